Source: an optimization exercise on an open RTL-to-GDS flow (aim: small area, a short achievable clock period and few clock cycles per item). Production flows keep margins and buffers that such runs may drop. Only simulation tests tie the RTL to the original design; equivalence was not proved. Order is by start time. A run may have started before the one above it ended, and the first run may already hold edits. The series may have gaps, and a smaller design here may also do less where the tests do not look. No activity file was given, so power comes from the tool's default toggle rates.

==> design.v <==
module sc_ram #(
    parameter ADDR_WIDTH=8, 
    parameter DATA_WIDTH=16
)
(
    input logic clk,
    input logic rst,
    input logic wea,
    output logic wready,
    input logic [ADDR_WIDTH-1:0] addra,
    input logic [DATA_WIDTH-1:0] dia,
    input logic [ADDR_WIDTH-1:0] addrb,
    output logic [DATA_WIDTH-1:0] dob
);
localparam LW = 4;                     
localparam HW = ADDR_WIDTH - LW;       
localparam NP = 2**LW;                 
localparam NR = 2**HW;                 
logic [DATA_WIDTH-1:0] ring [NR-1:0][NP-1:0];
logic [LW-1:0] phase;
logic [LW-1:0] tag [NP-1:0];
logic                  wb_valid;
logic [ADDR_WIDTH-1:0] wb_addr;
logic [LW-1:0]         wb_place;       
logic [DATA_WIDTH-1:0] wb_data;
logic                  wb_commit;      
assign wready = !wb_valid;
assign wb_commit = wb_valid && (wb_place == NP-1);
always_ff @(posedge clk or posedge rst) begin
    if (rst) begin
        phase <= '0;
        for (int p = 0; p < NP; p++)
            tag[p] <= p[LW-1:0];
        wb_valid <= 1'b0;
    end else begin
        phase <= phase + 1'b1;
        for (int p = 1; p < NP; p++)
            tag[p] <= tag[p-1];
        tag[0] <= tag[NP-1];
        if (wea && wready)
            wb_valid <= 1'b1;
        else if (wb_commit)
            wb_valid <= 1'b0;
    end
end
always_ff @(posedge clk) begin
    if (wea && wready) begin
        wb_addr  <= addra;
        wb_place <= addra[LW-1:0] + phase + 1'b1;
        wb_data  <= dia;
    end else begin
        wb_place <= wb_place + 1'b1;
    end
end
always_ff @(posedge clk) begin
    for (int r = 0; r < NR; r++) begin
        for (int p = 1; p < NP; p++)
            ring[r][p] <= ring[r][p-1];
        ring[r][0] <= (wb_commit && wb_addr[ADDR_WIDTH-1:LW] == r[HW-1:0]) ? wb_data : ring[r][NP-1];
    end
end
logic [NP-1:0] rd_place;
logic          rd_fwd;
always_comb begin
    for (int p = 0; p < NP; p++)
        rd_place[p] = addrb[LW-1:0] == tag[p];
end
assign rd_fwd = wb_valid && (wb_addr == addrb);
logic [DATA_WIDTH-1:0] by_place [NP-1:0];
logic [DATA_WIDTH-1:0] rd_word;
logic [DATA_WIDTH-1:0] t1 [NP-1:0][7:0];
logic [DATA_WIDTH-1:0] t2 [NP-1:0][3:0];
logic [DATA_WIDTH-1:0] t3 [NP-1:0][1:0];
logic [HW-1:0] hi;
assign hi = addrb[ADDR_WIDTH-1:LW];
always_comb begin
    for (int p = 0; p < NP; p++) begin
        for (int k = 0; k < 8; k++) t1[p][k] = hi[0] ? ring[2*k+1][p] : ring[2*k][p];
        for (int k = 0; k < 4; k++) t2[p][k] = hi[1] ? t1[p][2*k+1] : t1[p][2*k];
        for (int k = 0; k < 2; k++) t3[p][k] = hi[2] ? t2[p][2*k+1] : t2[p][2*k];
        by_place[p] = hi[3] ? t3[p][1] : t3[p][0];
    end
    rd_word = '0;
    for (int p = 0; p < NP; p++)
        rd_word = rd_word | (by_place[p] & {DATA_WIDTH{rd_place[p]}});
end
assign dob = rd_fwd ? wb_data : rd_word;
endmodule  
module li_ram #(
    parameter ADDR_WIDTH=8,
    parameter DATA_WIDTH=16
)
(
    input clk,
    input rst,
    input logic [ADDR_WIDTH-1:0] rd_req_addr_in,
    input logic                      rd_req_valid_in,
    output logic                     rd_req_ready_out,
    output logic [DATA_WIDTH-1:0] rd_resp_data_out,
    output logic                      rd_resp_valid_out,
    input logic                       rd_resp_ready_in,
    input logic [ADDR_WIDTH-1:0]  wr_addr_in,
    input logic [DATA_WIDTH-1:0]  wr_data_in,
    input logic                       wr_valid_in,
    output logic                      wr_ready_out
);
logic [DATA_WIDTH-1:0] rd_data;   
logic rd_acc;
assign rd_acc = rd_req_valid_in && rd_req_ready_out;
sc_ram #(
    .ADDR_WIDTH(ADDR_WIDTH),
    .DATA_WIDTH(DATA_WIDTH)
) li_ram_storage (
    .clk(clk),
    .rst(rst),
    .wea(wr_valid_in),
    .wready(wr_ready_out),
    .addra(wr_addr_in),
    .dia(wr_data_in),
    .addrb(rd_req_addr_in),
    .dob(rd_data)
);
logic [DATA_WIDTH-1:0] skid_data;
logic                  skid_valid;
logic                  out_free;
assign rd_req_ready_out = !skid_valid;
assign out_free = !rd_resp_valid_out || rd_resp_ready_in;
always_ff @(posedge clk or posedge rst) begin
    if (rst) begin
        rd_resp_valid_out <= 1'b0;
        skid_valid <= 1'b0;
    end else begin
        if (out_free) begin
            rd_resp_valid_out <= skid_valid || rd_acc;
            skid_valid <= 1'b0;
        end else if (rd_acc) begin
            skid_valid <= 1'b1;
        end
    end
end
always_ff @(posedge clk) begin
    if (out_free)
        rd_resp_data_out <= skid_valid ? skid_data : rd_data;
    if (!out_free && !skid_valid)
        skid_data <= rd_data;
end
endmodule  
==> run.sh <==
#!/bin/bash
# synth_recipe.tcl (not shown) runs the flow's synth.tcl, then flattens the netlist and writes it again
# the make line also repeats each setting of config.mk as NAME=value (left out here)
make -C /OpenROAD-flow-scripts/flow DESIGN_CONFIG=/design/flow/config.mk WORK_HOME=/design/flow/orfs CLKGATE_MAP_FILE= SYNTH_SCRIPT=/design/flow/synth_recipe.tcl finish
==> config.mk <==
export PLATFORM = sky130hd
export DESIGN_NAME = li_ram
export DESIGN_NICKNAME = li_ram
export VERILOG_FILES = /design/flow/design.v
export SDC_FILE = /design/flow/constraint.sdc
export NUM_CORES = 4
export LEC_CHECK = 0
export CAP_MARGIN = 20
export CORE_MARGIN = 2
export CORE_UTILIZATION = 40
export CTS_CLUSTER_DIAMETER = 100
export CTS_CLUSTER_SIZE = 30
export SETUP_SLACK_MARGIN = 1.5
export SLEW_MARGIN = 20
==> constraint.sdc <==
create_clock -name core_clock -period 3.7 [get_ports {clk}]
set_input_delay 0.7400 -clock core_clock [delete_from_list [all_inputs] [get_ports {clk}]]
set_output_delay 0.7400 -clock core_clock [all_outputs]
set_load 0.01 [all_outputs]
==> reports/metrics.yaml, run 1 <==
status:
  outcome: "finished clean"
sta:
  final-hold-violation-count: 0
  tightestPinTransition_ns: 0.892
  drv_slew: 0
  fin_skew_ns: 0.0510
  layout_worst_path_cycle_share: 0.759
  hold_ws_ns: 0.0614
  fmax_ghz: 0.356
  setup_viol_count_final: 0
  fin_crit_ns: 2.81
  rsz0062_at_grt: "yes"
  setup_tns_ns: 0
  slew_headroom: 0.405
yosys:
  synth-main-ff-cell: "dfxtp_1"
  syn_area_sq_mm: 0.123
  synth_edf_count: 56
  synth_top_area_cell: "dfxtp_1"
  netlist.area_leader.share: 0.666
  ys_seq_area_frac: 0.694
  ys_ff_latch: 4227
  synth_fp_nets: 7496
  synth.top_cells.by_area: "dfxtp_1 67%, mux4_2 17%, mux2_2 2.7%"
  ys_async_sr_fraction: 0.0168
  ys_warn_count: 8
  avgSynthCellArea_sq_um: 16.5
  yosysUniqueCellTypes: 81
  synthCells: 7453
finish:
  layout.cells.most_common: "dfxtp_1"
  fin_cells: 12400
  syn_to_final_growth_pct: 17.6
  fin_util: 0.473
  mostFrequentLayoutCells: "4092 x dfxtp_1, 938 x mux4_2, 579 x buf_4, 316 x mux2i_1, 234 x mux2_2"
  layout.nets: 8268
  drive_gt1_frac: 0.328
critical_path:
  crit_chain: "mux4_2 -> mux2i_2 -> buf_4 -> o32ai_2 -> o21ai_2 -> buf_4 -> nand2_1 -> or4_4 -> nor4_4 -> o31ai_1"
  max_stage_delay_ns: 0.55
  cp.required_ns: 4.34
  worst_path_most_repeated_cell: "buf_4"
  crit_path_end_kind: "flop"
  cp_max_fo: 2
  startpoint_type: "flop"
  arrival_ns: 3.45
  cp_slowest_cell: "or4_4"
  worst-setup-path-type: "reg -> reg"
clocking:
  cts_made_buffers: 168
  clock_sink_count: 4227
  cts_tree: "built"
  htreeDepth: 4
  clk_pin_slew_ns: 0.11
  clockRootBuffer: "clkbuf_16"
  insertion_delay_ns: 0.92
  clockBufferDepth: 4
die:
  ios: 56
  die_y_um: 559
  fp.dieArea_sq_mm: 0.313
  row_count: 203
  start_util: 0.403
  die_w_um: 559
  core_sq_mm: 0.306
power:
  p_per_area_mw_per_mm2: 522
  p_sw_frac: 0.229
  peakVddDrop_mv: 0.419
  p_switching_mw: 17.4
  leakage_nw: 55.2
  seqPwrFrac: 0.637
  p_int_mw: 58.3
  power_frac_comb: 0.069
  power_frac_clock: 0.294
  power_mw: 75.7
drt:
  vias_per_cell: 5.45
  dr_total_vias: 67400
  dr.first_iter.drc_count: 6712
  ant_nets: 0
  first_pass_iters: 5
  remaining_drc_errors: 0
  drt-total-wl_um: 383000
  wl_per_cell_um: 30.9
place:
  place_hpwl_um: 257000
  portBuffers: 55
  placed_cells: 11800
  gp_congestion: 0.896
global_route:
  grt_pass1_vias: 70100
  grt_max_degree: 65
  grt-ovfl-total: 0
  grt_pass1_wl_um: 534000
  grtUsageTotal: 0.237
  antenna_found_initial: 17
hold_path:
  hold_path.class: "in -> async"
job:
  maxCapViolCount: 0
## repair_timing
item,in CTS,in global routing
setup endpoints to repair,295,203
gates resized for setup,464,250
hold buffers,0,0
setup buffers,185,82
pin swaps,77,63
cloned,33,12
## logic make-up (layout without fill, tap and decap cells)
group,count (synthesis),after routing,share of synthesized area
and+or+nand+nor,592,592,0.0231
AOI/OAI and AO/OA,538,538,0.0297
other,0,6,0
muxes,1568,1568,0.226
buffers and inverters,443,1257,0.0207
adders and majority gates,6,6,0.000670
DFF,4227,4227,0.694
xor gates and xnor gates,79,79,0.00562
## state kept, by name, summed over array words and instances, names as in the netlist
register,cells
li_ram_storage.wb_valid,1
li_ram_storage.tag,64
li_ram_storage.ring,4096
li_ram_storage.wb_addr,8
rd_resp_valid_out,1
li_ram_storage.phase,4
skid_data,16
rd_resp_data_out,16
li_ram_storage.wb_place,4
li_ram_storage.wb_data,16
skid_valid,1
## worst max-delay path: cells and delay by family, from the launching register on
kind            cells  cell delay [ns]
flops               1             0.35
simple gates        3             0.79
mux                 2             0.67
compound gates      3             0.41
buf+inv             2             0.33
## through the flow
stage	instance area, sq um	worst slack (ns)
after floorplan	124000	0.488
after global placement	134000	-0.537
after detailed placement	134000	-0.450
after CTS	143000	0.952
after global routing	145000	0.822
final	145000	0.891
## final timing paths
check                                                 start                     endpoint  slack, ns  cells past startpoint
max in group asynchronous                               rst     li_ram_storage.tag[2][3]       2.63                      3
worst max-delay path            li_ram_storage.ring[116][4]          rd_resp_data_out[4]       0.89                     10
min in group core_clock         li_ram_storage.ring[251][2]  li_ram_storage.ring[250][2]       0.32                      0
worst min register to register  li_ram_storage.ring[251][2]  li_ram_storage.ring[250][2]       0.32                      0
worst max register to register  li_ram_storage.ring[116][4]          rd_resp_data_out[4]       0.89                     10
worst min-delay path                                    rst      li_ram_storage.phase[1]       0.06                      2
## synthesized netlist by cell type, drive strengths merged (56+ instances only)
| cell type | number |
|---|---|
| nor3 | 105 |
| xnor2 | 70 |
| nand2 | 187 |
| mux2i | 330 |
| o22ai | 135 |
| dfxtp | 4100 |
| a21oi | 83 |
| nor2 | 116 |
| mux4 | 938 |
| clkbuf | 117 |
| edfxtp | 56 |
| mux2 | 300 |
| buf | 315 |
| a22oi | 107 |
## power groups by stage
stage | clock network, mW | registers [mW] | logic [mW]
6_report | 22.3 | 48.2 | 5.19
2_1_floorplan | 0 | 48.6 | 2.61
3_3_place_gp | 0 | 49.2 | 4.28
4_1_cts | 22.5 | 48.2 | 4.91
5_1_grt | 24.1 | 48.4 | 5.36
3_5_place_dp | 0 | 49.2 | 4.29
## metal layers
layer	track usage	vias up	share of wire	wire (um)
li1	-	28800	-	-
met1	0.323	35300	0.42	161000
met2	0.375	2817	0.46	175000
met3	0.0458	580	0.079	30200
met4	0.0858	10	0.042	16000
met5	0.00427	-	0.00065	250
## cell type report
type / count / area (sq um)
inverter: 11 / 86.3
clock inverter: 7 / 95.1
clock buffer: 205 / 4450
tap: 4100 / 5130
antenna: 6 / 15.0
sequential: 4227 / 85600
timing repair buffer: 1034 / 12700
multi-input combinational: 2783 / 36800
fill: 25800 / 161000
Testbench counts, summed over its fixed seeds: cycles 24,008, reads 20,000.
==> run 2: changes to the inputs <==
--- a/config.mk
+++ b/config.mk
@@ -7,7 +7,7 @@
 export LEC_CHECK = 0
 export CAP_MARGIN = 20
 export CORE_MARGIN = 2
-export CORE_UTILIZATION = 40
+export CORE_UTILIZATION = 30
 export CTS_CLUSTER_DIAMETER = 100
 export CTS_CLUSTER_SIZE = 30
 export SETUP_SLACK_MARGIN = 1.5
==> run 2 against run 1 <==
Cell count increased by 10%. Flip-flop and latch count unchanged. Global-route usage decreased by 6.1 points. Register-to-register slack improved by 0.08 ns. Largest cell class unchanged. Clock power about the same. Highest routed layer unchanged. Core utilization decreased by 12 points.
==> reports/metrics.yaml, run 2 <==
status:
  outcome: "finished clean"
finish:
  reg.largest.list: "li_ram_storage.ring x4096, li_ram_storage.tag x64"
  layout.cells.most_common: "dfxtp_1"
  largest_reg_flops: 4096  # unchanged
  drive_gt1_frac: 0.310  # -0.0183
  fin_cells: 13600  # +10%
  top_register: "li_ram_storage.ring"
  nFillCells: 38300  # +48%
  layout.nets: 8163  # -1.3%
  multiInputGateArea_sq_mm: 0.0366  # -0.57%
  syn_to_final_growth_pct: 17.5  # about the same
  final_area_sq_mm: 0.145  # about the same
  mostFrequentLayoutCells: "4098 x dfxtp_1, 938 x mux4_2, 566 x buf_4, 318 x mux2i_1, 206 x buf_12"
  seq_area_sq_mm: 0.0856  # about the same
power:
  leakage_nw: 54.4  # -1.3%
  p_switching_mw: 17.5  # +0.92%
  p_sw_frac: 0.231  # +0.00223
  peakVddDrop_mv: 0.325  # -22%
  seqPwrFrac: 0.637  # about the same
  power_frac_clock: 0.298  # +0.004
  power_frac_comb: 0.065  # -0.004
  p_int_mw: 58.2  # -0.34%
  power_mw: 75.7  # about the same
  p_per_area_mw_per_mm2: 523  # about the same
critical_path:
  arrival_ns: 3.43  # -0.02 ns
  cp_num_buf_inv: 5  # +3
  rrSetupSlack_ns: 0.97  # +0.08 ns
  startpoint_type: "input pin"
  cp_max_fo: 17  # +15
  crit_path_end_kind: "flop"
  worst_path_most_repeated_cell: "buf_12"
  cp.required_ns: 4.36  # +0.02 ns
  max_stage_delay_ns: 0.51  # -0.04 ns
  path_delay_family: "buffers and inverters"
  worst-setup-path-type: "in -> reg"
  crit_chain: "clkdlybuf4s50_1 -> buf_12 -> xor2_1 -> nor3_1 -> nand4_1 -> buf_12 -> buf_12 -> buf_12 -> o21ai_4 -> or4_4 -> nor3_4 -> a21oi_2 -> mux2_4"
  cp_slowest_cell: "clkdlybuf4s50_1"
clocking:
  cts_tree: "built"
  clockBufferDepth: 4  # unchanged
  clockRootBuffer: "clkbuf_16"
  cts_made_buffers: 166  # -1.2%
  clk_pin_slew_ns: 0.12  # about the same
  insertion_delay_ns: 0.90  # -0.02 ns
  htreeDepth: 4  # unchanged
  hold_buffers: 0  # unchanged
  clock_sink_count: 4227  # unchanged
die:
  fp.dieArea_sq_mm: 0.416  # +33%
  ios: 56  # unchanged
  row_count: 235  # +16%
  start_util: 0.301  # -0.102
  die_w_um: 645  # +15%
  die_y_um: 645  # +15%
  core_sq_mm: 0.409  # +34%
hold_path:
  hold_path.class: "in -> async"
global_route:
  grt_busiest_layer: "met2"
  met1_usage: 0.236  # -0.0879
  use_met2: 0.288  # -0.0871
  grt_pass1_wl_um: 531000  # -0.56%
  antenna_found_initial: 17  # unchanged
  grt_pass1_vias: 69900  # -0.27%
  grt-ovfl-total: 0  # unchanged
  grtUsageTotal: 0.176  # -0.0610
  grt_max_degree: 47  # -28%
  use_met3: 0.0326  # -0.0132
sta:
  rsz0062_at_grt: "yes"
  fin_skew_ns: 0.0476  # -0.00335 ns
  drv_slew: 0  # unchanged
  setup_tns_ns: 0  # unchanged
  fmax_ghz: 0.361  # +1.4%
  hold_ws_ns: 0.240  # +0.178 ns
  final-hold-violation-count: 0  # unchanged
  setup_viol_count_final: 0  # unchanged
  tightestPinTransition_ns: 0.889  # -0.00268 ns
  slew_headroom: 0.407  # +0.00179
  fin_crit_ns: 2.77  # -0.0377 ns
  layout_worst_path_cycle_share: 0.749  # -0.0102
place:
  placed_cells: 13200  # +12%
  gp_congestion: 0.885  # -1.3%
  place_area_sq_mm: 0.136  # +1.7%
  portBuffers: 55  # unchanged
  place_hpwl_um: 265000  # +2.9%
yosys:
  avgSynthCellArea_sq_um: 16.5  # unchanged
  synth_fp_nets: 7496  # unchanged
  netlist.area_leader.share: 0.666  # unchanged
  syn_area_sq_mm: 0.123  # unchanged
  ys_warn_count: 8  # unchanged
  synth-main-ff-cell: "dfxtp_1"
  yosys-top-cells-count: "4100 x dfxtp_1, 938 x mux4_2, 330 x mux2i_1"
  synth.top_cells.by_area: "dfxtp_1 67%, mux4_2 17%, mux2_2 2.7%"
  synth.most_common_cell: "dfxtp_1"
  yosysUniqueCellTypes: 81  # unchanged
  synthCells: 7453  # unchanged
  ys_ff_latch: 4227  # unchanged
  ys_async_sr_fraction: 0.0168  # unchanged
  synth_edf_count: 56  # unchanged
  synth_top_area_cell: "dfxtp_1"
  ys_seq_area_frac: 0.694  # unchanged
drt:
  dr.first_iter.drc_count: 6431  # -4.2%
  wl_per_cell_um: 27.9  # -9.7%
  ant_nets: 0  # unchanged
  first_pass_iters: 6  # +1
  dr_total_vias: 66500  # -1.3%
  vias_per_cell: 4.88  # -10%
  drt-total-wl_um: 380000  # -0.54%
  remaining_drc_errors: 0  # unchanged
job:
  maxCapViolCount: 0  # unchanged
-- run 2: cell counts after synthesis --
No cell type changed its count.
-- run 2: metal layers --
metal | share of wire | vias to the layer above | wire length (um)
li1 | - | 28500 | -
met1 | 0.42 | 34800 | 161000
met2 | 0.47 | 2592 | 177000
met3 | 0.073 | 578 | 27600
met4 | 0.038 | 6 | 14400
met5 | 0.00011 | - | 43
-- run 2: final timing paths --
path | startpoint | to | cells past startpoint
worst max-delay path | rd_req_addr_in[3] | rd_resp_data_out[2] | 13
worst min-delay path | rst | li_ram_storage.phase[0] | 2
worst max register to register | li_ram_storage.wb_addr[7] | rd_resp_data_out[2] | 11
worst min register to register | li_ram_storage.ring[237][12] | li_ram_storage.ring[236][12] | 0
max in group asynchronous | rst | li_ram_storage.tag[7][2] | 3
min in group core_clock | li_ram_storage.ring[237][12] | li_ram_storage.ring[236][12] | 0
-- run 2: power groups by stage --
stage          Sequential [mW]  Combinational [mW]  Clock, mW
6_report                  48.2                4.92       22.5
5_1_grt                   48.4                5.10       24.3
4_1_cts                   48.2                4.69       22.8
3_5_place_dp              49.2                4.36          0
3_3_place_gp              49.2                4.34          0
2_1_floorplan             48.6                2.61          0
-- run 2: final cells by class --
class                      instances  share of cell area
multi-input combinational       2783               0.253
inverter                          11            0.000536
clock inverter                    15             0.00170
tap                             5451              0.0471
sequential                      4227               0.591
antenna                            5           0.0000864
clock buffer                     208              0.0304
timing repair buffer             931              0.0761
-- run 2: logic make-up (layout without fill, tap and decap cells) --
family,after synthesis,after routing,share of synthesized area
and+or+nand+nor,592,592,0.0231
muxes,1568,1568,0.226
AOI/OAI and AO/OA,538,538,0.0297
buffers and inverters,443,1165,0.0207
xor gates and xnor gates,79,79,0.00562
DFF,4227,4227,0.694
adders and majority gates,6,6,0.000670
other,0,5,0
-- run 2: what timing repair did --
item	4_1_cts	5_1_grt
setup buffers	71	66
gates resized for setup	261	293
endpoints found under the hold margin	0	0
pin swaps	26	49
gates cloned	14	17
endpoints found under the setup margin	305	239
-- run 2: through the flow --
stage / util / worst slack (ns)
2_1_floorplan: - / 0.488
3_3_place_gp: 0.332 / -0.302
3_5_place_dp: 0.332 / -0.290
4_1_cts: 0.348 / 0.978
5_1_grt: 0.354 / 0.879
6_report: 0.354 / 0.928
-- run 2: worst register-to-register path, cell delays in order (launching register included) --
cell      delay, ns
edfxtp_1       0.50
xor2_1         0.21
nor3_1         0.08
nand4_1        0.19
buf_12         0.21
buf_12         0.18
buf_12         0.11
o21ai_4        0.05
or4_4          0.44
nor3_4         0.16
a21oi_2        0.09
mux2_4         0.26
==> run 3: changes to the inputs <==
--- a/design.v
+++ b/design.v
@@ -24,7 +24,6 @@
 logic [LW-1:0]         wb_place;       
 logic [DATA_WIDTH-1:0] wb_data;
 logic                  wb_commit;      
-assign wready = !wb_valid;
 assign wb_commit = wb_valid && (wb_place == NP-1);
 always_ff @(posedge clk or posedge rst) begin
     if (rst) begin
@@ -32,15 +31,19 @@
         for (int p = 0; p < NP; p++)
             tag[p] <= p[LW-1:0];
         wb_valid <= 1'b0;
+        wready <= 1'b1;
     end else begin
         phase <= phase + 1'b1;
         for (int p = 1; p < NP; p++)
             tag[p] <= tag[p-1];
         tag[0] <= tag[NP-1];
-        if (wea && wready)
+        if (wea && wready) begin
             wb_valid <= 1'b1;
-        else if (wb_commit)
+            wready <= 1'b0;
+        end else if (wb_commit) begin
             wb_valid <= 1'b0;
+            wready <= 1'b1;
+        end
     end
 end
 always_ff @(posedge clk) begin
@@ -123,18 +126,20 @@
 logic [DATA_WIDTH-1:0] skid_data;
 logic                  skid_valid;
 logic                  out_free;
-assign rd_req_ready_out = !skid_valid;
 assign out_free = !rd_resp_valid_out || rd_resp_ready_in;
 always_ff @(posedge clk or posedge rst) begin
     if (rst) begin
         rd_resp_valid_out <= 1'b0;
         skid_valid <= 1'b0;
+        rd_req_ready_out <= 1'b1;
     end else begin
         if (out_free) begin
             rd_resp_valid_out <= skid_valid || rd_acc;
             skid_valid <= 1'b0;
+            rd_req_ready_out <= 1'b1;
         end else if (rd_acc) begin
             skid_valid <= 1'b1;
+            rd_req_ready_out <= 1'b0;
         end
     end
 end
==> flow/run.sh (new file) <==
#!/bin/bash
# The standard layout (standard.sh: standard synthesis, then ORFS to
# finish), except that the port buffers are plain buf_4 cells instead of the
# delay cell ORFS picks by default. Every port still gets its own buffer.
set -e
export BUFFER_PORTS_ARGS="-buffer_cell sky130_fd_sc_hd__buf_4"
bash standard.sh > standard_flow.log 2>&1
==> standard.sh (new file) <==
#!/bin/bash
# synth_recipe.tcl (not shown) runs the flow's synth.tcl, then flattens the netlist and writes it again
# the make line also repeats each setting of config.mk as NAME=value (left out here)
make -C /OpenROAD-flow-scripts/flow DESIGN_CONFIG=/design/flow/config.mk WORK_HOME=/design/flow/orfs CLKGATE_MAP_FILE= SYNTH_SCRIPT=/design/flow/synth_recipe.tcl "${@:-finish}"
--- a/config.mk
+++ b/config.mk
@@ -8,7 +8,7 @@
 export CAP_MARGIN = 20
 export CORE_MARGIN = 2
 export CORE_UTILIZATION = 30
-export CTS_CLUSTER_DIAMETER = 100
+export CTS_CLUSTER_DIAMETER = 80
 export CTS_CLUSTER_SIZE = 30
 export SETUP_SLACK_MARGIN = 1.5
 export SLEW_MARGIN = 20
removed: run.sh
==> run 3 against run 2 <==
Sequential share of layout area is 1.2 points lower. Synthesized area rose by 0.68%. Clock power is 7% higher. Global-route usage up 0.42 points. Fmax down 0.17%. Combinational power down 7.9%. Via count increased by 4.3%. Synthesized cell count grew 4.3%. Cell count rose by 3.2%. Critical path type unchanged.
==> reports/metrics.yaml, run 3 <==
clocking:
  clockBufferDepth: 4  # unchanged
  clk_pin_slew_ns: 0.10  # -0.02 ns
  insertion_delay_ns: 0.93  # +0.03 ns
  clock_sink_count: 4229  # +0.047%
  cts_made_buffers: 176  # +6.0%
  clockRootBuffer: "clkbuf_16"
  htreeDepth: 4  # unchanged
  cts_tree: "built"
yosys:
  netlist.area_leader.share: 0.662  # -0.00453
  synthCells: 7773  # +4.3%
  synth_fp_nets: 7816  # +4.3%
  syn_area_sq_mm: 0.124  # +0.68%
  synth.most_common_cell: "dfxtp_1"
  synth_edf_count: 56  # unchanged
  yosys-top-cells-count: "4100 x dfxtp_1, 811 x mux4_2, 517 x mux2i_1"
  ys_warn_count: 8  # unchanged
  synth_top_area_cell: "dfxtp_1"
  synth-main-ff-cell: "dfxtp_1"
  ys_async_sr_fraction: 0.0173  # +0.000465
  ys_ff_latch: 4229  # +0.047%
  synth.top_cells.by_area: "dfxtp_1 66%, mux4_2 15%, mux2i_1 4.2%"
  yosysUniqueCellTypes: 75  # -7.4%
  avgSynthCellArea_sq_um: 16.0  # -3.5%
  ys_seq_area_frac: 0.690  # -0.00430
finish:
  drive_gt1_frac: 0.315  # +0.00535
  fin_cells: 14100  # +3.2%
  reg.largest.list: "li_ram_storage.ring x4096, li_ram_storage.tag x64"
  layout.nets: 8540  # +4.6%
  top_register: "li_ram_storage.ring"
  layout.cells.most_common: "dfxtp_1"
  fin_util: 0.358  # +0.00460
  largest_reg_flops: 4096  # unchanged
  syn_to_final_growth_pct: 19.2
  mostFrequentLayoutCells: "4097 x dfxtp_1, 815 x mux4_2, 604 x buf_4, 480 x mux2i_1, 353 x mux2_2"
sta:
  hold_ws_ns: 0.0468  # -0.193 ns
  layout_worst_path_cycle_share: 0.750  # +0.00124
  setup_tns_ns: 0  # unchanged
  slew_headroom: 0.426  # +0.0186
  setup_viol_count_final: 0  # unchanged
  rsz0062_at_grt: "yes"
  tightestPinTransition_ns: 0.861  # -0.0279 ns
  fin_skew_ns: 0.0663  # +0.0187 ns
  final-hold-violation-count: 0  # unchanged
  drv_slew: 0  # unchanged
  fin_crit_ns: 2.78  # +0.00460 ns
  fmax_ghz: 0.360  # -0.17%
die:
  die_w_um: 647  # +0.34%
  fp.dieArea_sq_mm: 0.419  # +0.68%
  ios: 56  # unchanged
  die_y_um: 647  # +0.34%
  row_count: 236  # +0.43%
  core_sq_mm: 0.413  # +0.79%
  start_util: 0.301  # -0.000304
drt:
  first_pass_iters: 5  # -1
  dr_total_vias: 69400  # +4.3%
  dr.first_iter.drc_count: 7293  # +13%
  vias_per_cell: 4.93  # +1.0%
  ant_nets: 0  # unchanged
  remaining_drc_errors: 0  # unchanged
  drt-total-wl_um: 393000  # +3.2%
  wl_per_cell_um: 27.9  # about the same
critical_path:
  startpoint_type: "input pin"
  max_stage_delay_ns: 0.47  # -0.04 ns
  worst_path_most_repeated_cell: "buf_16"
  arrival_ns: 3.39  # -0.04 ns
  crit_path_end_kind: "flop"
  cp_slowest_cell: "mux4_2"
  cp.required_ns: 4.32  # -0.04 ns
  crit_chain: "buf_16 -> buf_12 -> buf_16 -> buf_12 -> buf_16 -> buf_16 -> buf_8 -> buf_6 -> buf_6 -> mux4_2 -> mux2i_1 -> nor3_1 -> nor3_1 -> nand4_1 -> nor3_4 -> o31ai_2"
  rrSetupSlack_ns: 0.97  # about the same
  worst-setup-path-type: "in -> reg"
  cp_max_fo: 6  # -11
power:
  power_mw: 75.7  # about the same
  leakage_nw: 56.2  # +3.3%
  p_per_area_mw_per_mm2: 512  # -2.0%
  peakVddDrop_mv: 0.375  # +15%
global_route:
  grt_max_degree: 47  # unchanged
  antenna_found_initial: 38  # +21
  grt-ovfl-total: 0  # unchanged
  grtUsageTotal: 0.180  # +0.00422
  grt_pass1_vias: 71200  # +1.9%
  grt_pass1_wl_um: 543000  # +2.3%
place:
  gp_congestion: 0.890  # +0.66%
  place_hpwl_um: 269000  # +1.5%
  placed_cells: 13500  # +1.7%
  portBuffers: 55  # unchanged
status:
  outcome: "finished clean"
hold_path:
  hold_path.class: "in -> reg"
job:
  maxCapViolCount: 0  # unchanged
==> run 3: final cells by class <==
| cell class | instances | area [sq um] |
|---|---|---|
| antenna | 13 | 32.5 |
| clock buffer | 213 | 4700 |
| clock inverter | 53 | 728 |
| fill | 38300 | 265000 |
| inverter | 12 | 90.1 |
| multi-input combinational | 3074 | 37700 |
| sequential | 4229 | 85600 |
| tap | 5474 | 6850 |
| timing repair buffer | 1004 | 12000 |
==> run 3: stage by stage <==
stage	instance area [sq um]	setup slack, ns
floorplan	125000	0.535
global placement	136000	-0.387
CTS	145000	0.989
finish	148000	0.924
detailed placement	136000	-0.371
global route	148000	0.843
==> run 3: worst paths after layout <==
kind                                              start                     endpoint  cells past startpoint
setup / recovery                      rd_req_addr_in[5]          rd_resp_data_out[6]                     16
hold / removal                            wr_data_in[7]    li_ram_storage.wb_data[7]                      1
setup reg to reg           li_ram_storage.ring[141][13]         rd_resp_data_out[13]                      7
hold reg to reg             li_ram_storage.ring[200][0]  li_ram_storage.ring[199][0]                      0
max in group asynchronous                           rst     li_ram_storage.tag[1][0]                      4
min in group asynchronous                           rst     li_ram_storage.tag[4][1]                      3
==> run 3: kinds of logic after synthesis <==
kind of cell / Yosys count / synth area share
adder cells (fa/ha/maj): 6 / 0.000666
multiplexers: 1700 / 0.223
AO/OA/AOI/OAI: 559 / 0.0318
buffers and inverters: 470 / 0.0197
XOR/XNOR: 79 / 0.00558
flip-flops: 4229 / 0.690
AND/OR/NAND/NOR: 730 / 0.0288
==> run 3: routing by layer <==
metal	track usage	part of all wire	vias up
met4	0.0627	0.040	8
met2	0.286	0.45	2932
met1	0.246	0.42	36100
met5	0	0.00015	-
li1	-	-	29800
met3	0.0341	0.082	604
==> run 3: worst max-delay path: cells and delay by family <==
| kind | cells | cell delay (ns) |
|---|---|---|
| buf+inv | 9 | 1.14 |
| simple gates | 4 | 0.71 |
| compound gates | 1 | 0.09 |
| mux | 2 | 0.63 |
==> run 3: report_power, final <==
group / total, mW / switching, mW / internal, mW
clock network: 24.1 / 14.4 / 9.70
registers: 47.0 / 0.590 / 46.4
logic: 4.53 / 2.45 / 2.07
total: 75.7 / 17.5 / 58.2
==> run 3: repair_timing <==
| action | 4_1_cts | 5_1_grt |
|---|---|---|
| gates cloned | 19 | 16 |
| hold endpoints to repair | 27 | 0 |
| resized for setup | 308 | 256 |
| hold buffers | 20 | 0 |
| endpoints found under the setup margin | 307 | 159 |
| pin swaps | 59 | 106 |
| setup buffers | 132 | 149 |
Testbench counts for the RTL of run 3, summed over its fixed seeds: cycles 24,008, reads 20,000.
==> run 4: changes to the inputs <==
==> run.sh (new file) <==
#!/bin/bash
# synth_recipe.tcl (not shown) runs the flow's synth.tcl, then flattens the netlist and writes it again
# the make line also repeats each setting of config.mk as NAME=value (left out here)
make -C /OpenROAD-flow-scripts/flow DESIGN_CONFIG=/design/flow/config.mk WORK_HOME=/design/flow/orfs CLKGATE_MAP_FILE= SYNTH_SCRIPT=/design/flow/synth_recipe.tcl finish
removed: flow/run.sh
removed: standard.sh
==> run 4 against run 3 <==
Still clean. Worst setup slack improved by 0.076 ns. Cell area rose by 0.39%. Synthesized cell count did not move. Routed wire length rose by 1.2%. Clock-buffer cell count rose by 2. Core utilization rose by 0.14 points. Cell count fell by 0.28%. Worst hold slack improved by 0.18 ns. Flip-flop and latch count did not move. Global-route usage rose by 0.27 points. Critical endpoint is now rd_resp_data_out[13].
==> reports/metrics.yaml, run 4 <==
status:
  outcome: "finished clean"
global_route:
  antenna_found_initial: 26  # -32%
  use_met2: 0.291  # +0.00553
  grt_pass1_wl_um: 551000  # +1.5%
  grt_pass1_vias: 72100  # +1.2%
  grt_max_degree: 74  # +57%
  grt_busiest_layer: "met2"
  use_met3: 0.0349  # +0.000873
  met1_usage: 0.243  # -0.00255
  grtUsageTotal: 0.183  # +0.00270
  grt-ovfl-total: 0  # unchanged
power:
  peakVddDrop_mv: 0.390  # +4.0%
  p_per_area_mw_per_mm2: 508  # -0.87%
  power_mw: 75.3  # -0.48%
  leakage_nw: 56.3  # about the same
yosys:
  ys_async_sr_fraction: 0.0173  # unchanged
  synth_top_area_cell: "dfxtp_1"
  synth.most_common_cell: "dfxtp_1"
  syn_area_sq_mm: 0.124  # unchanged
  synth-main-ff-cell: "dfxtp_1"
  ys_warn_count: 8  # unchanged
  yosysUniqueCellTypes: 75  # unchanged
  synthCells: 7773  # unchanged
  ys_seq_area_frac: 0.690  # unchanged
  synth.top_cells.by_area: "dfxtp_1 66%, mux4_2 15%, mux2i_1 4.2%"
  synth_edf_count: 56  # unchanged
  yosys-top-cells-count: "4100 x dfxtp_1, 811 x mux4_2, 517 x mux2i_1"
  avgSynthCellArea_sq_um: 16.0  # unchanged
  ys_ff_latch: 4229  # unchanged
  netlist.area_leader.share: 0.662  # unchanged
  synth_fp_nets: 7816  # unchanged
critical_path:
  cp.required_ns: 4.37  # +0.05 ns
  arrival_ns: 3.37  # -0.02 ns
  r2r-end: "rd_resp_data_out[13]"
  worst-setup-path-type: "reg -> reg"
  cp_max_fo: 2  # -4
  startpoint_type: "flop"
  r2r_start: "li_ram_storage.ring[10][13]"
  crit_path_end_kind: "flop"
  r2r_cells: 7  # unchanged
  cp-endpoint: "rd_resp_data_out[13]"
  startpoint: "li_ram_storage.ring[10][13]"
  rrSetupSlack_ns: 1.0  # +0.03 ns
sta:
  fin_skew_ns: 0.0731  # +0.00681 ns
  hold_ws_ns: 0.224  # +0.177 ns
  setup_viol_count_final: 0  # unchanged
  drv_slew: 0  # unchanged
  final-hold-violation-count: 0  # unchanged
  layout_worst_path_cycle_share: 0.730  # -0.0205
  fin_crit_ns: 2.70  # -0.0760 ns
  rsz0062_at_grt: "yes"
  tightestPinTransition_ns: 0.902  # +0.0405 ns
  slew_headroom: 0.399  # -0.0270
  fmax_ghz: 0.370  # +2.8%
finish:
  syn_to_final_growth_pct: 19.6
  layout.nets: 8520  # -0.23%
  drive_gt1_frac: 0.315  # about the same
  top_register: "li_ram_storage.ring"
  layout.cells.most_common: "dfxtp_1"
  fin_cells: 14000  # -0.28%
  reg.largest.list: "li_ram_storage.ring x4096, li_ram_storage.tag x64"
  mostFrequentLayoutCells: "4096 x dfxtp_1, 813 x mux4_2, 538 x buf_4, 471 x mux2i_1, 284 x mux2_2"
  largest_reg_flops: 4096  # unchanged
  nFillCells: 38300  # -0.013%
place:
  portBuffers: 55  # unchanged
  gp_congestion: 0.904  # +1.5%
  placed_cells: 13400  # -0.24%
  place_hpwl_um: 272000  # +1.1%
hold_path:
  hold_path.class: "in -> async"
job:
  maxCapViolCount: 0  # unchanged
drt:
  remaining_drc_errors: 0  # unchanged
  wl_per_cell_um: 28.3  # +1.5%
  dr_total_vias: 69500  # +0.17%
  dr.first_iter.drc_count: 7203  # -1.2%
  ant_nets: 0  # unchanged
  drt-total-wl_um: 397000  # +1.2%
  vias_per_cell: 4.95  # +0.46%
  first_pass_iters: 6  # +1
clocking:
  clockRootBuffer: "clkbuf_16"
  hold_buffers: 0  # -100%
  cts_tree: "built"
  cts_made_buffers: 176  # unchanged
  clockBufferDepth: 4  # unchanged
  clk_pin_slew_ns: 0.11  # about the same
  insertion_delay_ns: 0.94  # about the same
  htreeDepth: 4  # unchanged
  clock_sink_count: 4229  # unchanged
die:
  die_y_um: 647  # unchanged
  row_count: 236  # unchanged
  ios: 56  # unchanged
  core_sq_mm: 0.413  # unchanged
  die_w_um: 647  # unchanged
  fp.dieArea_sq_mm: 0.419  # unchanged
  start_util: 0.301  # unchanged
-- run 4: cell counts after synthesis --
No cell type changed its count.
-- run 4: logic make-up (layout without fill, tap and decap cells) --
family                   after synthesis  count (layout)  share of synthesized area
AO/OA/AOI/OAI                        559             559                     0.0318
XOR/XNOR                              79              79                    0.00558
adder cells (fa/ha/maj)                6               6                   0.000666
buffers and inverters                470            1244                     0.0197
flip-flops                          4229            4229                      0.690
multiplexers                        1700            1700                      0.223
other                                  0              11                          0
AND/OR/NAND/NOR                      730             730                     0.0288
-- run 4: metrics by stage --
step | util | TNS [ns] | worst slack [ns] | cell area, sq um
floorplan | - | 0 | 0.535 | 125000
global route | 0.360 | 0 | 0.964 | 148000
finish | 0.360 | 0 | 1.00 | 148000
detailed placement | 0.329 | -0.893 | -0.151 | 136000
CTS | 0.353 | 0 | 0.996 | 146000
global placement | 0.329 | -1.74 | -0.211 | 136000
-- run 4: how the worst min path moves through the flow --
| stage | endpoint | slack [ns] |
|---|---|---|
| finish | li_ram_storage.phase[2] | 0.22 |
| global route | li_ram_storage.phase[0] | 0.25 |
| CTS | li_ram_storage.phase[1] | 0.24 |
| detailed placement | li_ram_storage.ring[164][0] | 0.33 |
| global placement | li_ram_storage.ring[199][12] | 0.33 |
| floorplan | li_ram_storage.ring[199][13] | 0.32 |
-- run 4: layer usage --
metal / vias to the layer above / wire [um]
met5: - / 62
met2: 2879 / 181000
met1: 36200 / 165000
met3: 721 / 32100
met4: 10 / 18600
li1: 29700 / -
-- run 4: final cells by class --
class	instances	area, sq um	share of cell area
well taps	5474	6850	0.0461
flip-flops and latches	4229	85600	0.577
clock inverters	33	520	0.00351
inverters	12	80.1	0.000540
clock buffers	215	4680	0.0315
repair buffers	984	12200	0.0824
diodes	11	27.5	0.000185
multi-input cells	3074	38400	0.259
-- run 4: what timing repair did --
action                                 4_1_cts  5_1_grt
setup buffers                              199      111
gates resized for setup                    512      318
gates cloned                                27       11
pin swaps                                  115       97
setup endpoints to repair                  307      264
endpoints found under the hold margin        0        0
-- run 4: report_power, final --
group / leakage (nW) / switching, mW / internal [mW] / total, mW
Combinational: 19.3 / 2.49 / 2.11 / 4.61
Sequential: 34.4 / 0.586 / 46.4 / 47.0
Clock: 2.53 / 14.2 / 9.53 / 23.7
Total: 56.3 / 17.3 / 58.1 / 75.3
-- run 4: critical path, stage by stage, from the launching register on --
cell	delay, ns
dfxtp_2	0.34
mux4_2	0.45
mux2_4	0.30
a222oi_1	0.39
mux2i_1	0.13
or4_4	0.56
nor4_4	0.17
o31ai_1	0.11
==> run 5: changes to the inputs <==
--- a/design.v
+++ b/design.v
@@ -83,11 +83,25 @@
         for (int k = 0; k < 2; k++) t3[p][k] = hi[2] ? t2[p][2*k+1] : t2[p][2*k];
         by_place[p] = hi[3] ? t3[p][1] : t3[p][0];
     end
-    rd_word = '0;
-    for (int p = 0; p < NP; p++)
-        rd_word = rd_word | (by_place[p] & {DATA_WIDTH{rd_place[p]}});
 end
+genvar gb, gp;
+generate
+    for (gb = 0; gb < DATA_WIDTH; gb++) begin : g_out
+        logic [NP-1:0] col;
+        for (gp = 0; gp < NP; gp++) begin : g_place
+            assign col[gp] = by_place[gp][gb];
+        end
+        sel_or16 u_sel (.sel(rd_place), .d(col), .y(rd_word[gb]));
+    end
+endgenerate
 assign dob = rd_fwd ? wb_data : rd_word;
+endmodule  
+module sel_or16 (
+    input  logic [15:0] sel,
+    input  logic [15:0] d,
+    output logic        y
+);
+assign y = |(sel & d);
 endmodule  
 module li_ram #(
     parameter ADDR_WIDTH=8,
==> flow/run.sh (new file) <==
#!/bin/bash
# The standard layout (standard.sh: standard synthesis, then ORFS to
# finish), except that the port buffers are plain buf_4 cells instead of the
# delay cell ORFS picks by default. Every port still gets its own buffer.
set -e
export BUFFER_PORTS_ARGS="-buffer_cell sky130_fd_sc_hd__buf_4"
bash standard.sh > standard_flow.log 2>&1
==> standard.sh (new file) <==
#!/bin/bash
# synth_recipe.tcl (not shown) runs the flow's synth.tcl, then flattens the netlist and writes it again
# the make line also repeats each setting of config.mk as NAME=value (left out here)
make -C /OpenROAD-flow-scripts/flow DESIGN_CONFIG=/design/flow/config.mk WORK_HOME=/design/flow/orfs CLKGATE_MAP_FILE= SYNTH_SCRIPT=/design/flow/synth_recipe.tcl "${@:-finish}"
--- a/config.mk
+++ b/config.mk
@@ -12,3 +12,5 @@
 export CTS_CLUSTER_SIZE = 30
 export SETUP_SLACK_MARGIN = 1.5
 export SLEW_MARGIN = 20
+export SYNTH_HIERARCHICAL = 1
+export SYNTH_MINIMUM_KEEP_SIZE = 0
removed: run.sh
==> run 5 against run 4 <==
Clock skew fell by 0.020 ns. Via count fell by 13%. Die area fell by 1.8%. Cell count fell by 7.4%. Flip-flop and latch count did not move. Critical path depth rose by 5. Non-clock buffer count fell by 311. Core utilization fell by 1.1 points. Synthesized area fell by 1.8%. First-iteration DRC count fell by 33%. Critical path type is now in -> reg.
==> reports/metrics.yaml, run 5 <==
critical_path:
  crit_chain: "buf_16 -> clkbuf_16 -> buf_4 -> clkbuf_16 -> mux4_2 -> a22oi_1 -> nand2_1 -> a22o_1 -> a221oi_2 -> nand4_1 -> mux2_4 -> mux2_2"
  worst_path_most_repeated_cell: "clkbuf_16"
  r2r_start: "li_ram_storage.ring[194][4]"
  crit_path_end_kind: "flop"
  arrival_ns: 3.54  # +0.17 ns
  cp_slowest_cell: "mux4_2"
  worst-setup-path-type: "in -> reg"
  max_stage_delay_ns: 0.51  # -0.05 ns
  startpoint_type: "input pin"
  startpoint: "rd_req_addr_in[4]"
  cp_max_fo: 6  # +4
  cp.required_ns: 4.35  # -0.02 ns
sta:
  setup_viol_count_final: 0  # unchanged
  fmax_ghz: 0.346  # -6.5%
  drv_slew: 0  # unchanged
  layout_worst_path_cycle_share: 0.781  # +0.0511
  final-hold-violation-count: 0  # unchanged
  fin_skew_ns: 0.0530  # -0.0201 ns
  fin_crit_ns: 2.89  # +0.189 ns
  tightestPinTransition_ns: 1.01  # +0.105 ns
  slew_headroom: 0.329  # -0.0698
  rsz0062_at_grt: "yes"
drt:
  first_pass_iters: 5  # -1
  ant_nets: 0  # unchanged
  vias_per_cell: 4.67  # -5.8%
  drt-total-wl_um: 314000  # -21%
  dr_total_vias: 60600  # -13%
  dr.first_iter.drc_count: 4798  # -33%
  remaining_drc_errors: 0  # unchanged
  wl_per_cell_um: 24.2  # -15%
global_route:
  grtUsageTotal: 0.148  # -0.0344
  grt_max_degree: 79  # +6.8%
  grt_pass1_vias: 65300  # -9.4%
  antenna_found_initial: 6  # -77%
  grt_pass1_wl_um: 455000  # -18%
  grt-ovfl-total: 0  # unchanged
  use_met3: 0.0252  # -0.00972
  use_met2: 0.242  # -0.0495
  grt_busiest_layer: "met2"
  met1_usage: 0.200  # -0.0427
finish:
  mostFrequentLayoutCells: "4098 x dfxtp_1, 1024 x mux4_2, 397 x buf_4, 332 x a22oi_1, 238 x mux2_2"
  layout.cells.most_common: "dfxtp_1"
  seq_area_sq_mm: 0.0856  # about the same
  layout.nets: 7544  # -11%
  multiInputGateArea_sq_mm: 0.0357  # -7.1%
  fin_cells: 13000  # -7.4%
  reg.largest.list: "li_ram_storage.ring x4096, li_ram_storage.tag x64"
  drive_gt1_frac: 0.328  # +0.0133
  top_register: "li_ram_storage.ring"
  syn_to_final_growth_pct: 15.9
  nFillCells: 38000  # -0.85%
  largest_reg_flops: 4096  # unchanged
power:
  leakage_nw: 52.9  # -5.9%
  p_per_area_mw_per_mm2: 518  # +2.0%
  power_mw: 73.1  # -2.9%
  peakVddDrop_mv: 0.407  # +4.2%
die:
  die_y_um: 641  # -0.88%
  start_util: 0.301  # about the same
  row_count: 234  # -0.85%
  core_sq_mm: 0.405  # -1.8%
  fp.dieArea_sq_mm: 0.411  # -1.8%
  die_w_um: 641  # -0.88%
  ios: 56  # unchanged
yosys:
  syn_area_sq_mm: 0.122  # -1.8%
  synth-main-ff-cell: "dfxtp_1"
  avgSynthCellArea_sq_um: 17.3  # +8.4%
  ys_seq_area_frac: 0.703  # +0.0124
  yosys-top-cells-count: "4100 x dfxtp_1, 1024 x mux4_2, 460 x a22oi_1"
  ys_warn_count: 14  # +6
  yosysUniqueCellTypes: 46  # -39%
  synth_top_area_cell: "dfxtp_1"
  synth_fp_nets: 7088  # -9.3%
  synth.most_common_cell: "dfxtp_1"
  netlist.area_leader.share: 0.673  # +0.0119
  ys_ff_latch: 4229  # unchanged
  synth_edf_count: 56  # unchanged
  synthCells: 7045  # -9.4%
  synth.top_cells.by_area: "dfxtp_1 67%, mux4_2 19%, a22oi_1 2.8%"
  ys_async_sr_fraction: 0.0173  # unchanged
hold_path:
  hold_path.class: "in -> reg"
  hp-start: "wr_data_in[7]"
status:
  outcome: "finished clean"
place:
  gp_congestion: 0.816  # -9.8%
  placed_cells: 12600  # -6.5%
  portBuffers: 55  # unchanged
  place_hpwl_um: 201000  # -26%
clocking:
  clockRootBuffer: "clkbuf_16"
  htreeDepth: 4  # unchanged
  cts_tree: "built"
  clockBufferDepth: 4  # unchanged
  cts_made_buffers: 173  # -1.7%
  insertion_delay_ns: 0.90  # -0.04 ns
  clk_pin_slew_ns: 0.12  # about the same
  clock_sink_count: 4229  # unchanged
job:
  maxCapViolCount: 0  # unchanged
run 5: changes by cell type after synthesis, moves of 64 or more:
cell and delta:
a221oi_2 +64, a22oi_1 +314, mux2_2 -87, mux2i_1 -489, mux4_2 +213, nor2_1 -120
nor3_1 -164, o22ai_1 -133
run 5: per-module statistics from Yosys, one instance, submodules excluded, a selection:
module	copies in the design	cells inside	area [sq um]	flip-flops and latches
sel_or16	16	9	101	0
li_ram	1	61	1320	35
run 5: layout make-up:
class,instances,share of cell area
multi-input combinational,2416,0.252
timing repair buffer,673,0.0584
inverter,8,0.000239
tap,5428,0.0481
clock buffer,206,0.0324
antenna,12,0.000213
clock inverter,20,0.00193
sequential,4229,0.606
run 5: critical path: cells and delay by family:
kind | cells | cell delay, ns
mux | 3 | 1.06
simple gates | 2 | 0.25
compound gates | 3 | 0.79
buf+inv | 4 | 0.65
run 5: path summary, 6_finish.rpt:
check,slack (ns),endpoint,depth (start not counted)
hold / removal,0.06,li_ram_storage.wb_data[7],1
hold reg to reg,0.33,li_ram_storage.ring[181][5],0
setup / recovery,0.81,rd_resp_data_out[3],12
setup reg to reg,0.97,rd_resp_data_out[4],10
max in group asynchronous,2.41,li_ram_storage.tag[8][0],4
min in group asynchronous,0.33,skid_valid,3
run 5: logic make-up (layout without fill, tap and decap cells):
| family | Yosys count | after routing | share of synthesized area |
|---|---|---|---|
| fa+ha+maj | 6 | 6 | 0.000678 |
| flops | 4229 | 4229 | 0.703 |
| buf+inv | 400 | 907 | 0.0157 |
| compound gates | 647 | 647 | 0.0438 |
| other cells | 0 | 12 | 0 |
| xor+xnor | 78 | 78 | 0.00561 |
| simple gates | 345 | 345 | 0.0132 |
| mux | 1340 | 1340 | 0.218 |
run 5: metal layers:
layer	part of all wire	up-vias
li1	-	26900
met2	0.47	1606
met4	0.035	0
met1	0.44	31700
met3	0.060	404
met5	0	-
run 5: where the power goes:
group	leakage (nW)	internal, mW	total, mW	switching (mW)
Clock	2.37	9.07	22.8	13.7
Sequential	34.5	46.4	46.9	0.526
Combinational	16.1	1.64	3.47	1.83
Total	52.9	57.1	73.1	16.0
run 5: stage by stage:
step	utilization	hold WS, ns	area, sq um	setup WS [ns]	TNS (ns)
finish	0.349	0.0644	141000	0.811	0
global route	0.349	0.0226	141000	0.796	0
CTS	0.344	0.00759	139000	0.935	0
detailed placement	0.327	0.331	132000	-0.246	-3.02
global placement	0.327	0.328	132000	-0.295	-3.06
floorplan	-	0.326	123000	0.445	0
run 5: timing repair:
action,4_1_cts,5_1_grt
hold buffers,13,0
buffers inserted,82,70
gates cloned,10,20
gates resized for setup,179,171
pin swaps,19,61
hold endpoints to repair,15,0
endpoints found under the setup margin,281,96
Testbench counts for the RTL of run 5, summed over its fixed seeds: cycles 24,008, reads 20,000.
==> run 6: changes to the inputs <==
==> run.sh (new file) <==
#!/bin/bash
# synth_recipe.tcl (not shown) runs the flow's synth.tcl, then flattens the netlist and writes it again
# the make line also repeats each setting of config.mk as NAME=value (left out here)
make -C /OpenROAD-flow-scripts/flow DESIGN_CONFIG=/design/flow/config.mk WORK_HOME=/design/flow/orfs CLKGATE_MAP_FILE= SYNTH_SCRIPT=/design/flow/synth_recipe.tcl finish
removed: flow/run.sh
removed: standard.sh
==> run 6 against run 5 <==
Non-clock buffer count rose by 66. Clock-buffer cell count rose by 6. Routed wire length rose by 0.35%. Largest cell class unchanged. First-iteration DRC count up 0.35%. Power rose by 0.14%. Cell area is 0.69% higher. Die area unchanged. Critical path type unchanged. Worst hold slack improved by 0.040 ns. Synthesized cell count did not move. Combinational power grew 3%.
==> reports/metrics.yaml, run 6 <==
critical_path:
  worst-setup-path-type: "in -> reg"
  crit_path_end_kind: "flop"
  startpoint_type: "input pin"
  cp_max_fo: 5  # -1
  max_stage_delay_ns: 0.50  # about the same
  cp_slowest_cell: "mux4_2"
  cp.required_ns: 4.35  # about the same
  arrival_ns: 3.52  # -0.02 ns
  worst_path_most_repeated_cell: "buf_16"
  crit_chain: "buf_16 -> buf_12 -> buf_12 -> buf_16 -> buf_16 -> mux4_2 -> a22oi_2 -> nand2_1 -> a22o_1 -> a221oi_2 -> nand4_1 -> mux2_4 -> mux2_2"
sta:
  setup_tns_ns: 0  # unchanged
  fin_skew_ns: 0.0432  # -0.00980 ns
  hold_ws_ns: 0.105  # +0.0401 ns
  setup_viol_count_final: 0  # unchanged
  fin_crit_ns: 2.88  # -0.0123 ns
  layout_worst_path_cycle_share: 0.778  # -0.00333
  fmax_ghz: 0.348  # +0.43%
  final-hold-violation-count: 0  # unchanged
  slew_headroom: 0.269  # -0.0605
  drv_slew: 0  # unchanged
  rsz0062_at_grt: "yes"
  tightestPinTransition_ns: 1.09  # +0.0885 ns
drt:
  first_pass_iters: 6  # +1
  dr_total_vias: 60700  # +0.17%
  drt-total-wl_um: 316000  # +0.35%
  dr.first_iter.drc_count: 4815  # +0.35%
  vias_per_cell: 4.65  # -0.34%
  remaining_drc_errors: 0  # unchanged
  wl_per_cell_um: 24.2  # -0.17%
  ant_nets: 0  # unchanged
finish:
  fin_util: 0.351  # +0.00240
  mostFrequentLayoutCells: "4096 x dfxtp_1, 1024 x mux4_2, 421 x buf_4, 332 x a22oi_1, 267 x mux2_2"
  layout.nets: 7607  # +0.84%
  largest_reg_flops: 4096  # unchanged
  final_area_sq_mm: 0.142  # +0.69%
  top_register: "li_ram_storage.ring"
  layout.cells.most_common: "dfxtp_1"
  drive_gt1_frac: 0.334  # +0.00542
  syn_to_final_growth_pct: 16.7
  nFillCells: 37900  # -0.19%
  reg.largest.list: "li_ram_storage.ring x4096, li_ram_storage.tag x64"
clocking:
  htreeDepth: 4  # unchanged
  clk_pin_slew_ns: 0.12  # about the same
  cts_tree: "built"
  hold_buffers: 0  # -13
  insertion_delay_ns: 0.91  # about the same
  clock_sink_count: 4229  # unchanged
  cts_made_buffers: 170  # -1.7%
  clockBufferDepth: 4  # unchanged
  clockRootBuffer: "clkbuf_16"
yosys:
  ys_warn_count: 14  # unchanged
  netlist.area_leader.share: 0.673  # unchanged
  synth_top_area_cell: "dfxtp_1"
  avgSynthCellArea_sq_um: 17.3  # unchanged
  synth.most_common_cell: "dfxtp_1"
  synthCells: 7045  # unchanged
  synth.top_cells.by_area: "dfxtp_1 67%, mux4_2 19%, a22oi_1 2.8%"
  yosysUniqueCellTypes: 46  # unchanged
  synth-main-ff-cell: "dfxtp_1"
  ys_seq_area_frac: 0.703  # unchanged
  synth_edf_count: 56  # unchanged
  syn_area_sq_mm: 0.122  # unchanged
  yosys-top-cells-count: "4100 x dfxtp_1, 1024 x mux4_2, 460 x a22oi_1"
  synth_fp_nets: 7088  # unchanged
  ys_async_sr_fraction: 0.0173  # unchanged
  ys_ff_latch: 4229  # unchanged
place:
  place_hpwl_um: 209000  # +4.2%
  place_area_sq_mm: 0.133  # +0.39%
  portBuffers: 55  # unchanged
  gp_congestion: 0.820  # +0.49%
power:
  leakage_nw: 53.4  # +0.89%
  peakVddDrop_mv: 0.355  # -13%
  p_per_area_mw_per_mm2: 515  # -0.55%
die:
  start_util: 0.301  # unchanged
  fp.dieArea_sq_mm: 0.411  # unchanged
  die_w_um: 641  # unchanged
  ios: 56  # unchanged
  core_sq_mm: 0.405  # unchanged
  die_y_um: 641  # unchanged
  row_count: 234  # unchanged
job:
  maxCapViolCount: 0  # unchanged
global_route:
  grt_max_degree: 62  # -22%
  antenna_found_initial: 9  # +3
  grt_pass1_wl_um: 458000  # +0.63%
  grt-ovfl-total: 0  # unchanged
  grtUsageTotal: 0.150  # +0.00140
  grt_pass1_vias: 65200  # -0.13%
status:
  outcome: "finished clean"
hold_path:
  hold_path.class: "in -> async"
## run 6: cell types whose count changed in the layout (fill, tap and decap cells not counted), moves of 7 or more
cell             delta
a211oi_2            +7
a211oi_1            -8
bufbuf_16           +7
dlygate4sd3_1      -13
clkdlybuf4s50_1    +28
buf_4              +24
clkbuf_16           -9
mux2_4             -29
buf_16             +16
mux2_2             +29
## run 6: final cells by class
cell class / instances / area [sq um] / area share
Tap cell: 5428 / 6790 / 0.0478
Timing Repair Buffer: 739 / 9190 / 0.0646
Inverter: 8 / 33.8 / 0.000238
Clock inverter: 17 / 273 / 0.00192
Sequential cell: 4229 / 85600 / 0.602
Antenna cell: 10 / 25.0 / 0.000176
Multi-Input combinational cell: 2416 / 35700 / 0.251
Clock buffer: 212 / 4570 / 0.0321
## run 6: worst paths after layout
kind,slack (ns),start,cells after the start,to
setup / recovery,0.82,rd_req_addr_in[4],13,rd_resp_data_out[2]
hold / removal,0.10,rst,2,skid_valid
setup reg to reg,0.94,li_ram_storage.tag[8][3],8,rd_resp_data_out[6]
hold reg to reg,0.32,li_ram_storage.ring[157][14],0,li_ram_storage.ring[156][14]
max in group asynchronous,2.62,rst,3,li_ram_storage.tag[11][3]
min in group core_clock,0.32,li_ram_storage.ring[157][14],0,li_ram_storage.ring[156][14]
## run 6: Yosys stat by module (local to each module, per instance), excerpt
module	cell area [sq um]	copies in the design
li_ram	1320	1
sel_or16	101	16
## run 6: routing by layer
metal / track usage / part of all wire / up-vias
met1: 0.199 / 0.43 / 31800
met2: 0.250 / 0.48 / 1477
li1: - / - / 27100
met3: 0.0245 / 0.053 / 392
met5: 0 / 0 / -
met4: 0.0446 / 0.034 / 0
## run 6: what timing repair did
item,4_1_cts,5_1_grt
gates cloned,27,15
endpoints found under the setup margin,267,86
setup buffers,108,58
gates resized for setup,348,100
pin swaps,60,35
## run 6: kinds of logic after synthesis
family | synth area share
compound gates | 0.0438
buf+inv | 0.0157
simple gates | 0.0132
mux | 0.218
fa+ha+maj | 0.000678
xor+xnor | 0.00561
flops | 0.703
## run 6: where the power goes
| part | internal [mW] | leakage, nW | switching (mW) | total [mW] |
|---|---|---|---|---|
| sequential | 46.4 | 34.5 | 0.521 | 46.9 |
| clock | 9.16 | 2.35 | 13.6 | 22.8 |
| combinational | 1.73 | 16.6 | 1.83 | 3.56 |
| total | 57.3 | 53.4 | 16.0 | 73.2 |
## run 6: metrics by stage
| stage | total power [mW] | instances | setup slack (ns) |
|---|---|---|---|
| final | 73.2 | 13100 | 0.823 |
| after global placement | 50.9 | 12600 | -0.319 |
| after global routing | 75.5 | 13100 | 0.809 |
| after floorplan | 49.5 | 7045 | 0.445 |
| after detailed placement | 51.0 | 12600 | -0.304 |
| after CTS | 73.5 | 13000 | 0.909 |
## run 6: critical path: cells and delay by family
family	cells	cell delay [ns]
AOI/OAI and AO/OA	3	0.75
buffers and inverters	5	0.66
muxes	3	1.06
and+or+nand+nor	2	0.27
==> run 7: changes to the inputs <==
--- a/design.v
+++ b/design.v
@@ -10,7 +10,9 @@
     input logic [ADDR_WIDTH-1:0] addra,
     input logic [DATA_WIDTH-1:0] dia,
     input logic [ADDR_WIDTH-1:0] addrb,
-    output logic [DATA_WIDTH-1:0] dob
+    output logic [DATA_WIDTH-1:0] dob_ring,    
+    output logic                  dob_fwd,     
+    output logic [DATA_WIDTH-1:0] dob_buf      
 );
 localparam LW = 4;                     
 localparam HW = ADDR_WIDTH - LW;       
@@ -94,7 +96,9 @@
         sel_or16 u_sel (.sel(rd_place), .d(col), .y(rd_word[gb]));
     end
 endgenerate
-assign dob = rd_fwd ? wb_data : rd_word;
+assign dob_ring = rd_word;
+assign dob_fwd = rd_fwd;
+assign dob_buf = wb_data;
 endmodule  
 module sel_or16 (
     input  logic [15:0] sel,
@@ -121,7 +125,9 @@
     input logic                       wr_valid_in,
     output logic                      wr_ready_out
 );
-logic [DATA_WIDTH-1:0] rd_data;   
+logic [DATA_WIDTH-1:0] rd_ring;   
+logic                  rd_fwd;    
+logic [DATA_WIDTH-1:0] rd_buf;    
 logic rd_acc;
 assign rd_acc = rd_req_valid_in && rd_req_ready_out;
 sc_ram #(
@@ -135,7 +141,9 @@
     .addra(wr_addr_in),
     .dia(wr_data_in),
     .addrb(rd_req_addr_in),
-    .dob(rd_data)
+    .dob_ring(rd_ring),
+    .dob_fwd(rd_fwd),
+    .dob_buf(rd_buf)
 );
 logic [DATA_WIDTH-1:0] skid_data;
 logic                  skid_valid;
@@ -157,10 +165,16 @@
         end
     end
 end
+logic [DATA_WIDTH-1:0] alt_data;
+logic                  use_alt;
+logic [DATA_WIDTH-1:0] new_data;
+assign alt_data = skid_valid ? skid_data : rd_buf;
+assign use_alt  = skid_valid || rd_fwd;
+assign new_data = use_alt ? alt_data : rd_ring;
 always_ff @(posedge clk) begin
     if (out_free)
-        rd_resp_data_out <= skid_valid ? skid_data : rd_data;
+        rd_resp_data_out <= new_data;
     if (!out_free && !skid_valid)
-        skid_data <= rd_data;
+        skid_data <= new_data;
 end
 endmodule  
==> run 7 against run 6 <==
Largest power group unchanged. Clock-buffer cell count decreased by 4. Flip-flop and latch count unchanged. Combinational power increased by 18%. Register-to-register slack improved by 0.29 ns. Critical path depth decreased by 12. Core utilization increased by 0.48 points. Largest cell class unchanged. Die area decreased by 0.27%. Synthesized cell count increased by 1.6%. Clock power about the same.
==> reports/metrics.yaml, run 7 <==
sta:
  tightestPinTransition_ns: 0.969  # -0.126 ns
  hold_ws_ns: 0.100  # -0.00413 ns
  fin_skew_ns: 0.0343  # -0.00888 ns
  setup_viol_count_final: 0  # unchanged
  rsz0062_at_grt: "yes"
  fin_crit_ns: 2.69  # -0.183 ns
  fmax_ghz: 0.371  # +6.8%
  final-hold-violation-count: 0  # unchanged
  slew_headroom: 0.354  # +0.0854
  layout_worst_path_cycle_share: 0.728  # -0.0495
  drv_slew: 0  # unchanged
global_route:
  grtUsageTotal: 0.168  # +0.0177
  grt_pass1_vias: 67200  # +3.0%
  grt_pass1_wl_um: 499000  # +9.0%
  grt-ovfl-total: 0  # unchanged
  antenna_found_initial: 17  # +8
  grt_max_degree: 72  # +16%
drt:
  wl_per_cell_um: 26.7  # +10%
  vias_per_cell: 4.84  # +4.1%
  ant_nets: 0  # unchanged
  remaining_drc_errors: 0  # unchanged
  first_pass_iters: 6  # unchanged
  dr.first_iter.drc_count: 5794  # +20%
  dr_total_vias: 63600  # +4.7%
  drt-total-wl_um: 351000  # +11%
critical_path:
  path_delay_family: "flip-flops"
  max_stage_delay_ns: 0.84  # +0.34 ns
  cp_num_buf_inv: 1  # -4
  arrival_ns: 1.95  # -1.57 ns
  crit_chain: "buf_6"
  rrSetupSlack_ns: 1.23  # +0.29 ns
  startpoint: "rd_resp_data_out[8]"
  r2r_cells: 9  # +1
  cp_max_fo: 1  # -4
  startpoint_type: "flop"
  cp.depth: 1  # -12
  r2r_start: "li_ram_storage.ring[173][5]"
  crit_path_end_kind: "output pin"
  cp.required_ns: 2.96  # -1.39 ns
  cp_slowest_cell: "edfxtp_1"
  worst-setup-path-type: "reg -> out"
power:
  peakVddDrop_mv: 0.396  # +11%
  p_per_area_mw_per_mm2: 518  # +0.51%
  leakage_nw: 53.9  # +0.89%
  power_mw: 74.3  # +1.4%
clocking:
  cts_made_buffers: 167  # -1.8%
  cts_tree: "built"
  hold_buffers: 0  # unchanged
  htreeDepth: 4  # unchanged
  insertion_delay_ns: 0.88  # -0.03 ns
  clock_sink_count: 4229  # unchanged
  clockBufferDepth: 3  # -1
  clockRootBuffer: "clkbuf_16"
  clk_pin_slew_ns: 0.11  # about the same
yosys:
  ys_warn_count: 14  # unchanged
  synth_top_area_cell: "dfxtp_1"
  synth_fp_nets: 7200  # +1.6%
  synth_edf_count: 56  # unchanged
  synth.top_cells.by_area: "dfxtp_1 68%, mux4_2 18%, mux2_2 2.3%"
  synth-main-ff-cell: "dfxtp_1"
  syn_area_sq_mm: 0.122  # -0.27%
  yosysUniqueCellTypes: 50  # +8.7%
  avgSynthCellArea_sq_um: 17.0  # -1.8%
  synthCells: 7157  # +1.6%
  ys_async_sr_fraction: 0.0173  # unchanged
  ys_seq_area_frac: 0.705  # +0.00190
  yosys-top-cells-count: "4100 x dfxtp_1, 984 x mux4_2, 364 x a22oi_1"
  ys_ff_latch: 4229  # unchanged
  netlist.area_leader.share: 0.675  # +0.00182
  synth.most_common_cell: "dfxtp_1"
place:
  place_hpwl_um: 224000  # +7.2%
  place_area_sq_mm: 0.132  # -0.70%
  gp_congestion: 0.850  # +3.7%
  portBuffers: 55  # unchanged
  placed_cells: 12600  # -0.048%
finish:
  drive_gt1_frac: 0.331  # -0.00268
  reg.largest.list: "li_ram_storage.ring x4096, li_ram_storage.tag x64"
  layout.cells.most_common: "dfxtp_1"
  fin_cells: 13100  # +0.63%
  final_area_sq_mm: 0.143  # +0.86%
  mostFrequentLayoutCells: "4095 x dfxtp_1, 984 x mux4_2, 329 x buf_4, 226 x mux2_2, 224 x nand2_1"
  syn_to_final_growth_pct: 18.0
  nFillCells: 37400  # -1.3%
  layout.nets: 7691  # +1.1%
  largest_reg_flops: 4096  # unchanged
  top_register: "li_ram_storage.ring"
status:
  outcome: "finished clean"
job:
  maxCapViolCount: 0  # unchanged
die:
  start_util: 0.301  # +0.000693
  die_y_um: 641  # -0.13%
  row_count: 233  # -0.43%
  fp.dieArea_sq_mm: 0.410  # -0.27%
  core_sq_mm: 0.403  # -0.50%
  die_w_um: 641  # -0.13%
  ios: 56  # unchanged
hold_path:
  hold_path.class: "in -> async"
==> run 7: cell count changes after synthesis, moves of 20 or more <==
cell      delta
nor2_1      +75
mux4_2      -40
a21oi_1     -25
nor2b_1     -22
mux2_2      -34
buf_4       -37
nand4_1     +20
o22ai_1    +148
a22oi_1     -96
mux2i_1     +70
a211oi_1    -26
buf_2       +28
==> run 7: path summary, 6_finish.rpt <==
kind                                               end
hold / removal                       rd_resp_valid_out
hold reg to reg            li_ram_storage.ring[161][3]
setup reg to reg                   rd_resp_data_out[5]
min in group core_clock    li_ram_storage.ring[161][3]
setup / recovery                   rd_resp_data_out[8]
max in group asynchronous     li_ram_storage.tag[5][0]
==> run 7: what timing repair did <==
action | 4_1_cts | 5_1_grt
pin swaps | 88 | 81
cloned | 38 | 11
buffers inserted | 176 | 53
resized for setup | 501 | 172
endpoints found under the setup margin | 295 | 121
hold endpoints to repair | 0 | 0
==> run 7: Yosys stat by module (local to each module, per instance), excerpt <==
module,flip-flops and latches,area (sq um),cells,copies in the design
li_ram,35,1430,96,1
sel_or16,0,101,9,16
==> run 7: final cells by class <==
class | count | area, sq um | share of cell area
Clock buffer | 208 | 4460 | 0.0311
Inverter | 9 | 37.5 | 0.000262
Sequential cell | 4229 | 85600 | 0.597
Tap cell | 5405 | 6760 | 0.0471
Timing Repair Buffer | 718 | 9920 | 0.0692
Clock inverter | 41 | 547 | 0.00381
Multi-Input combinational cell | 2523 | 36100 | 0.251
Antenna cell | 8 | 20.0 | 0.000140
==> run 7: layer usage <==
metal / up-vias / track usage / wire length [um]
met5: - / 0 / 59
met4: 8 / 0.0587 / 12500
met3: 522 / 0.0250 / 23800
met2: 2293 / 0.275 / 166000
met1: 33500 / 0.225 / 148000
li1: 27300 / - / -
==> run 7: logic make-up (layout without fill, tap and decap cells) <==
kind of cell / after synthesis / in the layout / share of synthesized area
simple gates: 438 / 438 / 0.0163
fa+ha+maj: 6 / 6 / 0.000679
compound gates: 663 / 663 / 0.0436
buf+inv: 405 / 976 / 0.0151
mux: 1338 / 1338 / 0.214
flops: 4229 / 4229 / 0.705
other cells: 0 / 8 / 0
xor+xnor: 78 / 78 / 0.00562
==> run 7: stage by stage <==
step / TNS [ns] / setup WS [ns] / util
final: 0 / 1.01 / 0.356
after global routing: 0 / 0.975 / 0.356
after CTS: 0 / 0.978 / 0.352
after detailed placement: -0.780 / -0.0978 / 0.328
after global placement: -0.667 / -0.154 / 0.328
after floorplan: 0 / 0.789 / -
==> run 7: report_power, final <==
part	switching (mW)	internal [mW]	leakage, nW
sequential	0.580	46.4	34.5
clock	13.9	9.16	2.44
combinational	2.28	1.93	17.0
total	16.7	57.5	53.9
Testbench counts for the RTL of run 7, summed over its fixed seeds: cycles 24,008, reads 20,000.
==> run 8: changes to the inputs <==
--- a/config.mk
+++ b/config.mk
@@ -10,7 +10,7 @@
 export CORE_UTILIZATION = 30
 export CTS_CLUSTER_DIAMETER = 80
 export CTS_CLUSTER_SIZE = 30
-export SETUP_SLACK_MARGIN = 1.5
+export SETUP_SLACK_MARGIN = 1.2
 export SLEW_MARGIN = 20
 export SYNTH_HIERARCHICAL = 1
 export SYNTH_MINIMUM_KEEP_SIZE = 0
==> run 8 against run 7 <==
Still clean. Synthesized cell count did not move. Routed wire length fell by 1.5%. Cell count rose by 0.30%. Critical path type unchanged. Largest cell class unchanged.
==> reports/metrics.yaml, run 8 <==
clocking:
  clockRootBuffer: "clkbuf_16"
  clockBufferDepth: 4  # +1
  clock_sink_count: 4229  # unchanged
  htreeDepth: 4  # unchanged
  cts_tree: "built"
  insertion_delay_ns: 0.91  # +0.03 ns
  cts_made_buffers: 172  # +3.0%
  clk_pin_slew_ns: 0.11  # about the same
sta:
  fmax_ghz: 0.370  # -0.41%
  fin_skew_ns: 0.0543  # +0.0200 ns
  final-hold-violation-count: 0  # unchanged
  tightestPinTransition_ns: 0.889  # -0.0798 ns
  setup_tns_ns: 0  # unchanged
  setup_viol_count_final: 0  # unchanged
  rsz0062_at_grt: "yes"
  fin_crit_ns: 2.70  # +0.0110 ns
  drv_slew: 0  # unchanged
  layout_worst_path_cycle_share: 0.731  # +0.00298
  slew_headroom: 0.406  # +0.0520
critical_path:
  worst-setup-path-type: "reg -> out"
  cp.depth: 1  # unchanged
  startpoint_type: "flop"
  crit_chain: "buf_2"
  cp.required_ns: 2.96  # about the same
  r2r_start: "li_ram_storage.tag[12][2]"
  cp_max_fo: 1  # unchanged
  cp_slowest_cell: "edfxtp_1"
  cp-endpoint: "rd_resp_data_out[6]"
  cp_num_buf_inv: 1  # unchanged
  arrival_ns: 1.96  # about the same
  startpoint: "rd_resp_data_out[6]"
  r2r_cells: 9  # unchanged
  max_stage_delay_ns: 0.78  # -0.06 ns
  r2r-end: "skid_data[12]"
  path_delay_family: "flip-flops"
  crit_path_end_kind: "output pin"
  rrSetupSlack_ns: 1.15  # -0.08 ns
yosys:
  synth_fp_nets: 7200  # unchanged
  synthCells: 7157  # unchanged
  synth_top_area_cell: "dfxtp_1"
  ys_async_sr_fraction: 0.0173  # unchanged
  synth.most_common_cell: "dfxtp_1"
  ys_seq_area_frac: 0.705  # unchanged
  synth_edf_count: 56  # unchanged
  netlist.area_leader.share: 0.675  # unchanged
  syn_area_sq_mm: 0.122  # unchanged
  ys_ff_latch: 4229  # unchanged
  ys_warn_count: 14  # unchanged
  synth-main-ff-cell: "dfxtp_1"
  yosysUniqueCellTypes: 50  # unchanged
  yosys-top-cells-count: "4100 x dfxtp_1, 984 x mux4_2, 364 x a22oi_1"
  synth.top_cells.by_area: "dfxtp_1 68%, mux4_2 18%, mux2_2 2.3%"
  avgSynthCellArea_sq_um: 17.0  # unchanged
drt:
  first_pass_iters: 6  # unchanged
  dr_total_vias: 63300  # -0.54%
  wl_per_cell_um: 26.2  # -1.8%
  vias_per_cell: 4.80  # -0.83%
  drt-total-wl_um: 346000  # -1.5%
  dr.first_iter.drc_count: 6131  # +5.8%
  remaining_drc_errors: 0  # unchanged
  ant_nets: 0  # unchanged
global_route:
  grt_pass1_wl_um: 491000  # -1.6%
  grt_max_degree: 58  # -19%
  grt_pass1_vias: 66700  # -0.66%
  grt-ovfl-total: 0  # unchanged
  antenna_found_initial: 21  # +4
  grtUsageTotal: 0.164  # -0.00405
place:
  place_area_sq_mm: 0.133  # +0.46%
  placed_cells: 12700  # +0.58%
  portBuffers: 55  # unchanged
  place_hpwl_um: 226000  # +0.81%
  gp_congestion: 0.842  # -0.96%
power:
  p_per_area_mw_per_mm2: 519  # +0.32%
  peakVddDrop_mv: 0.416  # +5.2%
  leakage_nw: 53.7  # -0.29%
  power_mw: 73.9  # -0.48%
finish:
  final_area_sq_mm: 0.142  # -0.80%
  reg.largest.list: "li_ram_storage.ring x4096, li_ram_storage.tag x64"
  drive_gt1_frac: 0.321  # -0.0101
  mostFrequentLayoutCells: "4100 x dfxtp_1, 984 x mux4_2, 440 x buf_4, 272 x a22oi_1, 246 x mux2_2"
  top_register: "li_ram_storage.ring"
  layout.cells.most_common: "dfxtp_1"
  syn_to_final_growth_pct: 17.1
  layout.nets: 7756  # +0.85%
  largest_reg_flops: 4096  # unchanged
  fin_cells: 13200  # +0.30%
die:
  core_sq_mm: 0.403  # unchanged
  fp.dieArea_sq_mm: 0.410  # unchanged
  row_count: 233  # unchanged
  start_util: 0.301  # unchanged
  ios: 56  # unchanged
  die_w_um: 641  # unchanged
  die_y_um: 641  # unchanged
hold_path:
  hold_path.class: "reg -> reg"
job:
  maxCapViolCount: 0  # unchanged
status:
  outcome: "finished clean"
## run 8: area by class of cell
cell class                      instances  area (sq um)
Antenna cell                            6          15.0
Clock buffer                          207          4520
Clock inverter                         23           330
Fill cell                           37600        261000
Inverter                                9          33.8
Multi-Input combinational cell       2523         35400
Sequential cell                      4229         85600
Tap cell                             5405          6760
Timing Repair Buffer                  778          9570
## run 8: per-module statistics from Yosys (local to each module, per instance), excerpt
| module | times used | cell area (sq um) | flops+latches |
|---|---|---|---|
| li_ram | 1 | 1430 | 35 |
| sel_or16 | 16 | 101 | 0 |
## run 8: timing repair
action,CTS,global route
setup endpoints to repair,140,94
buffers inserted,100,125
hold endpoints to repair,2,0
gates cloned,19,20
pin swaps,30,53
resized for setup,219,219
hold buffers,1,0
## run 8: cells by family (layout without fill, tap and decap cells)
logic type / count (synthesis) / in the layout / synth area share
AOI/OAI and AO/OA: 663 / 663 / 0.0436
xor gates and xnor gates: 78 / 78 / 0.00562
adders and majority gates: 6 / 6 / 0.000679
buffers and inverters: 405 / 1017 / 0.0151
DFF: 4229 / 4229 / 0.705
muxes: 1338 / 1338 / 0.214
other: 0 / 6 / 0
and+or+nand+nor: 438 / 438 / 0.0163
## run 8: per-stage QoR
step	setup slack [ns]	util	hold slack (ns)
floorplan	0.789	-	0.326
global placement	-0.315	0.329	0.329
detailed placement	-0.277	0.329	0.331
CTS	0.957	0.347	0.325
global route	0.970	0.353	0.324
finish	0.995	0.353	0.314
## run 8: how the worst min path moves through the flow
stage                                      start                      endpoint  slack [ns]  cells past startpoint
floorplan           li_ram_storage.ring[101][14]  li_ram_storage.ring[100][14]        0.33                      0
global placement    li_ram_storage.ring[198][10]  li_ram_storage.ring[197][10]        0.33                      0
detailed placement    li_ram_storage.ring[70][6]    li_ram_storage.ring[69][6]        0.33                      0
CTS                 li_ram_storage.ring[233][14]  li_ram_storage.ring[232][14]        0.33                      0
global route        li_ram_storage.ring[233][14]  li_ram_storage.ring[232][14]        0.32                      0
finish              li_ram_storage.ring[233][14]  li_ram_storage.ring[232][14]        0.31                      0
## run 8: where the power goes
part	switching [mW]	total [mW]	internal [mW]
logic	2.18	4.03	1.84
clock network	13.8	22.9	9.07
registers	0.582	47.0	46.4
## run 8: per-layer routing
metal / GRT usage / part of all wire
met1: 0.220 / 0.43
met2: 0.260 / 0.46
met3: 0.0349 / 0.073
met4: 0.0548 / 0.037
met5: 0.00555 / 0.00097
==> run 9: changes to the inputs <==
--- a/config.mk
+++ b/config.mk
@@ -7,10 +7,11 @@
 export LEC_CHECK = 0
 export CAP_MARGIN = 20
 export CORE_MARGIN = 2
-export CORE_UTILIZATION = 30
+export CORE_UTILIZATION = 45
 export CTS_CLUSTER_DIAMETER = 80
 export CTS_CLUSTER_SIZE = 30
-export SETUP_SLACK_MARGIN = 1.2
+export PLACE_DENSITY = 0.7
+export SETUP_SLACK_MARGIN = 1.5
 export SLEW_MARGIN = 20
 export SYNTH_HIERARCHICAL = 1
 export SYNTH_MINIMUM_KEEP_SIZE = 0
==> run 9 against run 8 <==
Global-route usage increased by 7.3 points. Flip-flop and latch count did not move. Highest routed layer unchanged. Core utilization increased by 17 points. Cell area decreased by 2.1%. Critical endpoint is now rd_resp_data_out[10]. Still clean. Worst setup slack worse by 0.018 ns.
==> reports/metrics.yaml, run 9 <==
yosys:
  synth-main-ff-cell: "dfxtp_1"
  ys_ff_latch: 4229  # unchanged
  yosysUniqueCellTypes: 50  # unchanged
  yosys-top-cells-count: "4100 x dfxtp_1, 984 x mux4_2, 364 x a22oi_1"
  synth_edf_count: 56  # unchanged
  synth.most_common_cell: "dfxtp_1"
  synthCells: 7157  # unchanged
  ys_seq_area_frac: 0.705  # unchanged
  ys_warn_count: 14  # unchanged
  netlist.area_leader.share: 0.675  # unchanged
  syn_area_sq_mm: 0.122  # unchanged
  synth_top_area_cell: "dfxtp_1"
  synth_fp_nets: 7200  # unchanged
  synth.top_cells.by_area: "dfxtp_1 68%, mux4_2 18%, mux2_2 2.3%"
  ys_async_sr_fraction: 0.0173  # unchanged
  avgSynthCellArea_sq_um: 17.0  # unchanged
finish:
  syn_to_final_growth_pct: 14.6
  final_area_sq_mm: 0.139  # -2.1%
  mostFrequentLayoutCells: "4098 x dfxtp_1, 984 x mux4_2, 291 x buf_4, 245 x mux2_2, 231 x a22oi_1"
  layout.nets: 7605  # -1.9%
  reg.largest.list: "li_ram_storage.ring x4096, li_ram_storage.tag x64"
  fin_cells: 11200  # -15%
  layout.cells.most_common: "dfxtp_1"
  nFillCells: 21100  # -44%
  drive_gt1_frac: 0.318  # -0.00291
  largest_reg_flops: 4096  # unchanged
  fin_util: 0.519  # +0.166
  top_register: "li_ram_storage.ring"
power:
  power_frac_comb: 0.054  # about the same
  leakage_nw: 53.0  # -1.4%
  peakVddDrop_mv: 0.597  # +43%
  power_frac_clock: 0.303  # -0.006
  p_switching_mw: 16.3  # -1.6%
  p_int_mw: 56.8  # -0.88%
  seqPwrFrac: 0.643  # +0.007
  p_per_area_mw_per_mm2: 525  # +1.1%
  p_sw_frac: 0.223  # -0.00122
drt:
  dr.first_iter.drc_count: 6615  # +7.9%
  wl_met3_um: 27400  # +7.9%
  remaining_drc_errors: 0  # unchanged
  dr_total_vias: 63200  # -0.025%
  vias_per_cell: 5.66  # +18%
  drt-total-wl_um: 326000  # -5.6%
  wl_met1_um: 136000  # -9.2%
  wl_per_cell_um: 29.2  # +11%
  first_pass_iters: 6  # unchanged
  wl_met2_um: 150000  # -4.9%
  ant_nets: 0  # unchanged
  top_layer: "met5"
sta:
  drv_slew: 0  # unchanged
  final-hold-violation-count: 0  # unchanged
  fmax_ghz: 0.367  # -0.67%
  fin_skew_ns: 0.0552  # +0.000928 ns
  fin_crit_ns: 2.72  # +0.0182 ns
  setup_tns_ns: 0  # unchanged
  slew_headroom: 0.263  # -0.143
  tightestPinTransition_ns: 1.11  # +0.216 ns
  rsz0062_at_grt: "yes"
  layout_worst_path_cycle_share: 0.736  # +0.00493
  setup_viol_count_final: 0  # unchanged
  setup_slack_ns: 0.977  # -0.0182 ns
critical_path:
  startpoint: "rd_req_addr_in[4]"
  cp-endpoint: "rd_resp_data_out[10]"
  rrSetupSlack_ns: 1.22  # +0.07 ns
  r2r_cells: 8  # -1
  worst-setup-path-type: "in -> reg"
  r2r_start: "li_ram_storage.ring[200][3]"
  cp_max_fo: 7  # +6
  startpoint_type: "input pin"
  r2r-end: "rd_resp_data_out[3]"
  crit_path_end_kind: "flop"
  arrival_ns: 3.37  # +1.41 ns
  cp.required_ns: 4.35  # +1.39 ns
clocking:
  insertion_delay_ns: 0.91  # about the same
  clk_pin_slew_ns: 0.11  # about the same
  cts_made_buffers: 162  # -5.8%
  htreeDepth: 4  # unchanged
  clockBufferDepth: 3  # -1
  hold_buffers: 0  # -1
  clockRootBuffer: "clkbuf_16"
  cts_tree: "built"
  clock_sink_count: 4229  # unchanged
hold_path:
  hold_path.class: "in -> async"
place:
  gp_congestion: 0.909  # +8.0%
  portBuffers: 55  # unchanged
  place_hpwl_um: 213000  # -5.8%
  placed_cells: 10700  # -15%
  place_area_sq_mm: 0.130  # -2.3%
  place_ws_ns: -0.235  # +0.0415 ns
global_route:
  grt-ovfl-total: 0  # unchanged
  grt_pass1_wl_um: 470000  # -4.3%
  antenna_found_initial: 11  # -48%
  grt_pass1_vias: 66600  # -0.23%
  grtUsageTotal: 0.236  # +0.0726
  grt_max_degree: 73  # +26%
die:
  start_util: 0.453  # +0.151
  fp.dieArea_sq_mm: 0.274  # -33%
  die_y_um: 524  # -18%
  core_sq_mm: 0.268  # -33%
  die_w_um: 524  # -18%
  row_count: 190  # -18%
  ios: 56  # unchanged
status:
  outcome: "finished clean"
job:
  maxCapViolCount: 0  # unchanged
-- run 9: cell counts after synthesis --
No cell type changed its count.
-- run 9: cell type report --
class / count / area, sq um / share of cell area
flip-flops and latches: 4229 / 85600 / 0.615
multi-input cells: 2523 / 35800 / 0.257
repair buffers: 637 / 8650 / 0.0621
well taps: 3552 / 4440 / 0.0319
clock buffers: 197 / 4260 / 0.0306
clock inverters: 25 / 437 / 0.00314
inverters: 9 / 37.5 / 0.000270
diodes: 8 / 20.0 / 0.000144
-- run 9: timing repair --
| item | in CTS | in global routing |
|---|---|---|
| setup buffers | 115 | 47 |
| gates cloned | 36 | 7 |
| setup endpoints to repair | 293 | 210 |
| pin swaps | 111 | 51 |
| gates resized for setup | 478 | 106 |
-- run 9: stage by stage --
step	power [mW]	hold WS, ns
after floorplan	49.7	0.326
after global placement	51.3	0.327
after detailed placement	51.3	0.331
after CTS	73.1	0.0433
after global routing	75.0	0.0801
final	73.1	0.0969
-- run 9: logic make-up (layout without fill, tap and decap cells) --
family / Yosys count / count (layout) / synth area share
fa+ha+maj: 6 / 6 / 0.000679
simple gates: 438 / 438 / 0.0163
flops: 4229 / 4229 / 0.705
mux: 1338 / 1338 / 0.214
other cells: 0 / 8 / 0
compound gates: 663 / 663 / 0.0436
buf+inv: 405 / 868 / 0.0151
xor+xnor: 78 / 78 / 0.00562
-- run 9: routing by layer --
metal	vias to the layer above	global-route usage
met5	-	0.00433
met4	6	0.0844
met3	572	0.0504
met2	2675	0.372
met1	32900	0.323
li1	27100	-
-- run 9: Yosys stat by module, one instance, submodules excluded, excerpt --
module    flip-flops and latches  cells inside  times used
sel_or16                       0             9          16
li_ram                        35            96           1
-- run 9: how the worst min path moves through the flow --
stage | to | slack (ns) | cells past startpoint
2_1_floorplan | li_ram_storage.ring[100][14] | 0.33 | 0
3_3_place_gp | li_ram_storage.ring[88][8] | 0.33 | 0
3_5_place_dp | li_ram_storage.ring[16][11] | 0.33 | 0
4_1_cts | rd_resp_valid_out | 0.04 | 2
5_1_grt | rd_resp_valid_out | 0.08 | 2
6_report | rd_resp_valid_out | 0.1 | 2
-- run 9: power by group through the flow --
| stage | registers, mW | logic [mW] | clock network, mW |
|---|---|---|---|
| 2_1_floorplan | 47.7 | 1.97 | 0 |
| 3_3_place_gp | 48.0 | 3.28 | 0 |
| 3_5_place_dp | 48.0 | 3.31 | 0 |
| 4_1_cts | 47.0 | 3.77 | 22.4 |
| 5_1_grt | 47.1 | 4.04 | 23.9 |
| 6_report | 47.0 | 3.93 | 22.2 |
-- run 9: worst max-delay path: stages --
cell and delay (ns):
buf_16 0.14, buf_16 0.17, buf_8 0.12, buf_16 0.12, buf_12 0.12, mux4_2 0.51, a22oi_2 0.32, nand2_1 0.13
a22o_1 0.26, a221oi_2 0.21, nand4_1 0.19, mux2i_1 0.17, o21ai_1 0.10
==> run 10: changes to the inputs <==
--- a/design.v
+++ b/design.v
@@ -73,20 +73,20 @@
 assign rd_fwd = wb_valid && (wb_addr == addrb);
 logic [DATA_WIDTH-1:0] by_place [NP-1:0];
 logic [DATA_WIDTH-1:0] rd_word;
-logic [DATA_WIDTH-1:0] t1 [NP-1:0][7:0];
-logic [DATA_WIDTH-1:0] t2 [NP-1:0][3:0];
-logic [DATA_WIDTH-1:0] t3 [NP-1:0][1:0];
 logic [HW-1:0] hi;
 assign hi = addrb[ADDR_WIDTH-1:LW];
-always_comb begin
-    for (int p = 0; p < NP; p++) begin
-        for (int k = 0; k < 8; k++) t1[p][k] = hi[0] ? ring[2*k+1][p] : ring[2*k][p];
-        for (int k = 0; k < 4; k++) t2[p][k] = hi[1] ? t1[p][2*k+1] : t1[p][2*k];
-        for (int k = 0; k < 2; k++) t3[p][k] = hi[2] ? t2[p][2*k+1] : t2[p][2*k];
-        by_place[p] = hi[3] ? t3[p][1] : t3[p][0];
+genvar gb, gp, gr;
+generate
+    for (gp = 0; gp < NP; gp++) begin : g_l1
+        for (gb = 0; gb < DATA_WIDTH; gb++) begin : g_bit
+            logic [NR-1:0] col;
+            for (gr = 0; gr < NR; gr++) begin : g_ring
+                assign col[gr] = ring[gr][gp][gb];
+            end
+            mux16 u_mux (.s(hi), .d(col), .y(by_place[gp][gb]));
+        end
     end
-end
-genvar gb, gp;
+endgenerate
 generate
     for (gb = 0; gb < DATA_WIDTH; gb++) begin : g_out
         logic [NP-1:0] col;
@@ -106,6 +106,13 @@
     output logic        y
 );
 assign y = |(sel & d);
+endmodule  
+module mux16 (
+    input  logic [3:0]  s,
+    input  logic [15:0] d,
+    output logic        y
+);
+assign y = d[s];
 endmodule  
 module li_ram #(
     parameter ADDR_WIDTH=8,
--- a/config.mk
+++ b/config.mk
@@ -7,10 +7,9 @@
 export LEC_CHECK = 0
 export CAP_MARGIN = 20
 export CORE_MARGIN = 2
-export CORE_UTILIZATION = 45
+export CORE_UTILIZATION = 30
 export CTS_CLUSTER_DIAMETER = 80
 export CTS_CLUSTER_SIZE = 30
-export PLACE_DENSITY = 0.7
 export SETUP_SLACK_MARGIN = 1.5
 export SLEW_MARGIN = 20
 export SYNTH_HIERARCHICAL = 1
==> run 10 against run 9 <==
Critical path depth is 1 higher. Sequential share of layout area shrank 3.4 points. Still clean on timing, DRC and antenna. Global-route usage is 9.9 points lower. First-iteration DRC count decreased by 40%. Flip-flop and latch count did not move. Worst hold slack better by 0.21 ns. Combinational power decreased by 12%. Clock-buffer cell count grew 17. Power barely moved. Fmax is 2.6% lower. Core utilization fell by 17 points.
==> reports/metrics.yaml, run 10 <==
yosys:
  synth_edf_count: 56  # unchanged
  synth.most_common_cell: "dfxtp_1"
  synth-main-ff-cell: "dfxtp_1"
  synthCells: 6679  # -6.7%
  netlist.area_leader.share: 0.647  # -0.0279
  yosys-top-cells-count: "4100 x dfxtp_1, 1024 x mux4_1, 786 x mux2i_1"
  yosys.area_share.simple: 0.00540  # -0.0109
  synth-xor-area-share: 0.00539  # -0.000232
  yosys-mux-area-fraction: 0.297  # +0.0829
  yosysUniqueCellTypes: 44  # -12%
  ys_async_sr_fraction: 0.0173  # unchanged
  ys_warn_count: 13  # -1
  ys_ff_latch: 4229  # unchanged
  synth_compound_area_frac: 0.0130  # -0.0306
  synth.top_cells.by_area: "dfxtp_1 65%, mux4_1 21%, mux2i_1 6.2%"
  synth_top_area_cell: "dfxtp_1"
  synth_top_family_by_area: "multiplexers"
  ys_seq_area_frac: 0.675  # -0.0291
  avgSynthCellArea_sq_um: 19.0  # +12%
  syn_area_sq_mm: 0.127  # +4.3%
  synth_fp_nets: 6722  # -6.6%
  synthAdderAreaFrac: 0.000651  # -0.0000280
drt:
  dr.first_iter.drc_count: 3978  # -40%
  dr_total_vias: 60100  # -5.0%
  vias_per_cell: 4.56  # -19%
  ant_nets: 0  # unchanged
  drt-total-wl_um: 304000  # -6.7%
  wl_met3_um: 15700  # -43%
  remaining_drc_errors: 0  # unchanged
  top_layer: "met5"
  wl_met1_um: 139000  # +2.2%
  wl_met2_um: 141000  # -5.9%
  wl_per_cell_um: 23.1  # -21%
  first_pass_iters: 5  # -1
sta:
  layout_worst_path_cycle_share: 0.756  # +0.0200
  fmax_ghz: 0.358  # -2.6%
  drv_slew: 0  # unchanged
  fin_crit_ns: 2.80  # +0.0740 ns
  tightestPinTransition_ns: 0.951  # -0.155 ns
  setup_viol_count_final: 0  # unchanged
  slew_headroom: 0.366  # +0.103
  fin_skew_ns: 0.0526  # -0.00263 ns
  final-hold-violation-count: 0  # unchanged
  rsz0062_at_grt: "yes"
finish:
  drive_gt1_frac: 0.210  # -0.108
  layout.nets: 7505  # -1.3%
  mostFrequentLayoutCells: "4100 x dfxtp_1, 812 x mux4_1, 657 x mux2i_1, 317 x buf_4, 253 x mux2_2"
  layout.cells.most_common: "dfxtp_1"
  reg.largest.list: "li_ram_storage.ring x4096, li_ram_storage.tag x64"
  top_register: "li_ram_storage.ring"
  fin_util: 0.350  # -0.168
  fin_cells: 13200  # +18%
  syn_to_final_growth_pct: 16.2
  nFillCells: 39300  # +86%
  largest_reg_flops: 4096  # unchanged
clocking:
  clock_sink_count: 4229  # unchanged
  hold_buffers: 0  # unchanged
  insertion_delay_ns: 0.91  # about the same
  clk_pin_slew_ns: 0.11  # about the same
  htreeDepth: 4  # unchanged
  cts_made_buffers: 172  # +6.2%
  cts_tree: "built"
  clockBufferDepth: 4  # +1
  clockRootBuffer: "clkbuf_16"
place:
  portBuffers: 55  # unchanged
  gp_congestion: 0.796  # -13%
  place_hpwl_um: 194000  # -8.9%
  placed_cells: 12700  # +18%
global_route:
  grt-ovfl-total: 0  # unchanged
  grtUsageTotal: 0.137  # -0.0987
  grt_max_degree: 54  # -26%
  grt_pass1_vias: 63800  # -4.2%
  grt_pass1_wl_um: 440000  # -6.4%
  antenna_found_initial: 21  # +10
critical_path:
  crit_path_end_kind: "flop"
  startpoint_type: "input pin"
  r2r_cells: 8  # unchanged
  cp.required_ns: 4.32  # -0.03 ns
  worst-setup-path-type: "in -> reg"
  arrival_ns: 3.42  # +0.05 ns
  cp_max_fo: 7  # unchanged
power:
  leakage_nw: 60.6  # +14%
  p_per_area_mw_per_mm2: 497  # -5.4%
  peakVddDrop_mv: 0.380  # -36%
  power_mw: 73.2  # about the same
die:
  start_util: 0.301  # -0.151
  core_sq_mm: 0.420  # +57%
  die_w_um: 654  # +25%
  ios: 56  # unchanged
  fp.dieArea_sq_mm: 0.428  # +56%
  die_y_um: 654  # +25%
  row_count: 238  # +25%
hold_path:
  hold_path.class: "reg -> reg"
  min_delay_path_depth: 0
status:
  outcome: "finished clean"
job:
  maxCapViolCount: 0  # unchanged
[run 10: repair_timing]
| action | 4_1_cts | 5_1_grt |
|---|---|---|
| gates cloned | 31 | 15 |
| setup buffers | 110 | 74 |
| endpoints found under the setup margin | 291 | 124 |
| pin swaps | 38 | 51 |
| gates resized for setup | 454 | 207 |
[run 10: area by class of cell]
type	count	area, sq um	share of cell area
tap	5640	7060	0.0479
multi-input combinational	2393	41000	0.278
antenna	13	32.5	0.000221
inverter	9	37.5	0.000255
clock inverter	22	278	0.00189
sequential	4229	85600	0.581
clock buffer	214	4620	0.0314
timing repair buffer	657	8680	0.0589
[run 10: worst paths after layout]
path | slack [ns] | start | endpoint
worst max-delay path | 0.90 | rd_req_addr_in[4] | skid_data[0]
min in group asynchronous | 0.40 | rst | rd_resp_valid_out
worst min-delay path | 0.31 | li_ram_storage.ring[19][1] | li_ram_storage.ring[18][1]
max in group asynchronous | 2.34 | rst | li_ram_storage.wready
worst max register to register | 1.05 | li_ram_storage.tag[10][1] | rd_resp_data_out[6]
worst min register to register | 0.31 | li_ram_storage.ring[19][1] | li_ram_storage.ring[18][1]
[run 10: critical path, stage by stage]
cell and delay, ns:
buf_16 0.16, buf_12 0.13, buf_16 0.13, buf_12 0.14, buf_12 0.15, buf_12 0.14
mux4_2 0.50, mux2i_1 0.17, mux2i_1 0.17, a22o_1 0.23, a221oi_2 0.21, nand4_1 0.15
mux2i_2 0.23, o21ai_1 0.10
[run 10: per-module statistics from Yosys (local to each module, per instance), excerpt]
module	copies in the design	cells inside	cell area, sq um	flip-flops and latches
sel_or16	16	9	101	0
li_ram	1	96	1430	35
mux16	256	7	135	0
[run 10: cells by family (layout without fill, tap and decap cells)]
kind of cell | count (synthesis) | in the layout
other cells | 0 | 13
buf+inv | 57 | 902
fa+ha+maj | 6 | 6
simple gates | 92 | 92
mux | 2066 | 2066
compound gates | 151 | 151
xor+xnor | 78 | 78
flops | 4229 | 4229
[run 10: report_power, final]
group	internal, mW	switching (mW)
clock	9.16	13.7
combinational	1.77	1.68
sequential	46.4	0.508
[run 10: per-layer routing]
metal / up-vias / GRT usage
met3: 385 / 0.0265
li1: 27500 / -
met2: 1240 / 0.223
met1: 31000 / 0.186
met5: - / 0
met4: 4 / 0.0403
[run 10: per-stage QoR]
step | hold WS (ns) | instance area, sq um | setup WS (ns) | setup TNS [ns]
3_5_place_dp | 0.327 | 139000 | -0.591 | -5.17
2_1_floorplan | 0.323 | 127000 | 0.989 | 0
5_1_grt | 0.319 | 147000 | 0.881 | 0
6_report | 0.305 | 147000 | 0.903 | 0
4_1_cts | 0.308 | 146000 | 0.935 | 0
3_3_place_gp | 0.326 | 139000 | -0.504 | -4.59
Testbench counts for the RTL of run 10, summed over its fixed seeds: cycles 24,008, reads 20,000.
==> run 11: changes to the inputs <==
--- a/design.v
+++ b/design.v
@@ -73,20 +73,20 @@
 assign rd_fwd = wb_valid && (wb_addr == addrb);
 logic [DATA_WIDTH-1:0] by_place [NP-1:0];
 logic [DATA_WIDTH-1:0] rd_word;
+logic [DATA_WIDTH-1:0] t1 [NP-1:0][7:0];
+logic [DATA_WIDTH-1:0] t2 [NP-1:0][3:0];
+logic [DATA_WIDTH-1:0] t3 [NP-1:0][1:0];
 logic [HW-1:0] hi;
 assign hi = addrb[ADDR_WIDTH-1:LW];
-genvar gb, gp, gr;
-generate
-    for (gp = 0; gp < NP; gp++) begin : g_l1
-        for (gb = 0; gb < DATA_WIDTH; gb++) begin : g_bit
-            logic [NR-1:0] col;
-            for (gr = 0; gr < NR; gr++) begin : g_ring
-                assign col[gr] = ring[gr][gp][gb];
-            end
-            mux16 u_mux (.s(hi), .d(col), .y(by_place[gp][gb]));
-        end
+always_comb begin
+    for (int p = 0; p < NP; p++) begin
+        for (int k = 0; k < 8; k++) t1[p][k] = hi[0] ? ring[2*k+1][p] : ring[2*k][p];
+        for (int k = 0; k < 4; k++) t2[p][k] = hi[1] ? t1[p][2*k+1] : t1[p][2*k];
+        for (int k = 0; k < 2; k++) t3[p][k] = hi[2] ? t2[p][2*k+1] : t2[p][2*k];
+        by_place[p] = hi[3] ? t3[p][1] : t3[p][0];
     end
-endgenerate
+end
+genvar gb, gp;
 generate
     for (gb = 0; gb < DATA_WIDTH; gb++) begin : g_out
         logic [NP-1:0] col;
@@ -106,13 +106,6 @@
     output logic        y
 );
 assign y = |(sel & d);
-endmodule  
-module mux16 (
-    input  logic [3:0]  s,
-    input  logic [15:0] d,
-    output logic        y
-);
-assign y = d[s];
 endmodule  
 module li_ram #(
     parameter ADDR_WIDTH=8,
--- a/config.mk
+++ b/config.mk
@@ -10,7 +10,7 @@
 export CORE_UTILIZATION = 30
 export CTS_CLUSTER_DIAMETER = 80
 export CTS_CLUSTER_SIZE = 30
-export SETUP_SLACK_MARGIN = 1.5
+export SETUP_SLACK_MARGIN = 1.8
 export SLEW_MARGIN = 20
 export SYNTH_HIERARCHICAL = 1
 export SYNTH_MINIMUM_KEEP_SIZE = 0
==> run 11 against run 10 <==
Still clean. Power up 1.7%. Global-route usage up 3.1 points. Cell area decreased by 1.2%. Flip-flop and latch count unchanged. Largest cell class unchanged.
==> reports/metrics.yaml, run 11 <==
status:
  outcome: "finished clean"
clocking:
  htreeDepth: 4  # unchanged
  clockBufferDepth: 4  # unchanged
  clk_pin_slew_ns: 0.11  # about the same
  clock_sink_count: 4229  # unchanged
  hold_buffers: 0  # unchanged
  insertion_delay_ns: 0.92  # about the same
  cts_tree: "built"
  cts_made_buffers: 175  # +1.7%
  clockRootBuffer: "clkbuf_16"
critical_path:
  worst-setup-path-type: "reg -> out"
  crit_path_end_kind: "output pin"
  rrSetupSlack_ns: 1.01  # -0.04 ns
  r2r_cells: 10  # +2
  cp_slowest_cell: "edfxtp_1"
  cp.required_ns: 2.96  # -1.36 ns
  crit_chain: "buf_2"
  arrival_ns: 2.13  # -1.29 ns
  max_stage_delay_ns: 0.91  # +0.41 ns
  path_delay_family: "flip-flops"
  r2r_start: "li_ram_storage.tag[7][2]"
  cp_max_fo: 1  # -6
  r2r-end: "skid_data[11]"
  cp_num_buf_inv: 1  # -5
  startpoint_type: "flop"
sta:
  setup_viol_count_final: 0  # unchanged
  tightestPinTransition_ns: 1.24  # +0.286 ns
  slew_headroom: 0.176  # -0.191
  layout_worst_path_cycle_share: 0.775  # +0.0192
  setup_slack_ns: 0.832  # -0.0710 ns
  final-hold-violation-count: 0  # unchanged
  rsz0062_at_grt: "yes"
  fin_skew_ns: 0.0759  # +0.0233 ns
  fmax_ghz: 0.349  # -2.5%
  fin_crit_ns: 2.87  # +0.0710 ns
  drv_slew: 0  # unchanged
finish:
  reg.largest.list: "li_ram_storage.ring x4096, li_ram_storage.tag x64"
  nFillCells: 37300  # -5.0%
  top_register: "li_ram_storage.ring"
  mostFrequentLayoutCells: "4097 x dfxtp_1, 984 x mux4_2, 451 x buf_4, 255 x a22oi_1, 209 x nand2_1"
  layout.cells.most_common: "dfxtp_1"
  largest_reg_flops: 4096  # unchanged
  drive_gt1_frac: 0.342  # +0.132
  layout.nets: 7878  # +5.0%
  syn_to_final_growth_pct: 19.8
yosys:
  avgSynthCellArea_sq_um: 17.0  # -11%
  yosysUniqueCellTypes: 50  # +14%
  synth-main-ff-cell: "dfxtp_1"
  netlist.area_leader.share: 0.675  # +0.0279
  synth.top_cells.by_area: "dfxtp_1 68%, mux4_2 18%, mux2_2 2.3%"
  synthCells: 7157  # +7.2%
  synth_edf_count: 56  # unchanged
  ys_warn_count: 14  # +1
  ys_seq_area_frac: 0.705  # +0.0291
  yosys-top-cells-count: "4100 x dfxtp_1, 984 x mux4_2, 364 x a22oi_1"
  syn_area_sq_mm: 0.122  # -4.1%
  synth_fp_nets: 7200  # +7.1%
  synth.most_common_cell: "dfxtp_1"
  ys_ff_latch: 4229  # unchanged
  ys_async_sr_fraction: 0.0173  # unchanged
  synth_top_area_cell: "dfxtp_1"
die:
  core_sq_mm: 0.403  # -4.1%
  row_count: 233  # -2.1%
  start_util: 0.301  # about the same
  die_w_um: 641  # -2.1%
  die_y_um: 641  # -2.1%
  fp.dieArea_sq_mm: 0.410  # -4.1%
  ios: 56  # unchanged
place:
  portBuffers: 55  # unchanged
  place_ws_ns: -0.518  # +0.0730 ns
  place_hpwl_um: 233000  # +20%
  gp_congestion: 0.863  # +8.5%
power:
  p_per_area_mw_per_mm2: 511  # +2.9%
  leakage_nw: 55.0  # -9.1%
  power_mw: 74.4  # +1.7%
  peakVddDrop_mv: 0.377  # -0.79%
drt:
  wl_per_cell_um: 26.9  # +17%
  remaining_drc_errors: 0  # unchanged
  dr_total_vias: 64500  # +7.3%
  dr.first_iter.drc_count: 6453  # +62%
  ant_nets: 0  # unchanged
  drt-total-wl_um: 358000  # +18%
  first_pass_iters: 6  # +1
  vias_per_cell: 4.85  # +6.3%
global_route:
  antenna_found_initial: 19  # -9.5%
  grt-ovfl-total: 0  # unchanged
  grt_pass1_wl_um: 503000  # +14%
  grt_pass1_vias: 68000  # +6.6%
  grt_max_degree: 56  # +3.7%
  grtUsageTotal: 0.169  # +0.0312
job:
  maxCapViolCount: 0  # unchanged
hold_path:
  hold_path.class: "in -> async"
==> run 11: final cells by class <==
class	instances	area (sq um)	area share
inverters	9	37.5	0.000258
repair buffers	897	11700	0.0804
multi-input cells	2523	36500	0.250
diodes	4	10.0	0.0000687
flip-flops and latches	4229	85600	0.588
clock inverters	28	353	0.00242
clock buffers	208	4640	0.0319
well taps	5405	6760	0.0464
==> run 11: through the flow <==
step	TNS [ns]	std cells	hold WS, ns	util	instance area (sq um)
after global routing	0	13300	0.156	0.361	146000
final	0	13300	0.169	0.361	146000
after floorplan	0	7157	0.326	-	123000
after CTS	0	13200	0.141	0.356	143000
after global placement	-33.92	12700	0.330	0.329	133000
after detailed placement	-9.87	12700	0.331	0.330	133000
==> run 11: worst max path at each step <==
| stage | from | depth (start not counted) | slack [ns] | end |
|---|---|---|---|---|
| 2_1_floorplan | rd_req_addr_in[4] | 12 | 0.79 | rd_resp_data_out[4] |
| 4_1_cts | rd_resp_data_out[9] | 1 | 0.80 | rd_resp_data_out[9] |
| 3_3_place_gp | rd_req_addr_in[1] | 10 | -1.15 | rd_resp_data_out[14] |
| 6_report | rd_resp_data_out[9] | 1 | 0.83 | rd_resp_data_out[9] |
| 5_1_grt | rd_resp_data_out[9] | 1 | 0.87 | rd_resp_data_out[9] |
| 3_5_place_dp | rd_req_addr_in[1] | 12 | -0.52 | skid_data[11] |
==> run 11: logic make-up after synthesis <==
logic type      share of synthesized area
buf+inv                            0.0151
flops                               0.705
simple gates                       0.0163
compound gates                     0.0436
fa+ha+maj                        0.000679
mux                                 0.214
xor+xnor                          0.00562
==> run 11: modules after synthesis (local to each module, per instance), excerpt <==
module	flip-flops and latches	cells inside	area, sq um
li_ram	35	96	1430
sel_or16	0	9	101
==> run 11: repair_timing <==
item | 4_1_cts | 5_1_grt
gates cloned | 45 | 15
endpoints found under the setup margin | 307 | 309
pin swaps | 99 | 58
resized for setup | 570 | 238
setup buffers | 185 | 85
==> run 11: per-layer routing <==
layer / routed length [um] / track usage / up-vias / share of wire
met3: 27200 / 0.0324 / 586 / 0.076
met2: 163000 / 0.268 / 2459 / 0.45
met5: 296 / 0 / - / 0.00083
li1: - / - / 27700 / -
met1: 154000 / 0.230 / 33800 / 0.43
met4: 14200 / 0.0575 / 16 / 0.040
==> run 11: power by group <==
group / leakage [nW] / total (mW) / switching [mW] / internal (mW)
Clock: 2.43 / 23.1 / 14.0 / 9.17
Sequential: 34.5 / 47.0 / 0.607 / 46.4
Combinational: 18.2 / 4.25 / 2.25 / 1.99
Total: 55.0 / 74.4 / 16.8 / 57.6
Testbench counts for the RTL of run 11, summed over its fixed seeds: cycles 24,008, reads 20,000.
==> run 12: changes to the inputs <==
--- a/config.mk
+++ b/config.mk
@@ -7,10 +7,10 @@
 export LEC_CHECK = 0
 export CAP_MARGIN = 20
 export CORE_MARGIN = 2
-export CORE_UTILIZATION = 30
+export CORE_UTILIZATION = 35
 export CTS_CLUSTER_DIAMETER = 80
-export CTS_CLUSTER_SIZE = 30
-export SETUP_SLACK_MARGIN = 1.8
+export CTS_CLUSTER_SIZE = 25
+export SETUP_SLACK_MARGIN = 1.5
 export SLEW_MARGIN = 20
 export SYNTH_HIERARCHICAL = 1
 export SYNTH_MINIMUM_KEEP_SIZE = 0
==> run 12 against run 11 <==
Die area fell by 14%. Combinational power fell by 8.7%. Clock skew fell by 0.045 ns. Fmax rose by 6.8%. Worst setup slack improved by 0.18 ns. First-iteration DRC count fell by 21%. Cell count fell by 7.8%. Non-clock buffer count fell by 214. Synthesized area did not move. Largest power group unchanged.
==> reports/metrics.yaml, run 12 <==
yosys:
  ys_async_sr_fraction: 0.0173  # unchanged
  synthAdderAreaFrac: 0.000679  # unchanged
  ys_warn_count: 14  # unchanged
  synth_top_area_cell: "dfxtp_1"
  ys_ff_latch: 4229  # unchanged
  avgSynthCellArea_sq_um: 17.0  # unchanged
  synthCells: 7157  # unchanged
  yosysUniqueCellTypes: 50  # unchanged
  synth-main-ff-cell: "dfxtp_1"
  synth_top_family_by_area: "multiplexers"
  synth.most_common_cell: "dfxtp_1"
  syn_area_sq_mm: 0.122  # unchanged
  ys_seq_area_frac: 0.705  # unchanged
  synth_edf_count: 56  # unchanged
  synth_fp_nets: 7200  # unchanged
  yosys-mux-area-fraction: 0.214  # unchanged
  synth.top_cells.by_area: "dfxtp_1 68%, mux4_2 18%, mux2_2 2.3%"
  synth_compound_area_frac: 0.0436  # unchanged
  netlist.area_leader.share: 0.675  # unchanged
  yosys.area_share.simple: 0.0163  # unchanged
  synth-xor-area-share: 0.00562  # unchanged
  yosys-top-cells-count: "4100 x dfxtp_1, 984 x mux4_2, 364 x a22oi_1"
sta:
  slew_headroom: 0.419  # +0.244
  rsz0062_at_grt: "yes"
  final-hold-violation-count: 0  # unchanged
  drv_slew: 0  # unchanged
  fmax_ghz: 0.372  # +6.8%
  setup_viol_count_final: 0  # unchanged
  tightestPinTransition_ns: 0.871  # -0.365 ns
  layout_worst_path_cycle_share: 0.726  # -0.0492
  fin_crit_ns: 2.69  # -0.182 ns
  setup_slack_ns: 1.01  # +0.182 ns
  fin_skew_ns: 0.0313  # -0.0446 ns
critical_path:
  worst-setup-path-type: "in -> reg"
  r2r-end: "rd_resp_data_out[15]"
  startpoint_type: "input pin"
  arrival_ns: 3.32  # +1.19 ns
  cp.required_ns: 4.33  # +1.37 ns
  cp_max_fo: 7  # +6
  rrSetupSlack_ns: 1.16  # +0.15 ns
  r2r_cells: 10  # unchanged
  r2r_start: "li_ram_storage.tag[5][2]"
  crit_path_end_kind: "flop"
finish:
  multiInputGateArea_sq_mm: 0.0354  # -2.9%
  drive_gt1_frac: 0.311  # -0.0302
  final_area_sq_mm: 0.141  # -3.4%
  top_register: "li_ram_storage.ring"
  mostFrequentLayoutCells: "4098 x dfxtp_1, 984 x mux4_2, 374 x buf_4, 284 x a22oi_1, 241 x mux2_2"
  reg.largest.list: "li_ram_storage.ring x4096, li_ram_storage.tag x64"
  largest_reg_flops: 4096  # unchanged
  syn_to_final_growth_pct: 15.7
  layout.cells.most_common: "dfxtp_1"
  seq_area_sq_mm: 0.0856  # unchanged
  nFillCells: 30900  # -17%
  layout.nets: 7686  # -2.4%
global_route:
  antenna_found_initial: 16  # -3
  grtUsageTotal: 0.190  # +0.0212
  grt-ovfl-total: 0  # unchanged
  grt_max_degree: 71  # +27%
  grt_pass1_vias: 66500  # -2.2%
  grt_pass1_wl_um: 485000  # -3.6%
place:
  portBuffers: 55  # unchanged
  gp_congestion: 0.887  # +2.7%
  place_area_sq_mm: 0.131  # -1.3%
  place_hpwl_um: 225000  # -3.4%
  place_ws_ns: -0.293  # +0.224 ns
die:
  die_y_um: 593  # -7.4%
  start_util: 0.351  # +0.0499
  die_w_um: 593  # -7.4%
  row_count: 216  # -7.3%
  ios: 56  # unchanged
  fp.dieArea_sq_mm: 0.352  # -14%
  core_sq_mm: 0.346  # -14%
drt:
  dr_total_vias: 62500  # -3.1%
  first_pass_iters: 5  # -1
  vias_per_cell: 5.10  # +5.1%
  dr.first_iter.drc_count: 5070  # -21%
  wl_per_cell_um: 27.7  # +2.8%
  ant_nets: 0  # unchanged
  remaining_drc_errors: 0  # unchanged
  drt-total-wl_um: 340000  # -5.2%
clocking:
  hold_buffers: 0  # unchanged
  clock_sink_count: 4229  # unchanged
  cts_tree: "built"
  htreeDepth: 4  # unchanged
  clockBufferDepth: 4  # unchanged
  clk_pin_slew_ns: 0.09  # -0.02 ns
  insertion_delay_ns: 0.92  # about the same
  clockRootBuffer: "clkbuf_16"
  cts_made_buffers: 197  # +13%
hold_path:
  hold_path.class: "in -> async"
power:
  p_per_area_mw_per_mm2: 531  # +3.9%
  peakVddDrop_mv: 0.437  # +16%
  leakage_nw: 53.3  # -3.1%
status:
  outcome: "finished clean"
job:
  maxCapViolCount: 0  # unchanged
run 12: modules after synthesis, one instance, submodules excluded, a selection:
module / area (sq um) / cells inside
li_ram: 1430 / 96
sel_or16: 101 / 9
run 12: kinds of logic (layout without fill, tap and decap cells):
| family | after synthesis | after routing |
|---|---|---|
| flops | 4229 | 4229 |
| mux | 1338 | 1338 |
| compound gates | 663 | 663 |
| simple gates | 438 | 438 |
| buf+inv | 405 | 938 |
| xor+xnor | 78 | 78 |
| fa+ha+maj | 6 | 6 |
| other cells | 0 | 2 |
run 12: worst max-delay path by stage:
stage                          from  depth (start not counted)                   end  slack, ns
2_1_floorplan     rd_req_addr_in[4]                         12   rd_resp_data_out[4]       0.79
3_3_place_gp      rd_req_addr_in[1]                         10  rd_resp_data_out[15]      -0.45
3_5_place_dp      rd_req_addr_in[4]                         11   rd_resp_data_out[0]      -0.29
4_1_cts        rd_resp_data_out[11]                          1  rd_resp_data_out[11]       1.00
5_1_grt           rd_req_addr_in[4]                         14   rd_resp_data_out[2]       0.98
6_report          rd_req_addr_in[4]                         14  rd_resp_data_out[15]       1.01
run 12: worst max-delay path: stages:
cell      delay, ns
buf_16         0.12
buf_12         0.16
buf_12         0.11
buf_16         0.14
buf_4          0.17
buf_12         0.15
mux4_2         0.49
o22ai_1        0.18
nor2_1         0.06
a22o_1         0.21
a221oi_4       0.25
nand4_1        0.18
mux2i_1        0.18
o21ai_1        0.12
run 12: layout make-up:
| cell class | count | area share |
|---|---|---|
| Antenna cell | 2 | 0.0000356 |
| Clock buffer | 234 | 0.0366 |
| Inverter | 9 | 0.000267 |
| Sequential cell | 4229 | 0.609 |
| Clock inverter | 12 | 0.00110 |
| Tap cell | 4578 | 0.0407 |
| Multi-Input combinational cell | 2523 | 0.252 |
| Timing Repair Buffer | 683 | 0.0609 |
run 12: power breakdown:
part | switching [mW] | leakage [nW] | internal (mW)
logic | 2.13 | 16.3 | 1.75
clock network | 13.9 | 2.59 | 9.98
registers | 0.577 | 34.4 | 46.4
run 12: through the flow:
step	power, mW	hold slack (ns)	instances	util	TNS [ns]
floorplan	49.7	0.326	7157	-	0
global placement	51.4	0.329	11800	0.380	-9.80
detailed placement	51.4	0.331	11800	0.380	-3.31
CTS	75.0	0.0169	12200	0.404	0
global route	77.0	0.0781	12300	0.407	0
finish	74.7	0.0868	12300	0.407	0
run 12: metal layers:
metal  share of wire  up-vias  GRT usage
li1                -    27300          -
met1            0.44    32800      0.261
met2            0.46     1978      0.304
met3           0.065      490     0.0320
met4           0.035        2     0.0639
met5        0.000038        -          0
run 12: repair_timing:
action                                  CTS  global route
pin swaps                                71            41
resized for setup                       338            82
buffers inserted                        102            64
endpoints found under the setup margin  269           106
cloned                                   21             7

==> afterwards: timing with drivers on the ports <==
Ports are ideal in the flow. The routed layouts listed here were re-timed in OpenROAD. Step 1 assumes that a clkbuf_16 drives the clock port and a buf_2 every other input. Step 2 times the ports against the registers' clock, not the clock port: input delays grow and output delays shrink by t, the midpoint of the rising clock arrivals with the driver on. a / b / c = no drivers / after step 1 / after step 2; a / b = the first two.
run	t (ns)	setup WS [ns]	hold WS [ns]	clock arrival spread, ns	slew at the worst register clock pin (ns)	cell pins on the clock port's net
run 1	1.000	0.891 / 0.891 / -0.104	0.061 / -0.027 / 0.323	0.070 / 0.070	0.12 / 0.12	1
run 2	0.991	0.928 / 0.824 / -0.168	0.240 / 0.159 / 0.315	0.063 / 0.063	0.12 / 0.12	1
run 3	0.994	0.924 / 0.898 / -0.096	0.047 / -0.003 / 0.314	0.079 / 0.079	0.12 / 0.12	1
run 4	0.984	1.000 / 0.947 / -0.036	0.224 / 0.152 / 0.288	0.095 / 0.095	0.12 / 0.12	1
run 5	0.976	0.811 / 0.671 / -0.305	0.064 / -0.006 / 0.326	0.069 / 0.070	0.12 / 0.12	1
run 6	0.989	0.823 / 0.644 / -0.346	0.105 / 0.029 / 0.316	0.055 / 0.055	0.12 / 0.12	1
run 7	0.970	1.006 / 0.740 / -0.229	0.100 / 0.024 / 0.328	0.047 / 0.047	0.12 / 0.12	1
run 8	0.978	0.995 / 0.851 / -0.128	0.314 / 0.314 / 0.314	0.068 / 0.067	0.12 / 0.12	1
run 9	0.980	0.977 / 0.812 / -0.169	0.097 / 0.022 / 0.318	0.059 / 0.059	0.12 / 0.12	1
run 10	0.964	0.903 / 0.757 / -0.206	0.305 / 0.305 / 0.305	0.065 / 0.065	0.12 / 0.12	1
run 11	0.984	0.832 / 0.614 / -0.371	0.169 / 0.096 / 0.310	0.091 / 0.091	0.12 / 0.12	1
run 12	1.000	1.014 / 0.898 / -0.102	0.087 / 0.011 / 0.329	0.044 / 0.044	0.11 / 0.11	1
Met with ideal ports but missed after step 2: setup timing in every run listed. For run 7, which loses most, drivers alone change the setup slack by -0.266 ns; drivers and shift together by -1.235 ns.
